This is an optimization exercise on Yosys and OpenROAD, whose aim is small area, not a production implementation. At most, simulation tests tie the RTL to the original design; equivalence was not proved. Runs are listed by start time; runs that overlapped did not see each other's results, and the first one shown may already differ from the original design. Some runs may be left out. An edit can pass the tests and still lose a function that they never use. No functional check of the RTL was part of runs 4 and 5. The clock cells of runs 4 to 8, 10 and 12 to 15 come from the design's own scripts or RTL, not from TritonCTS. The clock input has no modelled driver; a real chip could not lean on it and would need a root buffer or a full tree.

===== run.sh =====
#!/bin/bash
# synth_recipe.tcl (not shown) runs the flow's synth.tcl, then flattens the netlist and writes it again
# the make line also repeats each setting of config.mk as NAME=value (left out here)
make -C /OpenROAD-flow-scripts/flow DESIGN_CONFIG=/design/flow/config.mk WORK_HOME=/design/flow/orfs CLKGATE_MAP_FILE= SYNTH_SCRIPT=/design/flow/synth_recipe.tcl finish

===== config.mk =====
export PLATFORM = sky130hd
export DESIGN_NAME = top
export DESIGN_NICKNAME = top
export VERILOG_FILES = /design/flow/design.v
export SDC_FILE = /design/flow/constraint.sdc
export NUM_CORES = 4
export LEC_CHECK = 0
export CAP_MARGIN = 20
export CORE_MARGIN = 2
export CORE_UTILIZATION = 40
export SLEW_MARGIN = 20

===== constraint.sdc =====
create_clock -name core_clock -period 20.0 [get_ports {clk}]
set_input_delay 4.0000 -clock core_clock [delete_from_list [all_inputs] [get_ports {clk}]]
set_output_delay 4.0000 -clock core_clock [all_outputs]
set_load 0.01 [all_outputs]

===== design.v =====
module top(
		o_seg_enb,
		o_seg_dp,
		o_seg,
		o_alarm,
		i_sw0,
		i_sw1,
		i_sw2,
		i_sw3,
		clk,
		rst_n);
output	[5:0]	o_seg_enb	;
output		o_seg_dp	;
output	[6:0]	o_seg		;
output		o_alarm		;
input		i_sw0		;
input		i_sw1		;
input		i_sw2		;
input		i_sw3		;
input		clk		;
input		rst_n		;
reg	[4:0]	c0;	 
reg	[2:0]	b0;	 
reg	[4:0]	b1;	 
reg	[1:0]	b2;	 
wire	c0_w = (c0 == 5'd24);
wire	b0_w = (b0 == 3'd7);
wire	b1_w = (b1 == 5'd24);
always @(posedge clk or negedge rst_n) begin
	if (!rst_n) begin
		c0 <= 5'd0; b0 <= 3'd0; b1 <= 5'd0; b2 <= 2'd0;
	end else begin
		c0 <= c0_w ? 5'd0 : c0 + 5'd1;
		if (c0_w) begin
			b0 <= b0 + 3'd1;
			if (b0_w) begin
				b1 <= b1_w ? 5'd0 : b1 + 5'd1;
				if (b1_w) b2 <= b2 + 2'd1;
			end
		end
	end
end
wire	c0_0	= (c0 == 5'd0);
wire	clk_bit	= b2[0];	 
wire	clk_1hz	= b2[1];	 
wire	disp_p	= c0_0 & b0[0];			 
wire	sw_p	= c0_0 & (b0 == 3'd4);		 
wire	b_4	= (b0 == 3'd4);
wire	p101	= (c0 == 5'd1) & b_4;
wire	p102	= (c0 == 5'd2) & b_4;
wire	p103	= (c0 == 5'd3) & b_4;
wire	bz	= (b0 == 3'd0) & (b1 == 5'd0);
wire	mel_p	= c0_0 & bz & b2[0];		 
wire	t10000	= c0_0 & bz & (b2 == 2'd2);
wire	t10001	= (c0 == 5'd1) & bz & (b2 == 2'd2);
reg	[3:0]	d1, d2;
reg	[2:0]	d3;	 
always @(posedge clk or negedge rst_n) begin
	if (!rst_n) begin
		d1 <= 4'h0; d2 <= 4'h0; d3 <= 3'h0;
	end else if (sw_p) begin
		d1 <= ~{i_sw3, i_sw2, i_sw1, i_sw0};
		d2 <= d1;
		d3 <= {d2[3], d2[1:0]};
	end
end
wire	n2 = d1[2] & ~d2[2];		 
wire	e0 = d2[0] & ~d3[0];		 
wire	e1 = d2[1] & ~d3[1];
wire	e3 = d2[3] & ~d3[2];
reg	[1:0]	mode;
reg		pos;
reg		alarm_en;
always @(posedge clk or negedge rst_n) begin
	if (!rst_n) begin
		mode <= 2'd0; pos <= 1'b0; alarm_en <= 1'b0;
	end else if (p101) begin
		if (e0) mode <= mode[1] ? 2'd0 : mode + 2'd1;
		if (e1) pos <= ~pos;
		if (e3) alarm_en <= ~alarm_en;
	end
end
wire	[1:0]	mode_o = e0 ? (mode == 2'd0 ? 2'd2 : mode - 2'd1) : mode;
wire		pos_o  = pos ^ e1;
reg	[3:0]	so, mo, aso, amo;
reg	[2:0]	st, mt, ast, amt;
reg		maxhit;
wire	mca   = ~mode[0];		 
wire	mca_o = ~mode_o[0];
wire	ms    = (mode == 2'd1);
wire	ms_o  = (mode_o == 2'd1);
wire	ma    = (mode == 2'd2);
wire	ma_o  = (mode_o == 2'd2);
wire	tk_s   = mca   ? clk_1hz : (ms   & ~pos   & n2);
wire	tk_s_o = mca_o ? clk_1hz : (ms_o & ~pos_o & n2);
wire	tk_m   = mca   ? maxhit  : (ms   &  pos   & n2);
wire	tk_m_o = mca_o ? maxhit  : (ms_o &  pos_o & n2);
wire	tk_as   = ma   & ~pos   & n2;
wire	tk_as_o = ma_o & ~pos_o & n2;
wire	tk_am   = ma   &  pos   & n2;
wire	tk_am_o = ma_o &  pos_o & n2;
wire	ed_s102 = tk_s & ~tk_s_o;
wire	ed_s  = (t10000 & mca) | (p101 & ms & ~pos & n2) | (p102 & ed_s102);
wire	ed_m  = (t10001 & mca & maxhit) | (p101 & ms & pos & n2) |
		(p102 & tk_m & ~tk_m_o) | (p103 & mca & maxhit & ed_s102);
wire	ed_as = (p101 & tk_as) | (p102 & tk_as & ~tk_as_o);
wire	ed_am = (p101 & tk_am) | (p102 & tk_am & ~tk_am_o);
wire	so_w = (so == 4'd9);
wire	s_w  = so_w & (st == 3'd5);
always @(posedge clk or negedge rst_n) begin
	if (!rst_n) begin
		so <= 4'd0; st <= 3'd0; maxhit <= 1'b0;
	end else if (ed_s) begin
		so <= so_w ? 4'd0 : so + 4'd1;
		if (so_w) st <= (st == 3'd5) ? 3'd0 : st + 3'd1;
		maxhit <= s_w;
	end
end
always @(posedge clk or negedge rst_n) begin
	if (!rst_n) begin
		mo <= 4'd0; mt <= 3'd0;
	end else if (ed_m) begin
		mo <= (mo == 4'd9) ? 4'd0 : mo + 4'd1;
		if (mo == 4'd9) mt <= (mt == 3'd5) ? 3'd0 : mt + 3'd1;
	end
end
always @(posedge clk or negedge rst_n) begin
	if (!rst_n) begin
		aso <= 4'd0; ast <= 3'd0;
	end else if (ed_as) begin
		aso <= (aso == 4'd9) ? 4'd0 : aso + 4'd1;
		if (aso == 4'd9) ast <= (ast == 3'd5) ? 3'd0 : ast + 3'd1;
	end
end
always @(posedge clk or negedge rst_n) begin
	if (!rst_n) begin
		amo <= 4'd0; amt <= 3'd0;
	end else if (ed_am) begin
		amo <= (amo == 4'd9) ? 4'd0 : amo + 4'd1;
		if (amo == 4'd9) amt <= (amt == 3'd5) ? 3'd0 : amt + 3'd1;
	end
end
reg		al;
always @(posedge clk or negedge rst_n) begin
	if (!rst_n) al <= 1'b0;
	else al <= ({st, so, mt, mo} == {ast, aso, amt, amo}) ? alarm_en : (al & alarm_en);
end
reg	[2:0]	dg;
always @(posedge clk or negedge rst_n) begin
	if (!rst_n) dg <= 3'd0;
	else if (disp_p) dg <= {~dg[0], dg[2:1]};
end
wire	g0 = ~dg[2] & ~dg[0];
wire	g1 =  dg[2] & ~dg[1];
wire	g2 =  dg[1] & ~dg[0];
wire	g3 =  dg[2] &  dg[0];
wire	g4 = ~dg[2] &  dg[1];
wire	g5 = ~dg[1] &  dg[0];
wire	[3:0]	num = ({4{g0}} & (ma ? aso : so)) |
		      ({4{g1}} & {1'b0, ma ? ast : st}) |
		      ({4{g2}} & (ma ? amo : mo)) |
		      ({4{g3}} & {1'b0, ma ? amt : mt});
reg	[6:0]	seg7;
always @(*) begin
	case (num)
		4'd0:	seg7 = 7'b111_1110;
		4'd1:	seg7 = 7'b011_0000;
		4'd2:	seg7 = 7'b110_1101;
		4'd3:	seg7 = 7'b111_1001;
		4'd4:	seg7 = 7'b011_0011;
		4'd5:	seg7 = 7'b101_1011;
		4'd6:	seg7 = 7'b101_1111;
		4'd7:	seg7 = 7'b111_0000;
		4'd8:	seg7 = 7'b111_1111;
		4'd9:	seg7 = 7'b111_0011;
		default:seg7 = 7'b000_0000;
	endcase
end
assign	o_seg = (g4 | g5) ? 7'd0 : seg7;
assign	o_seg_enb = ~{g5, g4, g3, g2, g1, g0};
assign	o_seg_dp = (g0 & mode[0]) | (g1 & mode[1]);
reg	[4:0]	note;
always @(posedge clk or negedge rst_n) begin
	if (!rst_n) note <= 5'd0;
	else if (mel_p) note <= (note >= 5'd24) ? 5'd0 : note + 5'd1;
end
reg	[3:0]	th;
always @(*) begin
	case (note)
		5'd00: th = 4'd14;	 
		5'd01: th = 4'd12;	 
		5'd02: th = 4'd7;	 
		5'd03: th = 4'd8;	 
		5'd04: th = 4'd12;
		5'd05: th = 4'd13;	 
		5'd06: th = 4'd14;
		5'd07: th = 4'd14;
		5'd08: th = 4'd14;
		5'd09: th = 4'd13;
		5'd10: th = 4'd12;
		5'd11: th = 4'd10;	 
		5'd12: th = 4'd12;
		5'd13: th = 4'd14;
		5'd14: th = 4'd12;
		5'd15: th = 4'd7;
		5'd16: th = 4'd8;
		5'd17: th = 4'd12;
		5'd18: th = 4'd13;
		5'd19: th = 4'd14;
		5'd20: th = 4'd12;
		5'd21: th = 4'd12;
		5'd22: th = 4'd10;
		5'd23: th = 4'd9;	 
		default: th = 4'd8;
	endcase
end
reg	[3:0]	tc;
reg		tone;
wire	tc_hit = al & (tc >= th);
always @(posedge clk or negedge rst_n) begin
	if (!rst_n) begin
		tc <= 4'd0; tone <= 1'b0;
	end else if (tc_hit) begin
		tc <= 4'd0; tone <= ~tone;
	end else if (tc != 4'd15) begin
		tc <= tc + 4'd1;
	end
end
assign	o_alarm = tone & al & clk_bit;
endmodule

==> results of run 1 <==
worst max-delay path, stage by stage (launching register included):
cell and delay [ps]:
dfrtp_1 470, inv_1 210, ha_1 720, mux2i_1 310, o22ai_1 110, nor2_1 380
inv_1 160, ha_1 340, nor2_1 110, a21oi_1 50, nor2_1 100, clkdlybuf4s50_1 540
path summary, 6_finish.rpt:
path | from | endpoint | cells past startpoint
worst max-delay path | mode[0] | o_seg[3] | 11
worst max register to register | mode[0] | st[1] | 9
worst min-delay path | tone | tone | 1
worst min register to register | tone | tone | 1
min in group asynchronous | rst_n | d1[1] | 1
max in group asynchronous | rst_n | mt[1] | 1
state kept, by name, summed over array words and instances, names as in the netlist, 2 cells and up:
signal / count
aso: 4
ast: 3
mt: 3
b0: 3
amo: 4
d1: 4
dg: 3
d2: 4
b1: 5
c0: 5
d3: 3
mode: 2
amt: 3
note: 5
tc: 4
so: 4
st: 3
mo: 4
b2: 2
metal layers:
metal | part of all wire [%] | global-route usage [%] | vias to the layer above
met1 | 51 | 21.8 | 1621
met5 | 0 | 0 | -
li1 | - | - | 1692
met4 | 1.3 | 5.10 | 0
met2 | 46 | 24.5 | 21
met3 | 1.5 | 2.52 | 9
through the flow:
step,hold WS [ps],std cells
3_3_place_gp,452,626
4_1_cts,468,642
3_5_place_dp,459,626
5_1_grt,479,642
6_report,466,642
2_1_floorplan,435,478
Yosys cell counts, drive strengths merged, types with 2 or more instances:
| library cell | count | area share (%) |
|---|---|---|
| a211o | 2 | 0.38 |
| a211oi | 4 | 0.76 |
| a21o | 6 | 0.98 |
| a21oi | 11 | 1.2 |
| a221o | 2 | 0.44 |
| a22o | 2 | 0.38 |
| a22oi | 3 | 0.49 |
| a31oi | 6 | 0.82 |
| and2 | 5 | 0.71 |
| and3 | 7 | 0.96 |
| and4b | 3 | 0.66 |
| buf | 5 | 0.71 |
| clkbuf | 10 | 0.82 |
| dfrtp | 73 | 40 |
| ha | 33 | 9.0 |
| inv | 27 | 2.2 |
| mux2 | 22 | 5.4 |
| mux2i | 16 | 3.5 |
| nand2 | 50 | 4.1 |
| nand2b | 5 | 0.68 |
| nand3 | 9 | 0.98 |
| nand4 | 5 | 0.68 |
| nand4b | 3 | 0.57 |
| nor2 | 41 | 3.4 |
| nor2b | 16 | 2.5 |
| nor3 | 6 | 0.66 |
| nor3b | 5 | 0.82 |
| nor4 | 2 | 0.27 |
| nor4b | 4 | 0.90 |
| o211ai | 2 | 0.33 |
| o21ai | 29 | 3.2 |
| o22ai | 8 | 1.1 |
| o41ai | 2 | 0.38 |
| or2 | 2 | 0.27 |
| xnor2 | 26 | 5.0 |
| xor2 | 14 | 2.7 |
layout make-up:
class	instances	area, sq um
clock buffer	10	229
fill	1078	6140
clock inverter	6	66.3
timing repair buffer	20	198
tap	143	179
sequential	73	1830
inverter	27	101
multi-input combinational	363	2580
logic make-up after synthesis:
family	after synthesis	synth area share (%)
xor gates and xnor gates	40	7.64
and+or+nand+nor	169	19.2
AOI/OAI and AO/OA	83	11.6
buffers and inverters	42	3.74
adders and majority gates	33	9.01
DFF	73	39.9
muxes	38	8.90
==> summary.md, run 1 <==
| Metric | Value |
|---|---|
| Status | `finished clean` |
| Min Tclk post-route | `~8000 ps` |
| Clock transition at path regs | `roughly 60 ps` |
| #FFs+latches synth | `73` |
| Crit Path Category | `flip-flop to primary output` |
| Clk sink count | `73` |
| Iter 0 DRT Violations | `161` |
| Hold Vio Cnt, Final | `0` |
| Commonest non-fill, non-tap cell in the layout | `dfrtp_1` |
| Initial core utilization | `between 40 and 50%` |
| Site Rows | `39` |
| RSZ-0062 raised after global routing | `no` |
| Share of cells above drive strength 1 | `around 9.6%` |
| CTS root buf | `clkbuf_16` |
| Remaining global-route overflow | `0` |
| Worst setup margin | `~12000 ps` |
| Fmax achieved | `around 0.13 GHz` |
| Gate Count Post-Synth | `~480` |
| Critical Path RT | `~16000 ps` |
| ANT cells | `0` |
| Post-CTS Setup Inserts | `0` |
| Ys async rst share | `between 90% and 100%` |
| Relative slew slack | `39.1%` |
| CTS buffer count | `9` |
| R2R setup slack | `approximately 17000 ps` |
| Core ar. | `11300 sq um` |
| Die area | `about 12000 sq um` |
| Clock Latency Late Sink | `approximately 330 ps` |
| CTS tree | `yes` |
| Area Overhead vs Synth | `13.1%` |
| Setup TNS | `0 ps` |
| Syn Area/Cell | `9.59 sq um` |
| First-pass GRT wire length | `15800 um` |
| Fin nets | `~530` |
| Vias/cell | `5.21` |
| Final core area utilization | `45.8%` |
| Most frequent cells in the layout | `73 x dfrtp_1, 50 x nand2_1, 41 x nor2_1` |
| Remaining antenna violation count | `0` |
| Startpoint types | `flip-flop` |
| Arr. time, crit path | `~3800 ps` |
| Worst Setup End Kind | `primary output` |
| PortBufs | `20` |
| Via count | `roughly 3300` |
| Routability Congestion | `between 0.8 and 0.9` |
| Vias in the first global route | `between 3000 and 4000` |
| Overall routed net length | `~9000 um` |
| Setup WS pre-CTS | `roughly 13000 ps` |
| Sequential element share of the synthesized area | `around two fifths` |
| Post-CTS Resized | `0` |
| Max FO, Critical Path | `16` |
| Synthesized Nets | `just over 500` |
| Fin area | `5180 sq um` |
| Num ports | `21` |
| CTS HTree Levels | `3` |
| Hold buffers post-CTS | `0` |
| Slew Viols, Final | `0` |
| Die Wd | `roughly 110 um` |
| Initial antenna violation count | `0` |
| Clock skew | `roughly 8.5 ps` |
| CTS Buffer Depth | `2` |
| Die H | `about 110 um` |
| Top_reg_cell synth | `dfrtp_1` |
| Drt drc | `0` |
| Yosys warning total | `1` |
| Final setup vio count | `0` |
| Hold/Removal Path Class | `flip-flop to flip-flop` |
| # Max-Cap Violations | `0` |
| Routed length per instance | `around 14 um` |
| GRT Total Usage | `between 10% and 20%` |
| Post-DP HPWL | `about 6600 um` |
| Worst Max-Slew Pin Slew | `between 900 and 1000 ps` |
| Post-route clock period utilization | `between 30% and 40%` |
| Number of synthesized flops with an enable pin | `0` |
| Placement Cell Area | `between 4000 and 5000 sq um` |
| Drt first pass iters | `4` |
| Yosys cell types | `55` |
| Largest net degree at the start of global routing | `between 70 and 80` |
| Post-Syn Area | `between 4000 and 5000 sq um` |
Power of run 1 is not shown: the default activity estimate is doubtful for this run.
==> inputs of run 2 (changes only) <==
--- a/config.mk
+++ b/config.mk
@@ -8,4 +8,7 @@
 export CAP_MARGIN = 20
 export CORE_MARGIN = 2
-export CORE_UTILIZATION = 40
+export CORE_UTILIZATION = 60
+export CTS_BUF_LIST = sky130_fd_sc_hd__clkbuf_8
+export CTS_CLUSTER_DIAMETER = 200
+export CTS_CLUSTER_SIZE = 80
 export SLEW_MARGIN = 20
==> run 2 against run 1 <==
  * Maximum frequency rose by 1.0%
  * Via count down 0.27%
  * Highest routed layer unchanged
  * Hold slack improved by 3.0 ps
  * Synthesized cell count did not move
  * Global-route usage increased by 7.0 points
==> summary.md, run 2 <==
| Metric | Value |
|---|---|
| Largest net degree at the start of global routing | `74 (unchanged)` |
| Mux cell area share after synthesis | `8.90% (unchanged)` |
| Post-Syn Area | `4580 sq um (unchanged)` |
| CTS HTree Levels | `3 (unchanged)` |
| Hold/Removal Path Class | `flip-flop to flip-flop` |
| Drt first pass iters | `4 (unchanged)` |
| Vias/cell | `5.58 (+7.1%)` |
| Remaining antenna violation count | `0 (unchanged)` |
| Final core area utilization | `68.7% (+23 points)` |
| Met2 Resource Use GR | `37.2% (+13 points)` |
| Sequential element share of the synthesized area | `39.9% (unchanged)` |
| Worst Max-Slew Pin Slew | `906 ps (-8.29 ps)` |
| Grt met3 use | `5.81% (+3.3 points)` |
| Final setup vio count | `0 (unchanged)` |
| Drt drc | `0 (unchanged)` |
| CTS root buf | `clkbuf_8` |
| Post-CTS Resized | `0 (unchanged)` |
| Site Rows | `31 (-21%)` |
| Count leader, synth | `dfrtp_1` |
| Iter 0 DRT Violations | `129 (-20%)` |
| Adder-Cell Fraction of Synth Area | `9.01% (unchanged)` |
| Area Overhead vs Synth | `9.91%` |
| #FFs+latches synth | `73 (unchanged)` |
| Top_reg_cell synth | `dfrtp_1` |
| Clock Latency Late Sink | `350 ps (+20 ps)` |
| Post-synthesis compound-gate area fraction | `11.6% (unchanged)` |
| Routability Congestion | `0.815 (+0.28%)` |
| Overall routed net length | `8710 um (-2.8%)` |
| CTS Buffer Depth | `2 (unchanged)` |
| Die Wd | `91.4 um (-18%)` |
| Via count | `3334 (-0.27%)` |
| Top cells by area, synth | `dfrtp_1 40%, ha_1 9.0%, mux2_2 5.4%` |
| Die H | `91.4 um (-18%)` |
| Min Tclk post-route | `7750 ps (-81.1 ps)` |
| Commonest non-fill, non-tap cell in the layout | `dfrtp_1` |
| Die area | `8350 sq um (-32%)` |
| Gate Count Post-Synth | `478 (unchanged)` |
| ANT cells | `0 (unchanged)` |
| Worst Setup End Kind | `primary output` |
| Yosys cell types | `55 (unchanged)` |
| Largest family of logic cells by synthesized area | `simple AND/OR/NAND/NOR gates` |
| Post-CTS Setup Inserts | `0 (unchanged)` |
| Clock transition at path regs | `80 ps (+20 ps)` |
| Max FO, Critical Path | `16 (unchanged)` |
| First-pass GRT wire length | `15200 um (-4.0%)` |
| Number of synthesized flops with an enable pin | `0 (unchanged)` |
| RSZ-0062 raised after global routing | `no` |
| GRT Total Usage | `22.5% (+7.0 points)` |
| Hold buffers post-CTS | `0 (unchanged)` |
| CTS buffer count | `9 (unchanged)` |
| End of the worst register-to-register path | `st[1]` |
| Area leader, netlist | `dfrtp_1` |
| R2R setup slack | `17080 ps (+30 ps)` |
| Initial antenna violation count | `0 (unchanged)` |
| Slew Viols, Final | `0 (unchanged)` |
| Status | `finished clean` |
| PortBufs | `20 (unchanged)` |
| Top Registers | `b1 x5, c0 x5, note x5` |
| Hold depth | `1 (unchanged)` |
| # Max-Cap Violations | `0 (unchanged)` |
| Routed length per instance | `14.6 um (+4.4%)` |
| Most frequent cells in the layout | `73 x dfrtp_1, 50 x nand2_1, 41 x nor2_1` |
| Num ports | `21 (unchanged)` |
| Hold Startpoint | `tone` |
| Worst R2R Path Depth | `9 (unchanged)` |
| Gr busiest metal | `met2` |
| Yosys warning total | `1 (unchanged)` |
| CTS tree | `yes` |
| Share of cells above drive strength 1 | `9.82% (+0.20 points)` |
| Fin nets | `533 (unchanged)` |
| Hold EP | `tone` |
| Critical Path RT | `16000 ps (about the same)` |
| Fmax achieved | `0.129 GHz (+1.0%)` |
| Relative slew slack | `39.6% (+0.55 points)` |
| Crit Path Category | `flip-flop to primary output` |
| Core ar. | `7330 sq um (-35%)` |
| Fin Hold WS | `469 ps (+3.01 ps)` |
| Clock skew | `10.2 ps (+1.72 ps)` |
| XOR/XNOR Fraction of Synth Area | `7.64% (unchanged)` |
| R2r startpoint | `mode[0]` |
| Synthesized Nets | `517 (unchanged)` |
| Yosys top cell area share | `39.9% (unchanged)` |
| Remaining global-route overflow | `0 (unchanged)` |
| Vias in the first global route | `3273 (+0.71%)` |
| Syn Area/Cell | `9.59 sq um (unchanged)` |
| Synth top cells by count | `73 x dfrtp_1, 50 x nand2_1, 41 x nor2_1` |
| Clk sink count | `73 (unchanged)` |
| Global Route met1 Usage | `28.7% (+6.8 points)` |
| Synth Area in Simple Gates | `19.2% (unchanged)` |
| Arr. time, crit path | `3750 ps (-80 ps)` |
| Setup TNS | `0 ps (unchanged)` |
| Hold Vio Cnt, Final | `0 (unchanged)` |
| Post-DP HPWL | `6430 um (-3.1%)` |
| Ys async rst share | `100% (unchanged)` |
| Post-route clock period utilization | `38.8% (-0.41 points)` |
| Startpoint types | `flip-flop` |
| Initial core utilization | `62.5% (+22 points)` |
[run 2: changes by cell type in the layout (fill, tap and decap cells not counted)]
cell	previous run	this run
clkbuf_1	1	0
clkbuf_16	9	0
clkbuf_8	0	10
clkinv_4	2	1
clkinvlp_4	0	1
[run 2: cells by family (layout without fill, tap and decap cells)]
family / Yosys count / count (layout)
and+or+nand+nor: 169 / 169
DFF: 73 / 73
buffers and inverters: 42 / 63
xor gates and xnor gates: 40 / 40
AOI/OAI and AO/OA: 83 / 83
adders and majority gates: 33 / 33
muxes: 38 / 38
[run 2: how the worst max path moves through the flow]
stage	startpoint	end	slack [ps]	cells past startpoint
2_1_floorplan	mode[0]	o_seg[3]	13490	12
3_3_place_gp	mode[0]	o_seg[3]	12760	11
3_5_place_dp	mode[0]	o_seg[3]	12640	11
4_1_cts	mode[0]	o_seg[3]	12240	11
5_1_grt	mode[0]	o_seg[3]	11890	11
6_report	mode[0]	o_seg[3]	12250	11
[run 2: worst max-delay path, cell delays in order (launching register included)]
cell and delay, ps:
dfrtp_1 480, inv_1 200, ha_1 690, mux2i_1 270, o22ai_1 100, nor2_1 370
inv_1 160, ha_1 340, nor2_1 110, a21oi_1 50, nor2_1 100, clkdlybuf4s50_1 530
[run 2: metal layers]
metal,share of wire (%),routed length (um)
met1,47,4070
met2,49,4300
met3,2.5,218
met4,1.3,115
met5,0,0
[run 2: cell type report]
| class | instances | area, sq um |
|---|---|---|
| Multi-Input combinational cell | 363 | 2580 |
| Fill cell | 591 | 2290 |
| Sequential cell | 73 | 1830 |
| Timing Repair Buffer | 20 | 198 |
| Clock buffer | 10 | 138 |
| Tap cell | 99 | 124 |
| Inverter | 27 | 101 |
| Clock inverter | 6 | 65.1 |
[run 2: stage by stage]
stage               setup slack, ps  instances  instance area (sq um)
finish                        12250        598                   5040
global route                  11890        598                   5040
CTS                           12240        598                   5040
detailed placement            12640        582                   4830
global placement              12760        582                   4830
floorplan                     13490        478                   4580
Power of run 2 is not shown: the default activity estimate is doubtful for this run.
==> inputs of run 3 (changes only) <==
==> flow/run.sh (new file) <==
#!/bin/bash
# Own layout flow: the standard synthesis, then its combinational logic re-mapped
# for area (registers untouched), then the standard layout steps from floorplan on.
set -euo pipefail
W=$PWD
F=$W/flow
R=$W/orfs/results/$FLOW_PLATFORM/top/base
PLAT=$FLOW_HOME/platforms/$FLOW_PLATFORM

bash standard.sh synth > $W/log_1_standard_synth.log 2>&1
cp $R/1_2_yosys.v $W/1_2_yosys.standard.v

printf 'set_driving_cell sky130_fd_sc_hd__buf_1\nset_load 5\n' > $W/abc.constr
export RS_LIB=$PLAT/lib/sky130_fd_sc_hd__tt_025C_1v80.lib
export RS_IN=$W/1_2_yosys.standard.v
export RS_OUT=$W/1_2_yosys.resyn.v
export RS_TOP=$FLOW_TOP
export RS_ABC=$F/area.abc
export RS_CONSTR=$W/abc.constr
export RS_PERIOD_PS=$(python3 -c "print(int(round($FLOW_PERIOD_NS*1000)))")
export RS_DONT_USE="$(sed -n '/DONT_USE_CELLS/,/^$/p' $PLAT/config.mk | grep -o 'sky130_fd_sc_hd__[a-z0-9_]*' | tr '\n' ' ')"
yosys -c $F/resyn.tcl > $W/log_2_resyn.log 2>&1
cp $RS_OUT $R/1_2_yosys.v

bash standard.sh do-1_synth > $W/log_3_synth_odb.log 2>&1
bash standard.sh \
  "BUFFER_PORTS_ARGS=-buffer_cell sky130_fd_sc_hd__buf_1" \
  "CTS_ARGS=-sink_clustering_enable -repair_clock_nets -dont_use_dummy_load -buf_list sky130_fd_sc_hd__clkbuf_8 -root_buf sky130_fd_sc_hd__clkbuf_8 -sink_clustering_size 40 -sink_clustering_max_diameter 150" \
  finish > $W/log_4_standard_finish.log 2>&1
==> flow/area.abc (new file) <==
strash
&get -n
&deepsyn -T 60
&put
dch -f
amap
topo
==> flow/resyn.tcl (new file) <==
# Re-map the combinational logic of the standard synthesis netlist for area.
# The flip-flops stay as they are (same instances, names and cell types).
set lib $::env(RS_LIB)
yosys read_liberty -ignore_miss_func $lib
yosys read_verilog $::env(RS_IN)
yosys hierarchy -top $::env(RS_TOP)
yosys blackbox sky130_fd_sc_hd__df*
yosys flatten
yosys delete t:\$scopeinfo
yosys opt -purge
set du {}
foreach c $::env(RS_DONT_USE) { lappend du -dont_use $c }
yosys abc -script $::env(RS_ABC) -liberty $lib {*}$du -constr $::env(RS_CONSTR) -D $::env(RS_PERIOD_PS)
yosys opt_clean -purge
yosys hilomap -singleton -hicell sky130_fd_sc_hd__conb_1 HI -locell sky130_fd_sc_hd__conb_1 LO
yosys splitnets
yosys opt_clean -purge
yosys stat -liberty $lib
yosys write_verilog -noattr -noexpr -nohex -nodec $::env(RS_OUT)
==> standard.sh (new file) <==
#!/bin/bash
# synth_recipe.tcl (not shown) runs the flow's synth.tcl, then flattens the netlist and writes it again
# the make line also repeats each setting of config.mk as NAME=value (left out here)
make -C /OpenROAD-flow-scripts/flow DESIGN_CONFIG=/design/flow/config.mk WORK_HOME=/design/flow/orfs CLKGATE_MAP_FILE= SYNTH_SCRIPT=/design/flow/synth_recipe.tcl "${@:-finish}"
--- a/config.mk
+++ b/config.mk
@@ -9,6 +9,3 @@
 export CORE_MARGIN = 2
 export CORE_UTILIZATION = 60
-export CTS_BUF_LIST = sky130_fd_sc_hd__clkbuf_8
-export CTS_CLUSTER_DIAMETER = 200
-export CTS_CLUSTER_SIZE = 80
 export SLEW_MARGIN = 20
removed: run.sh
==> run 3 against run 2 <==
  * Synthesized cell count shrank 9.2%
  * Routed wire length shrank 12%
  * Global-route usage grew 3.1 points
  * Highest routed layer unchanged
  * Critical path type unchanged
  * Synthesized area shrank 21%
  * Utilization shrank 1.9 points
==> summary.md, run 3 <==
| Metric | Value |
|---|---|
| Die area | `6690 sq um (-20%)` |
| Core ar. | `5890 sq um (-20%)` |
| Worst Max-Slew Pin Slew | `933 ps (+27.7 ps)` |
| CTS HTree Levels | `3 (unchanged)` |
| Crit Path Category | `flip-flop to primary output` |
| Syn Area/Cell | `8.37 sq um (-13%)` |
| Routability Congestion | `1.01 (+25%)` |
| Overall routed net length | `7660 um (-12%)` |
| FILL cells | `500 (-15%)` |
| Initial antenna violation count | `0 (unchanged)` |
| CTS tree | `yes` |
| CTS Buffer Depth | `2 (unchanged)` |
| Drt first pass iters | `6 (+2)` |
| Max FO, Critical Path | `7 (-9)` |
| Arr. time, crit path | `3130 ps (-620 ps)` |
| RSZ-0062 raised after global routing | `no` |
| Clock Latency Late Sink | `340 ps (about the same)` |
| Setup TNS | `0 ps (unchanged)` |
| Gate Count Post-Synth | `434 (-9.2%)` |
| Worst Setup End Kind | `primary output` |
| Die H | `81.8 um (-10%)` |
| Slew Viols, Final | `0 (unchanged)` |
| Sequential cell area | `1830 sq um (unchanged)` |
| Yosys warning total | `1 (unchanged)` |
| GRT Total Usage | `25.5% (+3.1 points)` |
| Post-CTS Resized | `0 (unchanged)` |
| R2r startpoint | `c0[4]` |
| Fin nets | `471 (-12%)` |
| Drt drc | `0 (unchanged)` |
| Hold buffers post-CTS | `0 (unchanged)` |
| Clock skew | `15.7 ps (+5.50 ps)` |
| Final setup vio count | `0 (unchanged)` |
| Routed length per instance | `14.2 um (-2.3%)` |
| Fmax achieved | `0.140 GHz (+8.7%)` |
| First-pass GRT wire length | `13000 um (-14%)` |
| Site Rows | `28 (-9.7%)` |
| Hold/Removal Path Class | `flip-flop to flip-flop` |
| Clock transition at path regs | `70 ps (about the same)` |
| Top Registers | `b1 x5, c0 x5, note x5` |
| Hold Vio Cnt, Final | `0 (unchanged)` |
| CTS buffer count | `9 (unchanged)` |
| ANT cells | `0 (unchanged)` |
| PortBufs | `20 (unchanged)` |
| Area Overhead vs Synth | `8.16%` |
| CTS root buf | `clkbuf_8` |
| Post-route clock period utilization | `35.7% (-3.1 points)` |
| # Max-Cap Violations | `0 (unchanged)` |
| Status | `finished clean` |
| Post-Syn Area | `3630 sq um (-21%)` |
| Remaining antenna violation count | `0 (unchanged)` |
| Vias/cell | `5.91 (+6.1%)` |
| Clk sink count | `73 (unchanged)` |
| Largest net degree at the start of global routing | `74 (unchanged)` |
| Min Tclk post-route | `7130 ps (-621 ps)` |
| Share of cells above drive strength 1 | `2.16% (-7.7 points)` |
| Startpoint types | `flip-flop` |
| Vias in the first global route | `2960 (-9.6%)` |
| Post-CTS Setup Inserts | `0 (unchanged)` |
| Relative slew slack | `37.5% (-2.1 points)` |
| Post-DP HPWL | `5670 um (-12%)` |
| Most frequent cells in the layout | `84 x nor2_1, 73 x dfrtp_1, 70 x clkinv_1` |
| Commonest non-fill, non-tap cell in the layout | `nor2_1` |
| Iter 0 DRT Violations | `236 (+83%)` |
| Via count | `3181 (-4.6%)` |
| Critical Path RT | `16000 ps (about the same)` |
| Num ports | `21 (unchanged)` |
| Initial core utilization | `61.7% (-0.78 points)` |
| Synthesized Nets | `440 (-15%)` |
| Remaining global-route overflow | `0 (unchanged)` |
| Hold Startpoint | `tone` |
| Die Wd | `81.8 um (-10%)` |
| Area of the multi-input gates | `1540 sq um (-40%)` |
| CP startpoint | `mode[1]` |
[run 3: cell count changes in the layout (fill, tap and decap cells not counted), moves of 13 or more]
cell             change
a21oi_1             +13
buf_1               +19
clkdlybuf4s50_1     -19
clkinv_1            +70
ha_1                -33
inv_1               -27
mux2_2              -22
mux2i_1             -16
nor2_1              +43
o21a_1              +15
xnor2_1             -26
xor2_1              -14
[run 3: area by class of cell]
type	instances	share of cell area (%)
well taps	75	2.39
inverters	70	6.69
clock buffers	9	3.15
multi-input cells	291	39.3
flip-flops and latches	73	46.5
repair buffers	20	2.01
[run 3: per-stage QoR]
stage	utilization, %	setup slack, ps	cell area (sq um)	hold slack (ps)	cells
finish	66.8	12870	3930	466	538
global route	66.8	12480	3930	491	538
CTS	66.8	13010	3930	462	538
detailed placement	64.7	13390	3810	451	529
global placement	64.7	13600	3810	446	529
floorplan	-	13730	3630	431	434
[run 3: worst paths after layout]
check	endpoint	slack [ps]	depth (start not counted)
setup / recovery	o_seg[1]	12870	13
hold reg to reg	tone	470	1
min in group asynchronous	mt[2]	3770	1
setup reg to reg	st[1]	16730	12
max in group asynchronous	ast[0]	15630	1
hold / removal	tone	470	1
[run 3: critical path, stage by stage, from the launching register on]
cell	delay, ps
dfrtp_1	410
clkinv_1	120
nor2_1	440
clkinv_1	320
nor3_1	250
o21ai_0	120
o41ai_1	150
clkinv_1	220
o21ai_0	160
nor2_1	70
nor3_1	220
nor2_1	80
nor2_1	80
buf_1	150
[run 3: layer usage]
metal / vias to the layer above / track usage [%] / part of all wire (%)
li1: 1572 / - / -
met1: 1458 / 33.8 / 46
met2: 122 / 39.9 / 45
met3: 29 / 5.60 / 4.9
met4: 0 / 12.2 / 3.5
met5: - / 0 / 0
Power of run 3 is not shown: the default activity estimate is doubtful for this run.
==> inputs of run 4 (changes only) <==
--- a/design.v
+++ b/design.v
@@ -216,14 +216,13 @@
 end
 reg	[3:0]	tc;
+always @(posedge clk) begin
+	if (!al) tc <= 4'd15;
+	else if (tc >= th) tc <= 4'd0;
+	else tc <= tc + 4'd1;
+end
 reg		tone;
-wire	tc_hit = al & (tc >= th);
-always @(posedge clk or negedge rst_n) begin
-	if (!rst_n) begin
-		tc <= 4'd0; tone <= 1'b0;
-	end else if (tc_hit) begin
-		tc <= 4'd0; tone <= ~tone;
-	end else if (tc != 4'd15) begin
-		tc <= tc + 4'd1;
-	end
+always @(posedge clk or negedge rst_n) begin
+	if (!rst_n) tone <= 1'b0;
+	else if (al && tc >= th) tone <= ~tone;
 end
 assign	o_alarm = tone & al & clk_bit;
--- a/flow/run.sh
+++ b/flow/run.sh
@@ -24,5 +24,8 @@
 
 bash standard.sh do-1_synth > $W/log_3_synth_odb.log 2>&1
+export OWN_FLOW_DIR=$F
+export OWN_CLK_LEAVES=5
 bash standard.sh \
+  "POST_CTS_TCL=$F/post_cts.tcl" \
   "BUFFER_PORTS_ARGS=-buffer_cell sky130_fd_sc_hd__buf_1" \
   "CTS_ARGS=-sink_clustering_enable -repair_clock_nets -dont_use_dummy_load -buf_list sky130_fd_sc_hd__clkbuf_8 -root_buf sky130_fd_sc_hd__clkbuf_8 -sink_clustering_size 40 -sink_clustering_max_diameter 150" \
==> flow/clk_tree.tcl (new file) <==
# Replace the clock tree that CTS built with a two-level tree: one root buffer
# on the clock port driving a few leaf buffers, each placed at the centre of a
# group of nearby registers (k-means on register positions).
proc rebuild_clock_tree { nleaf root_master leaf_master } {
  set db [ord::get_db]
  set block [ord::get_db_block]
  set clk [$block findNet clk]
  # find the root buffer (the clock buffer on the port net)
  set root ""
  foreach it [$clk getITerms] {
    set inst [$it getInst]
    if { [string match "*clkbuf*" [[$inst getMaster] getName]] } { set root $inst }
  }
  if { $root eq "" } { error "no root clock buffer" }
  set rootnet [[$root findITerm X] getNet]
  # walk the tree below the root: buffers and sinks
  set todo [list $rootnet]
  set bufs {}
  set sinks {}
  while { [llength $todo] } {
    set n [lindex $todo 0]; set todo [lrange $todo 1 end]
    foreach it [$n getITerms] {
      if { [$it isOutputSignal] } { continue }
      set inst [$it getInst]
      if { $inst eq $root } { continue }
      set m [[$inst getMaster] getName]
      if { [string match "*clkbuf*" $m] && [[$inst findITerm A] getNet] eq $n } {
        lappend bufs $inst
        lappend todo [[$inst findITerm X] getNet]
      } else {
        lappend sinks $it
      }
    }
  }
  # sink positions
  set pts {}
  foreach it $sinks {
    set b [[$it getInst] getBBox]
    lappend pts [list [expr {([$b xMin] + [$b xMax]) / 2}] [expr {([$b yMin] + [$b yMax]) / 2}]]
  }
  set n [llength $pts]
  # k-means, seeded with points spread along x
  set sorted [lsort -integer -index 0 [lmap p $pts {set p}]]
  set cent {}
  for {set k 0} {$k < $nleaf} {incr k} {
    lappend cent [lindex $sorted [expr {int(($k + 0.5) * $n / $nleaf)}]]
  }
  for {set iter 0} {$iter < 50} {incr iter} {
    set asg {}
    foreach p $pts {
      set best 0; set bd 1e30
      for {set k 0} {$k < $nleaf} {incr k} {
        set c [lindex $cent $k]
        set d [expr {abs([lindex $p 0] - [lindex $c 0]) + abs([lindex $p 1] - [lindex $c 1])}]
        if { $d < $bd } { set bd $d; set best $k }
      }
      lappend asg $best
    }
    set new {}
    for {set k 0} {$k < $nleaf} {incr k} {
      set sx 0; set sy 0; set c 0
      foreach p $pts a $asg { if { $a == $k } { incr sx [lindex $p 0]; incr sy [lindex $p 1]; incr c } }
      if { $c } { lappend new [list [expr {$sx / $c}] [expr {$sy / $c}]] } else { lappend new [lindex $cent $k] }
    }
    if { $new eq $cent } { break }
    set cent $new
  }
  # remove the old buffers below the root
  foreach b $bufs {
    set o [[$b findITerm X] getNet]
    foreach it [$o getITerms] { if { ![$it isOutputSignal] } { $it disconnect } }
    odb::dbInst_destroy $b
    odb::dbNet_destroy $o
  }
  foreach it $sinks { $it disconnect }
  $root swapMaster [$db findMaster $root_master]
  set lm [$db findMaster $leaf_master]
  for {set k 0} {$k < $nleaf} {incr k} {
    set inst [odb::dbInst_create $block $lm "clkbuf_leaf_${k}_clk"]
    set net [odb::dbNet_create $block "clknet_leaf_${k}_clk"]
    $net setSigType CLOCK
    [$inst findITerm A] connect $rootnet
    [$inst findITerm X] connect $net
    set c [lindex $cent $k]
    $inst setLocation [lindex $c 0] [lindex $c 1]
    $inst setPlacementStatus PLACED
    foreach it $sinks a $asg { if { $a == $k } { $it connect $net } }
  }
  # root buffer at the centre of the leaves
  set sx 0; set sy 0
  foreach c $cent { incr sx [lindex $c 0]; incr sy [lindex $c 1] }
  $root setLocation [expr {$sx / $nleaf}] [expr {$sy / $nleaf}]
  puts "rebuild_clock_tree: $n sinks, removed [llength $bufs] buffers, $nleaf leaves of $leaf_master, root $root_master"
}
==> flow/post_cts.tcl (new file) <==
# ORFS POST_CTS hook: swap the H-tree for a two-level tree, then legalize.
source $::env(OWN_FLOW_DIR)/clk_tree.tcl
rebuild_clock_tree $::env(OWN_CLK_LEAVES) sky130_fd_sc_hd__clkbuf_4 sky130_fd_sc_hd__clkbuf_8
detailed_placement
check_placement -verbose
--- a/config.mk
+++ b/config.mk
@@ -8,4 +8,4 @@
 export CAP_MARGIN = 20
 export CORE_MARGIN = 2
-export CORE_UTILIZATION = 60
+export CORE_UTILIZATION = 70
 export SLEW_MARGIN = 20
==> run 4 against run 3 <==
  * Cell count grew 0.19%
  * Still clean
  * Register-to-register slack lost 80 ps
  * First-iteration DRC count grew 0.42%
  * Highest routed layer unchanged
  * Critical endpoint is now o_seg[3]
  * Synthesized cell count grew 1.6%
  * Critical path type unchanged
  * Global-route usage grew 4.9 points
  * Die area shrank 14%
  * Sequential cell count is the same
  * Hold slack gained 20 ps
==> summary.md, run 4 <==
| Metric | Value |
|---|---|
| Worst Setup End Kind | `primary output` |
| Vias in the first global route | `3073 (+3.8%)` |
| First-pass GRT wire length | `14000 um (+7.7%)` |
| Core ar. | `5040 sq um (-14%)` |
| RSZ-0062 raised after global routing | `no` |
| Hold Vio Cnt, Final | `0 (unchanged)` |
| Crit Path Category | `flip-flop to primary output` |
| ANT cells | `0 (unchanged)` |
| Die area | `5780 sq um (-14%)` |
| FILL cells | `371 (-26%)` |
| Yosys warning total | `1 (unchanged)` |
| R2r startpoint | `mode[1]` |
| Met2 Resource Use GR | `47.5% (+7.6 points)` |
| R2R setup slack | `16650 ps (-80 ps)` |
| CP top delay family | `compound AO/OA/AOI/OAI gates` |
| Fin nets | `477 (+1.3%)` |
| Iter 0 DRT Violations | `237 (+0.42%)` |
| Largest net degree at the start of global routing | `70 (-5.4%)` |
| Syn Area/Cell | `8.24 sq um (-1.6%)` |
| Most frequent cells in the layout | `87 x nor2_1, 81 x clkinv_1, 69 x dfrtp_1` |
| Global Route met1 Usage | `42.7% (+9.0 points)` |
| Most frequent CP cell | `clkinv_1` |
| Startpoint types | `flip-flop` |
| Drt drc | `0 (unchanged)` |
| Clk sink count | `73 (unchanged)` |
| Num ports | `21 (unchanged)` |
| Site Rows | `26 (-7.1%)` |
| Initial core utilization | `72.0% (+10 points)` |
| Post-DP HPWL | `6140 um (+8.3%)` |
| GRT Total Usage | `30.4% (+4.9 points)` |
| Max FO, Critical Path | `8 (+1)` |
| Max incr delay on CP | `430 ps (about the same)` |
| PortBufs | `20 (unchanged)` |
| Worst Max-Slew Pin Slew | `841 ps (-91.9 ps)` |
| Grt met3 use | `7.23% (+1.6 points)` |
| Relative slew slack | `43.9% (+6.4 points)` |
| Drt first pass iters | `5 (-1)` |
| Placed insts | `533 (+0.76%)` |
| Levels on crit path | `12 (-1)` |
| Final core area utilization | `77.1% (+10 points)` |
| Fin Hold WS | `486 ps (+20.2 ps)` |
| Remaining antenna violation count | `0 (unchanged)` |
| Clock skew | `44.1 ps (+28.4 ps)` |
| Via count | `3198 (+0.53%)` |
| Post-Syn Area | `3630 sq um (about the same)` |
| Post-route insts no fill | `539 (+0.19%)` |
| End of the worst register-to-register path | `mt[2]` |
| # Max-Cap Violations | `0 (unchanged)` |
| Gr busiest metal | `met2` |
| Top Registers | `b1 x5, c0 x5, note x5` |
| Vias/cell | `5.93 (+0.35%)` |
| Die H | `76.0 um (-7.1%)` |
| Die Wd | `76.0 um (-7.1%)` |
| Final setup vio count | `0 (unchanged)` |
| Worst R2R Path Depth | `13 (+1)` |
| Gate Count Post-Synth | `441 (+1.6%)` |
| Routed length per instance | `14.8 um (+4.3%)` |
| Clock transition at path regs | `100 ps (+30 ps)` |
| CP startpoint | `mode[1]` |
| Hold/Removal Path Class | `flip-flop to flip-flop` |
| Buf/Inv on CP | `4 (unchanged)` |
| Setup TNS | `0 ps (unchanged)` |
| Area Overhead vs Synth | `7.03%` |
| Cell chain of the critical path | `clkinv_1 > nor2_1 > clkinv_1 > a22oi_1 > o22ai_1 > nor2_1 > clkinv_1 > o21ai_0 > o21ai_0 > and2_0 > a21o_1 > buf_1` |
| Arr. time, crit path | `3220 ps (+90 ps)` |
| Fmax achieved | `0.139 GHz (-1.2%)` |
| Commonest non-fill, non-tap cell in the layout | `nor2_1` |
| CP Capture Point | `o_seg[3]` |
| Status | `finished clean` |
| Overall routed net length | `8000 um (+4.5%)` |
| Initial antenna violation count | `0 (unchanged)` |
| Routability Congestion | `0.953 (-6.1%)` |
| Clock Latency Late Sink | `430 ps (+90 ps)` |
| Synthesized Nets | `447 (+1.6%)` |
| Slowest CP cell | `nor2_1` |
| Post-route clock period utilization | `36.1% (+0.42 points)` |
| Slew Viols, Final | `0 (unchanged)` |
| Share of cells above drive strength 1 | `1.92% (-0.24 points)` |
| Min Tclk post-route | `7220 ps (+84.9 ps)` |
| Remaining global-route overflow | `0 (unchanged)` |
| Critical Path RT | `16000 ps (about the same)` |
-- run 4: how the worst min path moves through the flow --
stage / startpoint / end / slack (ps) / cells past startpoint
2_1_floorplan: tone / tone / 430 / 1
3_3_place_gp: tone / tone / 440 / 1
3_5_place_dp: tone / tone / 470 / 1
5_1_grt: c0[0] / c0[0] / 510 / 1
6_report: c0[0] / c0[0] / 490 / 1
-- run 4: routing by layer --
layer,up-vias,routed length (um),share of wire (%)
li1,1604,-,-
met1,1470,3670,46
met2,102,3660,46
met3,22,483,6.0
met4,0,188,2.3
met5,-,0,0
-- run 4: stage by stage --
stage | setup WS, ps | instance area, sq um
after global routing | 12460 | 3890
after floorplan | 13660 | 3630
final | 12780 | 3890
after global placement | 13530 | 3810
after detailed placement | 13300 | 3810
-- run 4: layout make-up, clock buffers not listed --
class	instances	area [sq um]	share of cell area, %
repair buffers	22	91.3	2.35
plain buffers	5	68.8	1.77
inverters	81	304	7.82
flip-flops and latches	73	1810	46.5
well taps	70	87.6	2.25
multi-input cells	287	1520	39.1
-- run 4: worst reg2reg max path, cell delays in order (launching register included) --
cell      delay (ps)
dfrtp_1          340
clkinv_1         130
nor2_1           430
clkinv_1         320
a32oi_1          300
a21oi_1          110
or4_1            420
o311ai_0         170
nand2_1          240
o21ai_0          260
nor2_1           100
nand2_1          140
a21oi_1           70
o22a_1           190
Power of run 4 is not shown: the default activity estimate is doubtful for this run.
==> inputs of run 5 (changes only) <==
--- a/flow/run.sh
+++ b/flow/run.sh
@@ -25,5 +25,5 @@
 bash standard.sh do-1_synth > $W/log_3_synth_odb.log 2>&1
 export OWN_FLOW_DIR=$F
-export OWN_CLK_LEAVES=5
+export OWN_CLK_SLEW_TARGET=0.105
 bash standard.sh \
   "POST_CTS_TCL=$F/post_cts.tcl" \
--- a/flow/clk_tree.tcl
+++ b/flow/clk_tree.tcl
@@ -93,2 +93,24 @@
   puts "rebuild_clock_tree: $n sinks, removed [llength $bufs] buffers, $nleaf leaves of $leaf_master, root $root_master"
 }
+
+proc worst_clock_pin_slew { } {
+  set worst 0
+  foreach p [get_pins -hierarchical */CLK] {
+    set s [get_property $p slew_max]
+    if { $s > $worst } { set worst $s }
+  }
+  return $worst
+}
+
+# Fewest leaves whose estimated worst register clock-pin slew is below target (ns).
+proc build_small_clock_tree { target root_master leaf_master } {
+  for {set n 3} {$n <= 16} {incr n} {
+    rebuild_clock_tree $n $root_master $leaf_master
+    detailed_placement
+    estimate_parasitics -placement
+    set w [worst_clock_pin_slew]
+    puts "build_small_clock_tree: $n leaves, worst clock pin slew $w"
+    if { $w < $target } { return $n }
+  }
+  return $n
+}
==> flow/post_cts.tcl (replaced) <==
# ORFS POST_CTS hook: swap the H-tree for a two-level tree (root buffer on the
# clock port, a few leaf buffers near groups of registers), using the fewest
# leaves whose estimated register clock-pin slew stays well under the limit.
source $::env(OWN_FLOW_DIR)/clk_tree.tcl
build_small_clock_tree $::env(OWN_CLK_SLEW_TARGET) sky130_fd_sc_hd__clkbuf_4 sky130_fd_sc_hd__clkbuf_8
check_placement -verbose
==> run 5 against run 4 <==
  * Cell area increased by 0.71%
  * Global-route usage rose by 0.16 points
  * Register-to-register slack got worse by 100 ps
  * Sequential cell count did not move
  * Critical path depth did not move
==> summary.md, run 5 <==
| Metric | Value |
|---|---|
| Initial antenna violation count | `0 (unchanged)` |
| Clk sink count | `73 (unchanged)` |
| Post-DP HPWL | `6140 um (unchanged)` |
| Drt first pass iters | `8 (+3)` |
| Most frequent CP cell | `clkinv_1` |
| Die H | `76.0 um (unchanged)` |
| Site Rows | `26 (unchanged)` |
| Num ports | `21 (unchanged)` |
| Buf/Inv on CP | `4 (unchanged)` |
| Critical Path RT | `16000 ps (about the same)` |
| Max FO, Critical Path | `8 (unchanged)` |
| Fin area | `3920 sq um (+0.71%)` |
| Iter 0 DRT Violations | `268 (+13%)` |
| Die area | `5780 sq um (unchanged)` |
| Fin nets | `479 (+0.42%)` |
| Remaining antenna violation count | `0 (unchanged)` |
| RSZ-0062 raised after global routing | `no` |
| Relative slew slack | `43.9% (about the same)` |
| Min Tclk post-route | `7280 ps (+59.2 ps)` |
| First-pass GRT wire length | `14000 um (about the same)` |
| Max incr delay on CP | `450 ps (+20 ps)` |
| Clock transition at path regs | `80 ps (-20 ps)` |
| Worst Max-Slew Pin Slew | `842 ps (+0.419 ps)` |
| Worst Setup End Kind | `primary output` |
| Area Overhead vs Synth | `7.78%` |
| Remaining global-route overflow | `0 (unchanged)` |
| Startpoint types | `flip-flop` |
| Routability Congestion | `0.953 (unchanged)` |
| Arr. time, crit path | `3280 ps (+60 ps)` |
| Share of cells above drive strength 1 | `2.34% (+0.42 points)` |
| Overall routed net length | `8070 um (+0.81%)` |
| Drt drc | `0 (unchanged)` |
| Final core area utilization | `77.6% (+0.55 points)` |
| Die Wd | `76.0 um (unchanged)` |
| Yosys warning total | `1 (unchanged)` |
| Cell chain of the critical path | `clkinv_1 > nor2_1 > clkinv_1 > a22oi_1 > o22ai_1 > nor2_1 > clkinv_1 > o21ai_0 > o21ai_0 > and2_0 > a21o_1 > buf_1` |
| Largest net degree at the start of global routing | `70 (unchanged)` |
| ANT cells | `0 (unchanged)` |
| CP top delay family | `compound AO/OA/AOI/OAI gates` |
| Post-route clock period utilization | `36.4% (+0.30 points)` |
| Slew Viols, Final | `0 (unchanged)` |
| Initial core utilization | `72.0% (unchanged)` |
| # Max-Cap Violations | `0 (unchanged)` |
| Via count | `3211 (+0.41%)` |
| Final setup vio count | `0 (unchanged)` |
| PortBufs | `20 (unchanged)` |
| Hold/Removal Path Class | `flip-flop to flip-flop` |
| Clock Latency Late Sink | `440 ps (about the same)` |
| Setup TNS | `0 ps (unchanged)` |
| Vias in the first global route | `3068 (-0.16%)` |
| Synthesized Nets | `447 (unchanged)` |
| Gate Count Post-Synth | `441 (unchanged)` |
| Routed length per instance | `14.9 um (+0.44%)` |
| Crit Path Category | `flip-flop to primary output` |
| Vias/cell | `5.94 (about the same)` |
| Hold Vio Cnt, Final | `0 (unchanged)` |
| Clock skew | `25.6 ps (-18.5 ps)` |
| Fmax achieved | `0.137 GHz (-0.81%)` |
| Placement Cell Area | `3810 sq um (unchanged)` |
| Top Registers | `b1 x5, c0 x5, note x5` |
| Status | `finished clean` |
| Post-Syn Area | `3630 sq um (unchanged)` |
| Slowest CP cell | `nor2_1` |
| Commonest non-fill, non-tap cell in the layout | `nor2_1` |
| Core ar. | `5040 sq um (unchanged)` |
| GRT Total Usage | `30.6% (+0.16 points)` |
| Syn Area/Cell | `8.24 sq um (unchanged)` |
| Most frequent cells in the layout | `87 x nor2_1, 81 x clkinv_1, 69 x dfrtp_1` |
[run 5: worst paths after layout]
check | from | to | slack [ps] | cells past startpoint
worst max-delay path | mode[1] | o_seg[3] | 12720 | 12
worst min-delay path | c0[0] | c0[0] | 480 | 1
worst max register to register | mode[1] | mo[3] | 16550 | 13
worst min register to register | c0[0] | c0[0] | 480 | 1
max in group asynchronous | rst_n | c0[3] | 15690 | 2
min in group asynchronous | rst_n | b1[0] | 3740 | 2
[run 5: routing by layer]
| layer | global-route usage [%] | routed length (um) | up-vias |
|---|---|---|---|
| met1 | 42.5 | 3740 | 1477 |
| li1 | - | - | 1611 |
| met4 | 12.7 | 213 | 0 |
| met5 | 0 | 0 | - |
| met2 | 47.4 | 3670 | 102 |
| met3 | 6.52 | 446 | 21 |
[run 5: layout make-up, clock buffers not listed]
cell class,instances,area [sq um]
timing repair buffer,22,91.3
inverter,81,304
tap,70,87.6
multi-input combinational,287,1520
sequential,73,1810
buffer,7,96.3
fill,364,1130
[run 5: metrics by stage]
| stage | std cells | setup slack, ps | hold WS (ps) |
|---|---|---|---|
| 2_1_floorplan | 441 | 13660 | 432 |
| 3_3_place_gp | 533 | 13530 | 442 |
| 3_5_place_dp | 533 | 13300 | 471 |
| 5_1_grt | 541 | 12490 | 500 |
| 6_report | 541 | 12720 | 484 |
Power of run 5 is not shown: the default activity estimate is doubtful for this run.
==> inputs of run 6 (changes only) <==
--- a/design.v
+++ b/design.v
@@ -20,9 +20,30 @@
 input		clk		;
 input		rst_n		;
-reg	[4:0]	c0;	 
+reg	[4:0]	c0;
 reg	[2:0]	b0;	 
 reg	[4:0]	b1;	 
 reg	[1:0]	b2;	 
-wire	c0_w = (c0 == 5'd24);
+reg		c0_f;
+always @(*) begin
+	case ({c0[3], c0[1], c0[0], c0[4]})
+	4'd0: c0_f = 1'b1;
+	4'd1: c0_f = 1'b0;
+	4'd2: c0_f = 1'b1;
+	4'd3: c0_f = 1'b0;
+	4'd4: c0_f = 1'b0;
+	4'd5: c0_f = 1'b1;
+	4'd6: c0_f = 1'b1;
+	4'd7: c0_f = 1'b0;
+	4'd8: c0_f = 1'b0;
+	4'd9: c0_f = 1'b1;
+	4'd10: c0_f = 1'b0;
+	4'd11: c0_f = 1'b1;
+	4'd12: c0_f = 1'b0;
+	4'd13: c0_f = 1'b0;
+	4'd14: c0_f = 1'b0;
+	4'd15: c0_f = 1'b0;
+	endcase
+end
+wire	c0_w = (c0 == 5'd16);	 
 wire	b0_w = (b0 == 3'd7);
 wire	b1_w = (b1 == 5'd24);
@@ -31,5 +52,5 @@
 		c0 <= 5'd0; b0 <= 3'd0; b1 <= 5'd0; b2 <= 2'd0;
 	end else begin
-		c0 <= c0_w ? 5'd0 : c0 + 5'd1;
+		c0 <= {c0[3:0], c0_f};
 		if (c0_w) begin
 			b0 <= b0 + 3'd1;
@@ -41,5 +62,8 @@
 	end
 end
-wire	c0_0	= (c0 == 5'd0);
+wire	c0_0	= (c0 == 5'd0);	 
+wire	c0_1	= (c0 == 5'd1);	 
+wire	c0_2	= (c0 == 5'd3);	 
+wire	c0_3	= (c0 == 5'd7);	 
 wire	clk_bit	= b2[0];	 
 wire	clk_1hz	= b2[1];	 
@@ -47,11 +71,11 @@
 wire	sw_p	= c0_0 & (b0 == 3'd4);		 
 wire	b_4	= (b0 == 3'd4);
-wire	p101	= (c0 == 5'd1) & b_4;
-wire	p102	= (c0 == 5'd2) & b_4;
-wire	p103	= (c0 == 5'd3) & b_4;
+wire	p101	= c0_1 & b_4;
+wire	p102	= c0_2 & b_4;
+wire	p103	= c0_3 & b_4;
 wire	bz	= (b0 == 3'd0) & (b1 == 5'd0);
 wire	mel_p	= c0_0 & bz & b2[0];		 
 wire	t10000	= c0_0 & bz & (b2 == 2'd2);
-wire	t10001	= (c0 == 5'd1) & bz & (b2 == 2'd2);
+wire	t10001	= c0_1 & bz & (b2 == 2'd2);
 reg	[3:0]	d1, d2;
 reg	[2:0]	d3;	 
@@ -181,35 +205,57 @@
 assign	o_seg_dp = (g0 & mode[0]) | (g1 & mode[1]);
 reg	[4:0]	note;
+reg		note_f;
+always @(*) begin
+	case ({note[3], note[1], note[0], note[4]})
+	4'd0: note_f = 1'b1;
+	4'd1: note_f = 1'b0;
+	4'd2: note_f = 1'b1;
+	4'd3: note_f = 1'b0;
+	4'd4: note_f = 1'b0;
+	4'd5: note_f = 1'b1;
+	4'd6: note_f = 1'b1;
+	4'd7: note_f = 1'b0;
+	4'd8: note_f = 1'b0;
+	4'd9: note_f = 1'b1;
+	4'd10: note_f = 1'b0;
+	4'd11: note_f = 1'b1;
+	4'd12: note_f = 1'b0;
+	4'd13: note_f = 1'b0;
+	4'd14: note_f = 1'b0;
+	4'd15: note_f = 1'b0;
+	endcase
+end
 always @(posedge clk or negedge rst_n) begin
 	if (!rst_n) note <= 5'd0;
-	else if (mel_p) note <= (note >= 5'd24) ? 5'd0 : note + 5'd1;
+	else if (mel_p) note <= {note[3:0], note_f};
 end
 reg	[3:0]	th;
 always @(*) begin
 	case (note)
-		5'd00: th = 4'd14;	 
-		5'd01: th = 4'd12;	 
-		5'd02: th = 4'd7;	 
-		5'd03: th = 4'd8;	 
-		5'd04: th = 4'd12;
-		5'd05: th = 4'd13;	 
-		5'd06: th = 4'd14;
-		5'd07: th = 4'd14;
-		5'd08: th = 4'd14;
-		5'd09: th = 4'd13;
-		5'd10: th = 4'd12;
-		5'd11: th = 4'd10;	 
-		5'd12: th = 4'd12;
-		5'd13: th = 4'd14;
-		5'd14: th = 4'd12;
-		5'd15: th = 4'd7;
-		5'd16: th = 4'd8;
-		5'd17: th = 4'd12;
-		5'd18: th = 4'd13;
-		5'd19: th = 4'd14;
-		5'd20: th = 4'd12;
-		5'd21: th = 4'd12;
-		5'd22: th = 4'd10;
-		5'd23: th = 4'd9;	 
+		5'd0: th = 4'd14;	 
+		5'd1: th = 4'd12;	 
+		5'd3: th = 4'd7;	 
+		5'd7: th = 4'd8;	 
+		5'd15: th = 4'd12;	 
+		5'd30: th = 4'd13;	 
+		5'd28: th = 4'd14;	 
+		5'd25: th = 4'd14;	 
+		5'd19: th = 4'd14;	 
+		5'd6: th = 4'd13;	 
+		5'd12: th = 4'd12;	 
+		5'd24: th = 4'd10;	 
+		5'd17: th = 4'd12;	 
+		5'd2: th = 4'd14;	 
+		5'd4: th = 4'd12;	 
+		5'd9: th = 4'd7;	 
+		5'd18: th = 4'd8;	 
+		5'd5: th = 4'd12;	 
+		5'd11: th = 4'd13;	 
+		5'd22: th = 4'd14;	 
+		5'd13: th = 4'd12;	 
+		5'd26: th = 4'd12;	 
+		5'd20: th = 4'd10;	 
+		5'd8: th = 4'd9;	 
+		5'd16: th = 4'd8;	 
 		default: th = 4'd8;
 	endcase
--- a/flow/clk_tree.tcl
+++ b/flow/clk_tree.tcl
@@ -1,2 +1,19 @@
+proc split_points { pts idx parts } {
+  if { $parts <= 1 || [llength $idx] <= 1 } { return [list $idx] }
+  set xs {}; set ys {}
+  foreach i $idx { lappend xs [lindex $pts $i 0]; lappend ys [lindex $pts $i 1] }
+  set xs [lsort -integer $xs]; set ys [lsort -integer $ys]
+  set axis [expr {([lindex $xs end] - [lindex $xs 0]) >= ([lindex $ys end] - [lindex $ys 0]) ? 0 : 1}]
+  set keyed {}
+  foreach i $idx { lappend keyed [list [lindex $pts $i $axis] $i] }
+  set keyed [lsort -integer -index 0 $keyed]
+  set pa [expr {$parts / 2}]
+  set na [expr {int(round(double([llength $idx]) * $pa / $parts))}]
+  set a {}; set b {}
+  set j 0
+  foreach kv $keyed { if { $j < $na } { lappend a [lindex $kv 1] } else { lappend b [lindex $kv 1] }; incr j }
+  return [concat [split_points $pts $a $pa] [split_points $pts $b [expr {$parts - $pa}]]]
+}
+
 # Replace the clock tree that CTS built with a two-level tree: one root buffer
 # on the clock port driving a few leaf buffers, each placed at the centre of a
@@ -40,29 +57,16 @@
   }
   set n [llength $pts]
-  # k-means, seeded with points spread along x
-  set sorted [lsort -integer -index 0 [lmap p $pts {set p}]]
+  # balanced groups by recursive bisection along the wider side
+  set idx {}
+  for {set i 0} {$i < $n} {incr i} { lappend idx $i }
+  set groups [split_points $pts $idx $nleaf]
+  set asg [lrepeat $n 0]
   set cent {}
-  for {set k 0} {$k < $nleaf} {incr k} {
-    lappend cent [lindex $sorted [expr {int(($k + 0.5) * $n / $nleaf)}]]
-  }
-  for {set iter 0} {$iter < 50} {incr iter} {
-    set asg {}
-    foreach p $pts {
-      set best 0; set bd 1e30
-      for {set k 0} {$k < $nleaf} {incr k} {
-        set c [lindex $cent $k]
-        set d [expr {abs([lindex $p 0] - [lindex $c 0]) + abs([lindex $p 1] - [lindex $c 1])}]
-        if { $d < $bd } { set bd $d; set best $k }
-      }
-      lappend asg $best
-    }
-    set new {}
-    for {set k 0} {$k < $nleaf} {incr k} {
-      set sx 0; set sy 0; set c 0
-      foreach p $pts a $asg { if { $a == $k } { incr sx [lindex $p 0]; incr sy [lindex $p 1]; incr c } }
-      if { $c } { lappend new [list [expr {$sx / $c}] [expr {$sy / $c}]] } else { lappend new [lindex $cent $k] }
-    }
-    if { $new eq $cent } { break }
-    set cent $new
+  set k 0
+  foreach g $groups {
+    set sx 0; set sy 0
+    foreach i $g { lset asg $i $k; incr sx [lindex $pts $i 0]; incr sy [lindex $pts $i 1] }
+    lappend cent [list [expr {$sx / [llength $g]}] [expr {$sy / [llength $g]}]]
+    incr k
   }
   # remove the old buffers below the root
@@ -103,14 +107,22 @@
 }
 
-# Fewest leaves whose estimated worst register clock-pin slew is below target (ns).
-proc build_small_clock_tree { target root_master leaf_master } {
-  for {set n 3} {$n <= 16} {incr n} {
-    rebuild_clock_tree $n $root_master $leaf_master
+proc build_small_clock_tree { target root_master leaf_masters } {
+  set db [ord::get_db]
+  set cands {}
+  foreach m $leaf_masters {
+    set mst [$db findMaster $m]
+    set a [expr {[$mst getWidth] * [$mst getHeight]}]
+    for {set n 2} {$n <= 12} {incr n} { lappend cands [list [expr {$a * $n}] $n $m] }
+  }
+  set cands [lsort -integer -index 0 $cands]
+  foreach c $cands {
+    lassign $c a n m
+    rebuild_clock_tree $n $root_master $m
     detailed_placement
     estimate_parasitics -placement
     set w [worst_clock_pin_slew]
-    puts "build_small_clock_tree: $n leaves, worst clock pin slew $w"
-    if { $w < $target } { return $n }
+    puts "build_small_clock_tree: $n leaves of $m, worst clock pin slew $w"
+    if { $w < $target } { return $c }
   }
-  return $n
+  error "build_small_clock_tree: no candidate met the slew target"
 }
==> flow/post_cts.tcl (replaced) <==
source $::env(OWN_FLOW_DIR)/clk_tree.tcl
build_small_clock_tree $::env(OWN_CLK_SLEW_TARGET) sky130_fd_sc_hd__clkbuf_4 \
  {sky130_fd_sc_hd__clkbuf_4 sky130_fd_sc_hd__clkbuf_8 sky130_fd_sc_hd__clkbuf_16}
check_placement -verbose
==> run 6 against run 5 <==
  * Sequential cell count is the same
  * Still clean on timing, DRC and antenna
  * Largest cell class unchanged
  * Clock skew down 6.4 ps
  * Routed wire length is 2.4% lower
  * Critical path depth up 3
  * Synthesized cell count down 2.9%
  * Hold slack worse by 95 ps
==> summary.md, run 6 <==
| Metric | Value |
|---|---|
| Remaining antenna violation count | `0 (unchanged)` |
| Iter 0 DRT Violations | `314 (+17%)` |
| Yosys warning total | `1 (unchanged)` |
| ANT cells | `0 (unchanged)` |
| Clock Latency Late Sink | `400 ps (-40 ps)` |
| Clk sink count | `73 (unchanged)` |
| Final setup vio count | `0 (unchanged)` |
| Syn Area/Cell | `8.35 sq um (+1.4%)` |
| Die H | `75.5 um (-0.74%)` |
| # Max-Cap Violations | `0 (unchanged)` |
| Largest net degree at the start of global routing | `70 (unchanged)` |
| Relative slew slack | `36.8% (-7.1 points)` |
| Area Overhead vs Synth | `6.93%` |
| Die area | `5700 sq um (-1.5%)` |
| PortBufs | `20 (unchanged)` |
| Drt first pass iters | `5 (-3)` |
| Via count | `3200 (-0.34%)` |
| Clock skew | `19.2 ps (-6.39 ps)` |
| FILL cells | `404 (+11%)` |
| Synthesized Nets | `434 (-2.9%)` |
| Num ports | `21 (unchanged)` |
| Fmax achieved | `0.131 GHz (-4.4%)` |
| Vias/cell | `6.10 (+2.7%)` |
| Post-DP HPWL | `5640 um (-8.1%)` |
| Setup TNS | `0 ps (unchanged)` |
| Post-Syn Area | `3580 sq um (-1.6%)` |
| First-pass GRT wire length | `12600 um (-9.8%)` |
| Crit Path Category | `flip-flop to primary output` |
| Initial antenna violation count | `0 (unchanged)` |
| Clock transition at path regs | `100 ps (+20 ps)` |
| Share of cells above drive strength 1 | `1.76% (-0.58 points)` |
| Post-route insts no fill | `525 (-3.0%)` |
| Post-route clock period utilization | `38.1% (+1.7 points)` |
| Commonest non-fill, non-tap cell in the layout | `nor2_1` |
| Site Rows | `26 (unchanged)` |
| Sequential cell area | `1810 sq um (unchanged)` |
| GRT Total Usage | `29.5% (-1.1 points)` |
| Initial core utilization | `71.4% (-0.66 points)` |
| Critical Path RT | `16000 ps (about the same)` |
| Core ar. | `5010 sq um (-0.65%)` |
| Startpoint types | `flip-flop` |
| Placed insts | `519 (-2.6%)` |
| Fin nets | `463 (-3.3%)` |
| Slew Viols, Final | `0 (unchanged)` |
| Most frequent cells in the layout | `81 x nor2_1, 75 x clkinv_1, 69 x dfrtp_1` |
| Worst Setup End Kind | `primary output` |
| Routability Congestion | `0.902 (-5.3%)` |
| Area of the multi-input gates | `1490 sq um (-2.2%)` |
| Gate Count Post-Synth | `428 (-2.9%)` |
| Status | `finished clean` |
| Hold Vio Cnt, Final | `0 (unchanged)` |
| Routed length per instance | `15.0 um (+0.56%)` |
| Top Registers | `b1 x5, c0 x5, note x5` |
| Drt drc | `0 (unchanged)` |
| Hold/Removal Path Class | `flip-flop to flip-flop` |
| Overall routed net length | `7870 um (-2.4%)` |
| Die Wd | `75.5 um (-0.74%)` |
| Max FO, Critical Path | `11 (+3)` |
| Vias in the first global route | `2779 (-9.4%)` |
| Min Tclk post-route | `7610 ps (+337 ps)` |
| Remaining global-route overflow | `0 (unchanged)` |
| RSZ-0062 raised after global routing | `no` |
| Worst Max-Slew Pin Slew | `944 ps (+102 ps)` |
| Arr. time, crit path | `3610 ps (+330 ps)` |
run 6: area by class of cell, clock buffers not listed:
cell class / instances / area share (%)
inverters: 75 / 7.36
repair buffers: 21 / 2.19
plain buffers: 5 / 1.80
flip-flops and latches: 73 / 47.3
well taps: 70 / 2.29
multi-input cells: 280 / 38.9
run 6: worst paths after layout:
| check | startpoint | to | slack [ps] | cells after the start |
|---|---|---|---|---|
| worst min-delay path | c0[2] | c0[3] | 390 | 0 |
| worst min register to register | c0[2] | c0[3] | 390 | 0 |
| max in group asynchronous | rst_n | ast[0] | 15650 | 2 |
| min in group asynchronous | rst_n | mode[0] | 3790 | 2 |
| worst max-delay path | mode[1] | o_seg[6] | 12390 | 15 |
| worst max register to register | mode[1] | maxhit | 16570 | 16 |
run 6: metal layers:
| metal | share of wire [%] | vias up | global-route usage (%) | routed length, um |
|---|---|---|---|---|
| li1 | - | 1552 | - | - |
| met1 | 46 | 1497 | 42.6 | 3610 |
| met2 | 45 | 132 | 44.1 | 3550 |
| met3 | 7.0 | 19 | 6.75 | 554 |
| met4 | 2.0 | 0 | 10.9 | 157 |
| met5 | 0 | - | 0 | 0 |
run 6: through the flow:
| stage | area [sq um] | utilization [%] | setup WS, ps | hold WS, ps |
|---|---|---|---|---|
| finish | 3820 | 76.3 | 12390 | 389 |
| global placement | 3750 | 74.8 | 13150 | 368 |
| global route | 3820 | 76.3 | 12030 | 411 |
| detailed placement | 3750 | 74.8 | 12960 | 371 |
| floorplan | 3580 | - | 13200 | 361 |
run 6: worst max-delay path, stage by stage, from the launching register on:
cell and delay [ps]:
dfrtp_1 360, clkinv_1 110, nor2_1 540, clkinv_1 260, o22ai_1 210, a32o_1 190, or2_0 240, nor2b_1 110
nor2_1 180, nor2_1 70, nor2_1 140, o22ai_1 120, o21ai_0 290, nor2_1 90, o21bai_1 140, buf_1 160
Power of run 6 is not shown: the default activity estimate is doubtful for this run.
==> inputs of run 7 (changes only) <==
--- a/design.v
+++ b/design.v
@@ -262,13 +262,35 @@
 end
 reg	[3:0]	tc;
+reg	[3:0]	tci;
+always @(*) begin
+	case (tc)
+		4'd1: tci = 4'd0;
+		4'd2: tci = 4'd1;
+		4'd3: tci = 4'd4;
+		4'd4: tci = 4'd2;
+		4'd5: tci = 4'd8;
+		4'd6: tci = 4'd5;
+		4'd7: tci = 4'd10;
+		4'd8: tci = 4'd14;
+		4'd9: tci = 4'd3;
+		4'd10: tci = 4'd7;
+		4'd11: tci = 4'd9;
+		4'd12: tci = 4'd13;
+		4'd13: tci = 4'd6;
+		4'd14: tci = 4'd12;
+		4'd15: tci = 4'd11;
+		default: tci = 4'd14;
+	endcase
+end
+wire	hit = (tci >= th);
 always @(posedge clk) begin
-	if (!al) tc <= 4'd15;
-	else if (tc >= th) tc <= 4'd0;
-	else tc <= tc + 4'd1;
+	if (!al) tc <= 4'd8;
+	else if (hit) tc <= 4'd1;
+	else tc <= {tc[2:0], tc[3] ^ tc[2]};
 end
 reg		tone;
 always @(posedge clk or negedge rst_n) begin
 	if (!rst_n) tone <= 1'b0;
-	else if (al && tc >= th) tone <= ~tone;
+	else if (al && hit) tone <= ~tone;
 end
 assign	o_alarm = tone & al & clk_bit;
==> run 7 against run 6 <==
  * Routed wire length grew 7.6%
  * Clock skew is 5.8 ps higher
  * Global-route usage increased by 2.8 points
  * Sequential share of layout area shrank 0.46 points
  * Cell area up 0.98%
  * Via count is 4.9% higher
  * Critical endpoint is now o_seg[3]
  * Still clean
  * Synthesized area is 1.1% higher
  * Critical path depth fell by 2
  * Highest routed layer unchanged
  * Cell count grew 3.6%
  * First-iteration DRC count up 17%
==> summary.md, run 7 <==
| Metric | Value |
|---|---|
| CP top delay family | `compound AO/OA/AOI/OAI gates` |
| Worst Setup End Kind | `primary output` |
| Die area | `5750 sq um (+1.0%)` |
| Post-Syn Area | `3610 sq um (+1.1%)` |
| Routability Congestion | `0.986 (+9.3%)` |
| Post-route clock period utilization | `37.8% (-0.22 points)` |
| PortBufs | `20 (unchanged)` |
| Synthesized Nets | `449 (+3.5%)` |
| Vias in the first global route | `3023 (+8.8%)` |
| Crit Path Category | `flip-flop to primary output` |
| RSZ-0062 raised after global routing | `no` |
| # Max-Cap Violations | `0 (unchanged)` |
| Max FO, Critical Path | `8 (-3)` |
| Fin area | `3860 sq um (+0.98%)` |
| Most frequent cells in the layout | `85 x nor2_1, 73 x clkinv_1, 69 x dfrtp_1` |
| CP Capture Point | `o_seg[3]` |
| Levels on crit path | `13 (-2)` |
| Area Overhead vs Synth | `6.82%` |
| ANT cells | `0 (unchanged)` |
| Vias/cell | `6.17 (+1.2%)` |
| Worst Max-Slew Pin Slew | `839 ps (-105 ps)` |
| Iter 0 DRT Violations | `367 (+17%)` |
| Routed length per instance | `15.6 um (+3.8%)` |
| GRT Total Usage | `32.3% (+2.8 points)` |
| Top Registers | `b1 x5, c0 x5, note x5` |
| Num ports | `21 (unchanged)` |
| Drt first pass iters | `6 (+1)` |
| Clk sink count | `73 (unchanged)` |
| Share of cells above drive strength 1 | `2.53% (+0.77 points)` |
| Initial core utilization | `71.7% (+0.31 points)` |
| R2r startpoint | `mode[1]` |
| Buf/Inv on CP | `4 (+1)` |
| Yosys warning total | `1 (unchanged)` |
| Die Wd | `75.9 um (+0.51%)` |
| Placement Cell Area | `3790 sq um (+1.0%)` |
| Arr. time, crit path | `3570 ps (-40 ps)` |
| Min Tclk post-route | `7570 ps (-43.9 ps)` |
| Largest net degree at the start of global routing | `70 (unchanged)` |
| End of the worst register-to-register path | `st[1]` |
| Final setup vio count | `0 (unchanged)` |
| Remaining antenna violation count | `0 (unchanged)` |
| Status | `finished clean` |
| CP startpoint | `mode[1]` |
| Cell chain of the critical path | `clkinv_1 > nor2_1 > clkinv_1 > a31oi_1 > a31oi_1 > nor3_1 > clkinv_1 > o22ai_1 > nor2_1 > a311oi_1 > nor2b_1 > o21bai_1 > buf_1` |
| R2R setup slack | `16930 ps (+360 ps)` |
| Post-DP HPWL | `6060 um (+7.5%)` |
| Max incr delay on CP | `410 ps (-130 ps)` |
| Startpoint types | `flip-flop` |
| Drt drc | `0 (unchanged)` |
| Setup TNS | `0 ps (unchanged)` |
| Overall routed net length | `8470 um (+7.6%)` |
| Core ar. | `5040 sq um (+0.65%)` |
| Initial antenna violation count | `0 (unchanged)` |
| Gate Count Post-Synth | `443 (+3.5%)` |
| Site Rows | `26 (unchanged)` |
| Worst R2R Path Depth | `12 (-4)` |
| Remaining global-route overflow | `0 (unchanged)` |
| Critical Path RT | `16000 ps (about the same)` |
| Syn Area/Cell | `8.16 sq um (-2.3%)` |
| Hold/Removal Path Class | `flip-flop to flip-flop` |
| Via count | `3357 (+4.9%)` |
| First-pass GRT wire length | `13500 um (+6.9%)` |
| Clock transition at path regs | `90 ps (about the same)` |
| Die H | `75.9 um (+0.51%)` |
| Relative slew slack | `44.1% (+7.2 points)` |
| Clock Latency Late Sink | `450 ps (+50 ps)` |
| Fin nets | `482 (+4.1%)` |
| Slowest CP cell | `dfrtp_1` |
| Most frequent CP cell | `clkinv_1` |
| Fmax achieved | `0.132 GHz (+0.58%)` |
| Commonest non-fill, non-tap cell in the layout | `nor2_1` |
| Clock skew | `25.0 ps (+5.82 ps)` |
| Slew Viols, Final | `0 (unchanged)` |
| Hold Vio Cnt, Final | `0 (unchanged)` |
run 7: stage by stage:
step | utilization, % | cells | hold slack (ps) | setup WS (ps)
after floorplan | - | 443 | 396 | 13080
after global placement | 75.1 | 534 | 422 | 13210
after detailed placement | 75.1 | 534 | 419 | 13030
after global routing | 76.6 | 544 | 468 | 11970
final | 76.6 | 544 | 444 | 12430
run 7: layer usage:
layer	vias up	GRT usage [%]	part of all wire [%]
met5	-	0	0
met4	0	11.3	2.3
met3	31	9.13	7.3
met2	152	50.8	48
met1	1569	43.3	42
li1	1605	-	-
run 7: worst min-delay path by stage:
stage | start | end | slack [ps] | cells after the start
detailed placement | c0[0] | c0[1] | 420 | 0
global placement | c0[3] | c0[4] | 420 | 0
floorplan | c0[2] | c0[3] | 400 | 0
global route | c0[3] | c0[4] | 470 | 0
finish | c0[0] | c0[1] | 440 | 0
run 7: worst register-to-register path, cell delays in order (launching register included):
cell	delay, ps
dfrtp_1	410
clkinv_1	130
nor2_1	280
clkinv_1	290
a211o_1	350
or3_1	330
nand2_1	60
o21ai_0	220
o21ai_0	320
nor2_1	90
nand2_1	160
nor2_1	80
a211oi_1	250
run 7: layout make-up, clock buffers not listed:
cell class	count	area, sq um
flip-flops and latches	73	1810
multi-input cells	297	1530
fillers	362	1180
inverters	73	274
well taps	70	87.6
repair buffers	21	83.8
plain buffers	9	67.6
Power of run 7 is not shown: the default activity estimate is doubtful for this run.
==> inputs of run 8 (changes only) <==
--- a/flow/run.sh
+++ b/flow/run.sh
@@ -14,12 +14,21 @@
 export RS_LIB=$PLAT/lib/sky130_fd_sc_hd__tt_025C_1v80.lib
 export RS_IN=$W/1_2_yosys.standard.v
-export RS_OUT=$W/1_2_yosys.resyn.v
 export RS_TOP=$FLOW_TOP
-export RS_ABC=$F/area.abc
 export RS_CONSTR=$W/abc.constr
 export RS_PERIOD_PS=$(python3 -c "print(int(round($FLOW_PERIOD_NS*1000)))")
 export RS_DONT_USE="$(sed -n '/DONT_USE_CELLS/,/^$/p' $PLAT/config.mk | grep -o 'sky130_fd_sc_hd__[a-z0-9_]*' | tr '\n' ' ')"
-yosys -c $F/resyn.tcl > $W/log_2_resyn.log 2>&1
-cp $RS_OUT $R/1_2_yosys.v
+# one re-mapping per random seed of ABC's &deepsyn, in parallel; keep the smallest
+for S in 1 2 3 4; do
+  sed "s/@SEED@/$S/" $F/area.abc > $W/area_$S.abc
+  ( RS_ABC=$W/area_$S.abc RS_OUT=$W/1_2_yosys.resyn_$S.v \
+      yosys -c $F/resyn.tcl > $W/log_2_resyn_$S.log 2>&1 ) &
+done
+wait
+best=$(for S in 1 2 3 4; do
+  a=$(grep "Chip area for module" $W/log_2_resyn_$S.log | tail -1 | awk '{print $NF}')
+  [ -n "$a" ] && echo "$a $S"
+done | sort -g | head -1 | awk '{print $2}')
+echo "resyn seed $best" > $W/log_2_resyn_choice.log
+cp $W/1_2_yosys.resyn_$best.v $R/1_2_yosys.v
 
 bash standard.sh do-1_synth > $W/log_3_synth_odb.log 2>&1
==> flow/area.abc (replaced) <==
strash
&get -n
&deepsyn -T 90 -S @SEED@
&put
dch -f
amap
topo
==> run 8 against run 7 <==
  * Still clean
  * First-iteration DRC count rose by 10%
  * Sequential cell count stayed put
  * Routed wire length decreased by 3.7%
  * Synthesized cell count decreased by 4.7%
  * Global-route usage shrank 0.54 points
  * Cell area down 1.1%
  * Sequential share of layout area rose by 0.51 points
  * Cell count shrank 3.9%
  * Highest routed layer unchanged
==> summary.md, run 8 <==
| Metric | Value |
|---|---|
| Min Tclk post-route | `7430 ps (-142 ps)` |
| CP startpoint | `mode[1]` |
| Worst Setup End Kind | `primary output` |
| Die area | `5690 sq um (-1.1%)` |
| Overall routed net length | `8150 um (-3.7%)` |
| Post-route clock period utilization | `37.1% (-0.71 points)` |
| Worst setup margin | `12570 ps (+142 ps)` |
| Status | `finished clean` |
| Clock transition at path regs | `100 ps (about the same)` |
| Vias in the first global route | `2908 (-3.8%)` |
| PortBufs | `20 (unchanged)` |
| Critical Path RT | `16000 ps (about the same)` |
| Site Rows | `26 (unchanged)` |
| Clock Latency Late Sink | `430 ps (-20 ps)` |
| Commonest non-fill, non-tap cell in the layout | `nor2_1` |
| Num ports | `21 (unchanged)` |
| Drt first pass iters | `6 (unchanged)` |
| Slew Viols, Final | `0 (unchanged)` |
| Arr. time, crit path | `3430 ps (-140 ps)` |
| Synthesized Nets | `428 (-4.7%)` |
| GRT Total Usage | `31.7% (-0.54 points)` |
| Crit Path Category | `flip-flop to primary output` |
| Fmax achieved | `0.135 GHz (+1.9%)` |
| Syn Area/Cell | `8.47 sq um (+3.8%)` |
| Hold/Removal Path Class | `flip-flop to flip-flop` |
| Hold Vio Cnt, Final | `0 (unchanged)` |
| Top Registers | `b1 x5, c0 x5, note x5` |
| Routed length per instance | `15.6 um (+0.16%)` |
| Iter 0 DRT Violations | `404 (+10%)` |
| Worst Max-Slew Pin Slew | `992 ps (+153 ps)` |
| Core ar. | `5010 sq um (-0.65%)` |
| Most frequent cells in the layout | `82 x nor2_1, 69 x dfrtp_1, 68 x clkinv_1` |
| Die H | `75.5 um (-0.54%)` |
| Final setup vio count | `0 (unchanged)` |
| Yosys warning total | `1 (unchanged)` |
| Area Overhead vs Synth | `6.90% (about the same)` |
| Initial core utilization | `71.3% (-0.36 points)` |
| FILL cells | `385 (+6.4%)` |
| Startpoint types | `flip-flop` |
| Gate Count Post-Synth | `422 (-4.7%)` |
| First-pass GRT wire length | `13300 um (-1.2%)` |
| Initial antenna violation count | `0 (unchanged)` |
| Max FO, Critical Path | `8 (unchanged)` |
| Share of cells above drive strength 1 | `2.65% (+0.12 points)` |
| Largest net degree at the start of global routing | `70 (unchanged)` |
| Remaining global-route overflow | `0 (unchanged)` |
| Placed insts | `513 (-3.9%)` |
| Fin nets | `461 (-4.4%)` |
| Post-DP HPWL | `5830 um (-3.9%)` |
| Hold Startpoint | `c0[0]` |
| Via count | `3220 (-4.1%)` |
| Post-Syn Area | `3570 sq um (-1.1%)` |
| Routability Congestion | `0.909 (-7.9%)` |
| Remaining antenna violation count | `0 (unchanged)` |
| # Max-Cap Violations | `0 (unchanged)` |
| Die Wd | `75.5 um (-0.54%)` |
| ANT cells | `0 (unchanged)` |
| Clk sink count | `73 (unchanged)` |
| Post-route insts no fill | `523 (-3.9%)` |
| Setup TNS | `0 ps (unchanged)` |
| Setup WS pre-CTS | `13160 ps (+128 ps)` |
| Relative slew slack | `33.6% (-10 points)` |
| Drt drc | `0 (unchanged)` |
| Clock skew | `17.2 ps (-7.79 ps)` |
| Vias/cell | `6.16 (-0.23%)` |
| R2r startpoint | `d2[0]` |
| RSZ-0062 raised after global routing | `no` |
## run 8: routing by layer
layer | vias to the layer above | global-route usage (%) | share of wire (%) | wire length, um
met5 | - | 0 | 0 | 0
met1 | 1492 | 42.7 | 43 | 3520
met2 | 144 | 50.0 | 47 | 3860
met3 | 18 | 9.13 | 7.4 | 603
li1 | 1566 | - | - | -
met4 | 0 | 11.1 | 2.0 | 166
## run 8: per-stage QoR
stage | instance area, sq um | utilization (%) | hold WS, ps
3_5_place_dp | 3740 | 74.8 | 383
6_report | 3820 | 76.2 | 410
5_1_grt | 3820 | 76.2 | 438
3_3_place_gp | 3740 | 74.8 | 374
2_1_floorplan | 3570 | - | 368
## run 8: worst paths after layout
| check | to | slack, ps | cells after the start |
|---|---|---|---|
| max in group asynchronous | mo[2] | 15680 | 2 |
| max | o_seg[4] | 12570 | 13 |
| max reg2reg | maxhit | 16230 | 14 |
| min reg2reg | c0[1] | 410 | 0 |
| min in group asynchronous | so[2] | 3740 | 2 |
| min | c0[1] | 410 | 0 |
## run 8: final cells by class, clock buffers not listed
type                       count  area [sq um]  share of cell area (%)
inverter                      68           255                    6.68
tap                           70          87.6                    2.29
buffer                         9          67.6                    1.77
multi-input combinational    281          1510                    39.6
sequential                    73          1810                    47.3
timing repair buffer          21          83.8                    2.19
## run 8: worst max-delay path, stage by stage (launching register included)
cell      delay [ps]
dfrtp_1          410
clkinv_1         120
nor2_1           340
clkinv_1         340
a31oi_1          230
a31oi_1          180
nand2b_1         200
nand2_1           80
nand3_1          170
a211oi_1         370
nor2_1            80
a21oi_1          170
o21bai_1         130
buf_1            160
Power of run 8 is not shown: the default activity estimate is doubtful for this run.
==> inputs of run 9 (changes only) <==
--- a/design.v
+++ b/design.v
@@ -78,11 +78,13 @@
 wire	t10000	= c0_0 & bz & (b2 == 2'd2);
 wire	t10001	= c0_1 & bz & (b2 == 2'd2);
-reg	[3:0]	d1, d2;
+reg	[3:0]	d1;
+always @(posedge clk or negedge rst_n) begin
+	if (!rst_n) d1 <= 4'h0;
+	else if (sw_p) d1 <= ~{i_sw3, i_sw2, i_sw1, i_sw0};
+end
+reg	[3:0]	d2;
 reg	[2:0]	d3;	 
-always @(posedge clk or negedge rst_n) begin
-	if (!rst_n) begin
-		d1 <= 4'h0; d2 <= 4'h0; d3 <= 3'h0;
-	end else if (sw_p) begin
-		d1 <= ~{i_sw3, i_sw2, i_sw1, i_sw0};
+always @(posedge clk) begin
+	if (sw_p) begin
 		d2 <= d1;
 		d3 <= {d2[3], d2[1:0]};
--- a/flow/resyn.tcl
+++ b/flow/resyn.tcl
@@ -5,5 +5,5 @@
 yosys read_verilog $::env(RS_IN)
 yosys hierarchy -top $::env(RS_TOP)
-yosys blackbox sky130_fd_sc_hd__df*
+yosys blackbox sky130_fd_sc_hd__*df*
 yosys flatten
 yosys delete t:\$scopeinfo
--- a/config.mk
+++ b/config.mk
@@ -8,4 +8,4 @@
 export CAP_MARGIN = 20
 export CORE_MARGIN = 2
-export CORE_UTILIZATION = 70
+export CORE_UTILIZATION = 85
 export SLEW_MARGIN = 20
==> run 9 against run 8 <==
  * The run now fails in global placement without I/O (3_1_place_gp_skip_io)
  * Synthesized cell count unchanged
  * Synthesized area fell by 0.60%
==> summary.md, run 9 <==
| Metric | Value |
|---|---|
| Status | `stopped before the end` |
| Stop stage | `global placement without I/O (3_1_place_gp_skip_io)` |
| Tool error | `[ERROR GPL-0301] Utilization 100.900 % exceeds 100%.` |
| Initial core utilization | `88.8% (+17 points)` |
| Syn Area/Cell | `8.42 sq um (-0.60%)` |
| Die Wd | `68.6 um (-9.0%)` |
| Die H | `68.6 um (-9.0%)` |
| Site Rows | `23 (-12%)` |
| Yosys warning total | `1 (unchanged)` |
| Gate Count Post-Synth | `422 (unchanged)` |
| Synthesized Nets | `428 (unchanged)` |
| Post-Syn Area | `3550 sq um (-0.60%)` |
==> inputs of run 10 (changes only) <==
--- a/config.mk
+++ b/config.mk
@@ -8,4 +8,4 @@
 export CAP_MARGIN = 20
 export CORE_MARGIN = 2
-export CORE_UTILIZATION = 85
+export CORE_UTILIZATION = 70
 export SLEW_MARGIN = 20
==> run 10 against run 9 <==
  * Now clean on timing, DRC and antenna
  * Synthesized cell count is 2.4% lower
  * Synthesized area hardly changed
==> summary.md, run 10 <==
| Metric | Value |
|---|---|
| Status | `finished clean` |
| Min Tclk post-route | `slightly below 8000 ps` |
| Hold depth | `0` |
| Site Rows | `25 (+8.7%)` |
| Relative slew slack | `49.6%` |
| Initial core utilization | `73.8% (-15 points)` |
| Clk sink count | `73` |
| Routed length per instance | `between 15 and 20 um` |
| GRT Total Usage | `around a third` |
| Arr. time, crit path | `roughly 3700 ps` |
| Setup TNS | `0 ps` |
| Gate Count Post-Synth | `412 (-2.4%)` |
| Clock transition at path regs | `approximately 110 ps` |
| Clock Latency Late Sink | `between 400 and 500 ps` |
| Hold/Removal Path Class | `flip-flop to flip-flop` |
| Area Overhead vs Synth | `7.04%` |
| # Max-Cap Violations | `0` |
| Syn Area/Cell | `8.63 sq um (+2.5%)` |
| Synthesized Nets | `418 (-2.3%)` |
| Num ports | `21` |
| Vias/cell | `around 6.2` |
| Top Registers | `b1 x5, c0 x5, note x5` |
| ANT cells | `0` |
| Commonest non-fill, non-tap cell in the layout | `nor2_1` |
| First-pass GRT wire length | `around 13000 um` |
| Worst R2R Path Depth | `10` |
| Post-route clock period utilization | `slightly below 40%` |
| Final core area utilization | `79.0%` |
| Die Wd | `75.3 um (+9.6%)` |
| Post-Syn Area | `3550 sq um (about the same)` |
| Post-DP HPWL | `around 6000 um` |
| Fin area | `3800 sq um` |
| Worst Max-Slew Pin Slew | `about 760 ps` |
| Vias in the first global route | `~3000` |
| Placement Cell Area | `3720 sq um` |
| Routability Congestion | `slightly below 1` |
| Hold Vio Cnt, Final | `0` |
| Startpoint types | `flip-flop` |
| Worst Setup End Kind | `primary output` |
| Largest net degree at the start of global routing | `63` |
| Final setup vio count | `0` |
| Iter 0 DRT Violations | `about 390` |
| PortBufs | `20` |
| Core ar. | `around 4800 sq um` |
| Yosys warning total | `1 (unchanged)` |
| RSZ-0062 raised after global routing | `no` |
| Die H | `75.3 um (+9.6%)` |
| Overall routed net length | `a little over 8000 um` |
| Slew Viols, Final | `0` |
| Max FO, Critical Path | `8` |
| Initial antenna violation count | `0` |
| Remaining global-route overflow | `0` |
| Drt first pass iters | `6` |
| Share of cells above drive strength 1 | `under 10%` |
| Fin nets | `452` |
| Crit Path Category | `flip-flop to primary output` |
| Most frequent cells in the layout | `78 x nor2_1, 67 x clkinv_1, 62 x dfrtp_1` |
| Fmax achieved | `between 0.1 and 0.15 GHz` |
| Drt drc | `0` |
| Critical Path RT | `around 16000 ps` |
| Clock skew | `around 22 ps` |
| Remaining antenna violation count | `0` |
| Via count | `3164` |
| Die area | `between 5000 and 6000 sq um` |
run 10: worst max-delay path: stages (launching register included):
cell,delay (ps)
dfrtp_1,390
clkinv_1,110
nor2_1,400
clkinv_1,350
o41ai_1,530
clkinv_1,230
nor3_1,270
nor2_1,130
nor2_1,170
nor2_1,80
a21oi_1,200
a21o_1,190
or2_0,110
buf_1,150
run 10: worst paths after layout:
| path | start | to | slack [ps] |
|---|---|---|---|
| setup / recovery | mode[1] | o_seg[6] | 12270 |
| max in group asynchronous | rst_n | st[2] | 15770 |
| setup reg to reg | mode[1] | mt[1] | 16310 |
| hold reg to reg | c0[0] | c0[1] | 420 |
| min in group asynchronous | rst_n | note[0] | 3720 |
| hold / removal | c0[0] | c0[1] | 420 |
run 10: layout make-up, clock buffers not listed:
class	instances	area (sq um)
Tap cell	67	83.8
Timing Repair Buffer	22	91.3
Fill cell	339	1010
Sequential cell	73	1840
Multi-Input combinational cell	272	1460
Inverter	67	251
Buffer	9	67.6
run 10: through the flow:
stage	hold WS (ps)	setup slack (ps)	instances
after floorplan	376	13250	412
final	417	12270	511
after global routing	442	11860	511
after detailed placement	396	12790	500
after global placement	397	13100	500
run 10: per-layer routing:
metal	vias up	global-route usage [%]	wire, um
met3	23	8.43	635
li1	1510	-	-
met2	145	52.5	3850
met1	1486	43.2	3570
met5	-	0	0
met4	0	10.3	177
Power of run 10 is not shown: the default activity estimate is doubtful for this run.
==> inputs of run 11 (changes only) <==
--- a/config.mk
+++ b/config.mk
@@ -7,5 +7,7 @@
 export LEC_CHECK = 0
 export CAP_MARGIN = 20
+export CELL_PAD_IN_SITES_DETAIL_PLACEMENT = 0
+export CELL_PAD_IN_SITES_GLOBAL_PLACEMENT = 0
 export CORE_MARGIN = 2
-export CORE_UTILIZATION = 70
+export CORE_UTILIZATION = 85
 export SLEW_MARGIN = 20
==> run 11 against run 10 <==
  * The run now fails in global placement without I/O (3_1_place_gp_skip_io)
  * Synthesized cell count rose by 2.2%
  * Synthesized area is essentially flat
==> summary.md, run 11 <==
| Metric | Value |
|---|---|
| Stop stage | `global placement without I/O (3_1_place_gp_skip_io)` |
| Yosys warning total | `1 (unchanged)` |
| Initial core utilization | `88.9% (+15 points)` |
| Post-Syn Area | `3560 sq um (about the same)` |
| Die H | `68.7 um (-8.7%)` |
| Syn Area/Cell | `8.45 sq um (-2.1%)` |
| Status | `stopped before the end` |
| Synthesized Nets | `427 (+2.2%)` |
| Site Rows | `23 (-8.0%)` |
| Tool error | `[ERROR GPL-0301] Utilization 100.602 % exceeds 100%.` |
| Die Wd | `68.7 um (-8.7%)` |
| Gate Count Post-Synth | `421 (+2.2%)` |
==> inputs of run 12 (changes only) <==
--- a/flow/run.sh
+++ b/flow/run.sh
@@ -18,17 +18,30 @@
 export RS_PERIOD_PS=$(python3 -c "print(int(round($FLOW_PERIOD_NS*1000)))")
 export RS_DONT_USE="$(sed -n '/DONT_USE_CELLS/,/^$/p' $PLAT/config.mk | grep -o 'sky130_fd_sc_hd__[a-z0-9_]*' | tr '\n' ' ')"
-# one re-mapping per random seed of ABC's &deepsyn, in parallel; keep the smallest
-for S in 1 2 3 4; do
-  sed "s/@SEED@/$S/" $F/area.abc > $W/area_$S.abc
-  ( RS_ABC=$W/area_$S.abc RS_OUT=$W/1_2_yosys.resyn_$S.v \
-      yosys -c $F/resyn.tcl > $W/log_2_resyn_$S.log 2>&1 ) &
+# Re-map in rounds: each round runs ABC's &deepsyn with 4 random seeds in
+# parallel from the best netlist so far, and keeps a result only if smaller.
+area_of() { grep "Chip area for module" $1 | tail -1 | awk '{print $NF}'; }
+cur=$RS_IN
+cur_area=1e9
+: > $W/log_2_resyn_choice.log
+for round in 0 1 2; do
+  for k in 1 2 3 4; do
+    S=$((round * 4 + k))
+    sed "s/@SEED@/$S/" $F/area.abc > $W/area_$S.abc
+    ( RS_IN=$cur RS_ABC=$W/area_$S.abc RS_OUT=$W/1_2_yosys.resyn_$S.v \
+        yosys -c $F/resyn.tcl > $W/log_2_resyn_$S.log 2>&1 ) &
+  done
+  wait
+  for k in 1 2 3 4; do
+    S=$((round * 4 + k))
+    a=$(area_of $W/log_2_resyn_$S.log || true)
+    [ -n "$a" ] || continue
+    if python3 -c "import sys; sys.exit(0 if $a < $cur_area else 1)"; then
+      cur_area=$a; best=$S
+    fi
+  done
+  cur=$W/1_2_yosys.resyn_$best.v
+  echo "round $round: best seed $best, area $cur_area" >> $W/log_2_resyn_choice.log
 done
-wait
-best=$(for S in 1 2 3 4; do
-  a=$(grep "Chip area for module" $W/log_2_resyn_$S.log | tail -1 | awk '{print $NF}')
-  [ -n "$a" ] && echo "$a $S"
-done | sort -g | head -1 | awk '{print $2}')
-echo "resyn seed $best" > $W/log_2_resyn_choice.log
-cp $W/1_2_yosys.resyn_$best.v $R/1_2_yosys.v
+cp $cur $R/1_2_yosys.v
 
 bash standard.sh do-1_synth > $W/log_3_synth_odb.log 2>&1
--- a/config.mk
+++ b/config.mk
@@ -7,7 +7,5 @@
 export LEC_CHECK = 0
 export CAP_MARGIN = 20
-export CELL_PAD_IN_SITES_DETAIL_PLACEMENT = 0
-export CELL_PAD_IN_SITES_GLOBAL_PLACEMENT = 0
 export CORE_MARGIN = 2
-export CORE_UTILIZATION = 85
+export CORE_UTILIZATION = 70
 export SLEW_MARGIN = 20
==> run 12 against run 11 <==
  * Synthesized cell count shrank 4.8%
  * Now clean on timing, DRC and antenna
  * Synthesized area shrank 1.5%
==> summary.md, run 12 <==
| Metric | Value |
|---|---|
| Clock transition at path regs | `around 100 ps` |
| Vias in the first global route | `2876` |
| Largest net degree at the start of global routing | `44` |
| Share of cells above drive strength 1 | `about 2.6%` |
| Synthesized Nets | `407 (-4.7%)` |
| Post-Syn Area | `3500 sq um (-1.5%)` |
| Crit Path Category | `flip-flop to primary output` |
| ANT cells | `0` |
| Setup TNS | `0 ps` |
| Slew Viols, Final | `0` |
| Iter 0 DRT Violations | `around 350` |
| Max incr delay on CP | `approximately 420 ps` |
| Die area | `roughly 5600 sq um` |
| Post-route clock period utilization | `around two fifths` |
| Startpoint types | `flip-flop` |
| Remaining antenna violation count | `0` |
| Die H | `74.7 um (+8.8%)` |
| Gate Count Post-Synth | `401 (-4.8%)` |
| Min Tclk post-route | `7620 ps` |
| Fin area | `3740 sq um` |
| Site Rows | `25 (+8.7%)` |
| Via count | `~3100` |
| Worst Max-Slew Pin Slew | `999 ps` |
| Placement Cell Area | `approximately 3700 sq um` |
| Status | `finished clean` |
| Clk sink count | `73` |
| Slowest CP cell | `nor2_1` |
| Cell chain of the critical path | `clkinv_1 > nor2_1 > clkinv_1 > a221oi_1 > a2111oi_0 > nand2_1 > nor2_1 > nor2_1 > nor2_1 > nor2_1 > o22ai_1 > o22ai_1 > nor2_1 > or2_0 > buf_1` |
| Area Overhead vs Synth | `6.71%` |
| Top Registers | `b1 x5, c0 x5, note x5` |
| RSZ-0062 raised after global routing | `no` |
| Buf/Inv on CP | `3` |
| Initial core utilization | `73.2% (-16 points)` |
| Critical Path RT | `~16000 ps` |
| Hold/Removal Path Class | `flip-flop to flip-flop` |
| Hold Vio Cnt, Final | `0` |
| Post-DP HPWL | `between 5000 and 6000 um` |
| Relative slew slack | `about a third` |
| Most frequent cells in the layout | `76 x nor2_1, 63 x clkinv_1, 62 x dfrtp_1` |
| Syn Area/Cell | `8.74 sq um (+3.4%)` |
| Most frequent CP cell | `nor2_1` |
| Commonest non-fill, non-tap cell in the layout | `nor2_1` |
| Num ports | `21` |
| Drt first pass iters | `5` |
| GRT Total Usage | `approximately a third` |
| Routability Congestion | `roughly 0.94` |
| Fmax achieved | `0.131 GHz` |
| Max FO, Critical Path | `11` |
| Core ar. | `~4800 sq um` |
| # Max-Cap Violations | `0` |
| PortBufs | `20` |
| Initial antenna violation count | `0` |
| Arr. time, crit path | `between 3000 and 4000 ps` |
| Clock skew | `~12 ps` |
| Clock Latency Late Sink | `390 ps` |
| Fin nets | `439` |
| Drt drc | `0` |
| Yosys warning total | `1 (unchanged)` |
| Overall routed net length | `slightly above 8000 um` |
| Final setup vio count | `0` |
| Vias/cell | `roughly 6.3` |
| CP top delay family | `simple AND/OR/NAND/NOR gates` |
| Remaining global-route overflow | `0` |
| Die Wd | `74.7 um (+8.8%)` |
| First-pass GRT wire length | `roughly 13000 um` |
| Routed length per instance | `between 15 and 20 um` |
| Final core area utilization | `78.1%` |
| Worst Setup End Kind | `primary output` |
==> run 12: cell type report, clock buffers not listed <==
class / instances / area (sq um)
Fill cell: 323 / 1050
Timing Repair Buffer: 21 / 83.8
Multi-Input combinational cell: 265 / 1430
Buffer: 8 / 60.1
Tap cell: 67 / 83.8
Inverter: 63 / 236
Sequential cell: 73 / 1840
==> run 12: metrics by stage <==
stage	hold WS (ps)	setup WS, ps	cells
final	413	12380	498
after global routing	420	11980	498
after detailed placement	397	12920	489
after global placement	389	13080	489
after floorplan	368	13190	401
==> run 12: final timing paths <==
path	cells after the start	slack (ps)	endpoint	startpoint
setup / recovery	15	12380	o_seg[5]	mode[1]
hold / removal	0	410	c0[1]	c0[0]
setup reg to reg	10	16460	mt[2]	c0[1]
hold reg to reg	0	410	c0[1]	c0[0]
max in group asynchronous	2	15510	pos	rst_n
min in group asynchronous	1	3570	tone	rst_n
==> run 12: routing by layer <==
layer | vias up | share of wire (%) | routed length (um) | GRT usage (%)
met5 | - | 0 | 0 | 0
met4 | 0 | 2.3 | 184 | 10.5
met1 | 1476 | 43 | 3460 | 42.2
met3 | 22 | 6.7 | 538 | 7.90
li1 | 1487 | - | - | -
met2 | 141 | 48 | 3890 | 52.0
Power of run 12 is not shown: the default activity estimate is doubtful for this run.
==> inputs of run 13 (changes only) <==
--- a/flow/run.sh
+++ b/flow/run.sh
@@ -20,9 +20,12 @@
 # Re-map in rounds: each round runs ABC's &deepsyn with 4 random seeds in
 # parallel from the best netlist so far, and keeps a result only if smaller.
+# Stop after 8 rounds, or after 2 rounds in a row without a smaller result.
 area_of() { grep "Chip area for module" $1 | tail -1 | awk '{print $NF}'; }
 cur=$RS_IN
 cur_area=1e9
+stale=0
 : > $W/log_2_resyn_choice.log
-for round in 0 1 2; do
+for round in 0 1 2 3 4 5 6 7; do
+  improved=0
   for k in 1 2 3 4; do
     S=$((round * 4 + k))
@@ -37,9 +40,11 @@
     [ -n "$a" ] || continue
     if python3 -c "import sys; sys.exit(0 if $a < $cur_area else 1)"; then
-      cur_area=$a; best=$S
+      cur_area=$a; best=$S; improved=1
     fi
   done
   cur=$W/1_2_yosys.resyn_$best.v
   echo "round $round: best seed $best, area $cur_area" >> $W/log_2_resyn_choice.log
+  if [ $improved = 1 ]; then stale=0; else stale=$((stale + 1)); fi
+  [ $stale -ge 2 ] && break
 done
 cp $cur $R/1_2_yosys.v
==> run 13 against run 12 <==
  * Synthesized area rose by 0.32%
  * Routed wire length rose by 1.0%
  * Global-route usage rose by 0.21 points
  * Cell count rose by 1.8%
  * Clock skew rose by 3.1 ps
  * Critical path depth fell by 1
  * First-iteration DRC count rose by 6.5%
  * Via count rose by 0.93%
  * Still clean on timing, DRC and antenna
==> summary.md, run 13 <==
| Metric | Value |
|---|---|
| Status | `finished clean` |
| Drt drc | `0 (unchanged)` |
| Commonest non-fill, non-tap cell in the layout | `nor2_1` |
| Die Wd | `74.9 um (+0.15%)` |
| Drt first pass iters | `6 (+1)` |
| Critical Path RT | `16000 ps (about the same)` |
| GRT Total Usage | `32.0% (+0.21 points)` |
| Core ar. | `4790 sq um (unchanged)` |
| Top Registers | `b1 x5, c0 x5, note x5` |
| PortBufs | `20 (unchanged)` |
| Fin nets | `448 (+2.1%)` |
| CP top delay family | `compound AO/OA/AOI/OAI gates` |
| Clock Latency Late Sink | `430 ps (+40 ps)` |
| Area Overhead vs Synth | `6.69% (about the same)` |
| Clock transition at path regs | `110 ps (about the same)` |
| Hold Vio Cnt, Final | `0 (unchanged)` |
| Vias/cell | `6.22 (-0.86%)` |
| FILL cells | `334 (+3.4%)` |
| Crit Path Category | `flip-flop to primary output` |
| Post-Syn Area | `3510 sq um (+0.32%)` |
| Hold depth | `0 (unchanged)` |
| Max FO, Critical Path | `7 (-4)` |
| Synthesized Nets | `416 (+2.2%)` |
| Post-DP HPWL | `5730 um (-1.4%)` |
| Yosys warning total | `1 (unchanged)` |
| Remaining global-route overflow | `0 (unchanged)` |
| Fmax achieved | `0.137 GHz (+4.5%)` |
| Routability Congestion | `0.929 (-0.77%)` |
| RSZ-0062 raised after global routing | `no` |
| Die area | `5600 sq um (+0.31%)` |
| Largest net degree at the start of global routing | `63 (+43%)` |
| Buf/Inv on CP | `4 (+1)` |
| Area of the multi-input gates | `1410 sq um (-1.3%)` |
| Setup TNS | `0 ps (unchanged)` |
| Slowest CP cell | `o41ai_1` |
| R2R setup slack | `16790 ps (+330 ps)` |
| Share of cells above drive strength 1 | `2.50% (-0.052 points)` |
| Syn Area/Cell | `8.57 sq um (-1.9%)` |
| Cell chain of the critical path | `clkinv_1 > nand2_1 > o21ai_0 > o41ai_1 > clkinv_1 > o21ai_0 > nor2_1 > a21oi_1 > nor2_1 > nand2_1 > clkinv_1 > nor2_1 > a21oi_1 > buf_1` |
| Die H | `74.9 um (+0.15%)` |
| Arr. time, crit path | `3290 ps (-330 ps)` |
| Via count | `3155 (+0.93%)` |
| Startpoint types | `flip-flop` |
| CP startpoint | `dg[2]` |
| # Max-Cap Violations | `0 (unchanged)` |
| Slew Viols, Final | `0 (unchanged)` |
| Min Tclk post-route | `7290 ps (-329 ps)` |
| Clock skew | `15.6 ps (+3.07 ps)` |
| Worst Setup End Kind | `primary output` |
| Sequential cell area | `1840 sq um (unchanged)` |
| Vias in the first global route | `2904 (+0.97%)` |
| Relative slew slack | `36.0% (+2.9 points)` |
| Routed length per instance | `16.1 um (-0.75%)` |
| Initial antenna violation count | `0 (unchanged)` |
| Final setup vio count | `0 (unchanged)` |
| Hold/Removal Path Class | `flip-flop to flip-flop` |
| R2r startpoint | `c0[4]` |
| Iter 0 DRT Violations | `376 (+6.5%)` |
| Levels on crit path | `14 (-1)` |
| Num ports | `21 (unchanged)` |
| First-pass GRT wire length | `13200 um (+0.79%)` |
| Overall routed net length | `8160 um (+1.0%)` |
| Post-route insts no fill | `507 (+1.8%)` |
| Clk sink count | `73 (unchanged)` |
| Initial core utilization | `73.4% (+0.24 points)` |
| Gate Count Post-Synth | `410 (+2.2%)` |
| End of the worst register-to-register path | `mt[1]` |
| Max incr delay on CP | `610 ps (+190 ps)` |
| Remaining antenna violation count | `0 (unchanged)` |
| Most frequent cells in the layout | `78 x nor2_1, 71 x clkinv_1, 62 x dfrtp_1` |
| Hold Startpoint | `c0[0]` |
| Hold EP | `c0[1]` |
| Worst R2R Path Depth | `13 (+3)` |
| Placed insts | `498 (+1.8%)` |
| Site Rows | `25 (unchanged)` |
| Worst Max-Slew Pin Slew | `956 ps (-42.8 ps)` |
| Post-route clock period utilization | `36.5% (-1.6 points)` |
| ANT cells | `0 (unchanged)` |
[run 13: routing by layer]
| metal | track usage, % | share of wire [%] | routed length [um] | vias up |
|---|---|---|---|---|
| met2 | 49.8 | 47 | 3850 | 128 |
| met1 | 42.6 | 44 | 3560 | 1495 |
| met4 | 10.7 | 2.2 | 178 | 0 |
| met3 | 11.0 | 7.1 | 579 | 26 |
| li1 | - | - | - | 1506 |
| met5 | 0 | 0 | 0 | - |
[run 13: per-stage QoR]
step / cell area [sq um] / worst slack [ps] / hold WS, ps / util, %
5_1_grt: 3750 / 12400 / 424 / 78.4
3_3_place_gp: 3680 / 13470 / 368 / 76.9
3_5_place_dp: 3680 / 13230 / 385 / 76.9
2_1_floorplan: 3510 / 13540 / 361 / -
6_report: 3750 / 12710 / 416 / 78.4
[run 13: layout make-up, clock buffers not listed]
cell class | count | area share [%]
well taps | 67 | 2.24
inverters | 71 | 7.11
repair buffers | 21 | 2.24
flip-flops and latches | 73 | 49.1
multi-input cells | 266 | 37.5
plain buffers | 8 | 1.60
[run 13: worst max-delay path by stage]
stage,to,slack [ps]
final,o_seg[3],12710
after global routing,o_seg[3],12400
after detailed placement,o_seg[3],13230
after global placement,o_seg[3],13470
after floorplan,o_seg[3],13540
[run 13: worst register-to-register path: cells and delay by family (launching register included)]
kind	cells	cell delay, ps
simple gates	9	2060
flops	1	440
compound gates	4	620
Power of run 13 is not shown: the default activity estimate is doubtful for this run.
==> inputs of run 14 (changes only) <==
--- a/design.v
+++ b/design.v
@@ -109,6 +109,5 @@
 wire	[1:0]	mode_o = e0 ? (mode == 2'd0 ? 2'd2 : mode - 2'd1) : mode;
 wire		pos_o  = pos ^ e1;
-reg	[3:0]	so, mo, aso, amo;
-reg	[2:0]	st, mt, ast, amt;
+reg	[5:0]	sec, min, asec, amin;
 reg		maxhit;
 wire	mca   = ~mode[0];		 
@@ -132,43 +131,29 @@
 wire	ed_as = (p101 & tk_as) | (p102 & tk_as & ~tk_as_o);
 wire	ed_am = (p101 & tk_am) | (p102 & tk_am & ~tk_am_o);
-wire	so_w = (so == 4'd9);
-wire	s_w  = so_w & (st == 3'd5);
+wire	sec_w = (sec == 6'd59);
 always @(posedge clk or negedge rst_n) begin
 	if (!rst_n) begin
-		so <= 4'd0; st <= 3'd0; maxhit <= 1'b0;
+		sec <= 6'd0; maxhit <= 1'b0;
 	end else if (ed_s) begin
-		so <= so_w ? 4'd0 : so + 4'd1;
-		if (so_w) st <= (st == 3'd5) ? 3'd0 : st + 3'd1;
-		maxhit <= s_w;
-	end
-end
-always @(posedge clk or negedge rst_n) begin
-	if (!rst_n) begin
-		mo <= 4'd0; mt <= 3'd0;
-	end else if (ed_m) begin
-		mo <= (mo == 4'd9) ? 4'd0 : mo + 4'd1;
-		if (mo == 4'd9) mt <= (mt == 3'd5) ? 3'd0 : mt + 3'd1;
-	end
-end
-always @(posedge clk or negedge rst_n) begin
-	if (!rst_n) begin
-		aso <= 4'd0; ast <= 3'd0;
-	end else if (ed_as) begin
-		aso <= (aso == 4'd9) ? 4'd0 : aso + 4'd1;
-		if (aso == 4'd9) ast <= (ast == 3'd5) ? 3'd0 : ast + 3'd1;
-	end
-end
-always @(posedge clk or negedge rst_n) begin
-	if (!rst_n) begin
-		amo <= 4'd0; amt <= 3'd0;
-	end else if (ed_am) begin
-		amo <= (amo == 4'd9) ? 4'd0 : amo + 4'd1;
-		if (amo == 4'd9) amt <= (amt == 3'd5) ? 3'd0 : amt + 3'd1;
-	end
+		sec <= sec_w ? 6'd0 : sec + 6'd1;
+		maxhit <= sec_w;
+	end
+end
+always @(posedge clk or negedge rst_n) begin
+	if (!rst_n) min <= 6'd0;
+	else if (ed_m) min <= (min == 6'd59) ? 6'd0 : min + 6'd1;
+end
+always @(posedge clk or negedge rst_n) begin
+	if (!rst_n) asec <= 6'd0;
+	else if (ed_as) asec <= (asec == 6'd59) ? 6'd0 : asec + 6'd1;
+end
+always @(posedge clk or negedge rst_n) begin
+	if (!rst_n) amin <= 6'd0;
+	else if (ed_am) amin <= (amin == 6'd59) ? 6'd0 : amin + 6'd1;
 end
 reg		al;
 always @(posedge clk or negedge rst_n) begin
 	if (!rst_n) al <= 1'b0;
-	else al <= ({st, so, mt, mo} == {ast, aso, amt, amo}) ? alarm_en : (al & alarm_en);
+	else al <= ({sec, min} == {asec, amin}) ? alarm_en : (al & alarm_en);
 end
 reg	[2:0]	dg;
@@ -183,8 +168,8 @@
 wire	g4 = ~dg[2] &  dg[1];
 wire	g5 = ~dg[1] &  dg[0];
-wire	[3:0]	num = ({4{g0}} & (ma ? aso : so)) |
-		      ({4{g1}} & {1'b0, ma ? ast : st}) |
-		      ({4{g2}} & (ma ? amo : mo)) |
-		      ({4{g3}} & {1'b0, ma ? amt : mt});
+wire	[5:0]	v = g0 | g1 ? (ma ? asec : sec) : (ma ? amin : min);
+wire	[3:0]	vt = v / 10;
+wire	[3:0]	vo = v % 10;
+wire	[3:0]	num = (g1 | g3) ? vt : vo;
 reg	[6:0]	seg7;
 always @(*) begin
--- a/flow/run.sh
+++ b/flow/run.sh
@@ -20,12 +20,9 @@
 # Re-map in rounds: each round runs ABC's &deepsyn with 4 random seeds in
 # parallel from the best netlist so far, and keeps a result only if smaller.
-# Stop after 8 rounds, or after 2 rounds in a row without a smaller result.
 area_of() { grep "Chip area for module" $1 | tail -1 | awk '{print $NF}'; }
 cur=$RS_IN
 cur_area=1e9
-stale=0
 : > $W/log_2_resyn_choice.log
-for round in 0 1 2 3 4 5 6 7; do
-  improved=0
+for round in 0 1 2; do
   for k in 1 2 3 4; do
     S=$((round * 4 + k))
@@ -40,11 +37,9 @@
     [ -n "$a" ] || continue
     if python3 -c "import sys; sys.exit(0 if $a < $cur_area else 1)"; then
-      cur_area=$a; best=$S; improved=1
+      cur_area=$a; best=$S
     fi
   done
   cur=$W/1_2_yosys.resyn_$best.v
   echo "round $round: best seed $best, area $cur_area" >> $W/log_2_resyn_choice.log
-  if [ $improved = 1 ]; then stale=0; else stale=$((stale + 1)); fi
-  [ $stale -ge 2 ] && break
 done
 cp $cur $R/1_2_yosys.v
==> run 14 against run 13 <==
  * Still clean on timing, DRC and antenna
  * First-iteration DRC count decreased by 37%
  * Cell count increased by 1.2%
  * Cell area shrank 1.2%
  * Routed wire length is 3.5% lower
  * Synthesized cell count grew 1.5%
  * Maximum frequency down 11%
  * Synthesized area is 1.3% lower
  * Via count is 0.63% lower
  * Critical endpoint is now o_seg[6]
==> summary.md, run 14 <==
| Metric | Value |
|---|---|
| Status | `finished clean` |
| Share of cells above drive strength 1 | `2.47% (-0.034 points)` |
| Max incr delay on CP | `410 ps (-200 ps)` |
| Worst Max-Slew Pin Slew | `942 ps (-14.1 ps)` |
| Synthesized Nets | `422 (+1.4%)` |
| ANT cells | `0 (unchanged)` |
| Yosys warning total | `1 (unchanged)` |
| Area of the multi-input gates | `1470 sq um (+4.2%)` |
| GRT Total Usage | `32.2% (+0.17 points)` |
| Startpoint types | `flip-flop` |
| Clock Latency Late Sink | `420 ps (about the same)` |
| Final setup vio count | `0 (unchanged)` |
| CP top delay family | `simple AND/OR/NAND/NOR gates` |
| Vias/cell | `6.11 (-1.8%)` |
| Iter 0 DRT Violations | `237 (-37%)` |
| Sequential cell area | `1740 sq um (-5.4%)` |
| Fin nets | `454 (+1.3%)` |
| Hold/Removal Path Class | `flip-flop to flip-flop` |
| Site Rows | `25 (unchanged)` |
| Cell chain of the critical path | `clkinv_1 > nor2_1 > clkinv_1 > nand2_1 > o22ai_1 > a31oi_1 > o21ai_0 > nand2_1 > clkinv_1 > nor2_1 > clkinv_1 > o221ai_1 > a21oi_1 > a21oi_1 > clkinv_1 > or2_0 > nand3_1 > nand2_1 > o22ai_1 > buf_1` |
| Drt drc | `0 (unchanged)` |
| Routability Congestion | `0.910 (-2.1%)` |
| RSZ-0062 raised after global routing | `no` |
| Vias in the first global route | `2983 (+2.7%)` |
| Most frequent CP cell | `clkinv_1` |
| Post-Syn Area | `3470 sq um (-1.3%)` |
| Routed length per instance | `15.3 um (-4.7%)` |
| Final core area utilization | `77.9% (-0.43 points)` |
| Via count | `3135 (-0.63%)` |
| Max FO, Critical Path | `8 (+1)` |
| First-pass GRT wire length | `13300 um (+0.73%)` |
| Relative slew slack | `37.0% (+0.94 points)` |
| Core ar. | `4750 sq um (-0.65%)` |
| Critical Path RT | `16000 ps (about the same)` |
| Clock skew | `21.3 ps (+5.78 ps)` |
| Largest net degree at the start of global routing | `59 (-6.3%)` |
| Clk sink count | `69 (-5.5%)` |
| Worst Setup End Kind | `primary output` |
| Clock transition at path regs | `100 ps (about the same)` |
| Crit Path Category | `flip-flop to primary output` |
| Buf/Inv on CP | `6 (+2)` |
| Hold Vio Cnt, Final | `0 (unchanged)` |
| Drt first pass iters | `5 (-1)` |
| # Max-Cap Violations | `0 (unchanged)` |
| Initial antenna violation count | `0 (unchanged)` |
| Area Overhead vs Synth | `6.78% (about the same)` |
| Slowest CP cell | `nor2_1` |
| FILL cells | `344 (+3.0%)` |
| Fin Hold WS | `406 ps (-10.2 ps)` |
| Syn Area/Cell | `8.34 sq um (-2.7%)` |
| Fmax achieved | `0.122 GHz (-11%)` |
| Overall routed net length | `7870 um (-3.5%)` |
| Slew Viols, Final | `0 (unchanged)` |
| Gate Count Post-Synth | `416 (+1.5%)` |
| Initial core utilization | `73.0% (-0.46 points)` |
| PortBufs | `20 (unchanged)` |
| Post-DP HPWL | `5740 um (+0.16%)` |
| Die H | `74.4 um (-0.61%)` |
| Most frequent cells in the layout | `71 x nor2_1, 70 x clkinv_1, 58 x dfrtp_1` |
| Post-route clock period utilization | `41.1% (+4.7 points)` |
| Die area | `5540 sq um (-1.2%)` |
| Setup TNS | `0 ps (unchanged)` |
| Arr. time, crit path | `4230 ps (+940 ps)` |
| Die Wd | `74.4 um (-0.61%)` |
| Num ports | `21 (unchanged)` |
| Remaining antenna violation count | `0 (unchanged)` |
| Commonest non-fill, non-tap cell in the layout | `nor2_1` |
| Min Tclk post-route | `8230 ps (+932 ps)` |
| Remaining global-route overflow | `0 (unchanged)` |
## run 14: worst paths after layout
check / endpoint / from / cells past startpoint / slack (ps)
setup / recovery: o_seg[6] / mode[1] / 20 / 11770
hold / removal: c0[1] / c0[0] / 0 / 410
setup reg to reg: min[4] / mode[0] / 14 / 16630
hold reg to reg: c0[1] / c0[0] / 0 / 410
max in group asynchronous: sec[2] / rst_n / 2 / 15800
min in group asynchronous: al / rst_n / 2 / 3720
## run 14: worst register-to-register path: stages, from the launching register on
cell and delay (ps):
dfrtp_1 470, clkinv_1 190, or3_1 450, or2_0 240
a21oi_1 160, o221ai_1 160, a21oi_1 190, nor2_1 80
nor4_1 190, o21ai_0 180, nor2_1 210, nand2_1 150
nor2_1 240, nand2_1 100, a211oi_1 260
## run 14: metal layers
metal  global-route usage (%)  part of all wire [%]  vias to the layer above
met2                     49.0                    47                      144
li1                         -                     -                     1529
met5                        0                     0                        -
met4                     11.5                   1.6                        0
met3                     10.2                   7.6                       14
met1                     44.0                    43                     1448
## run 14: metrics by stage
step / worst slack (ps) / area, sq um / instances
after global routing: 11280 / 3700 / 513
after detailed placement: 12330 / 3640 / 504
final: 11770 / 3700 / 513
after global placement: 12630 / 3640 / 504
after floorplan: 12950 / 3470 / 416
## run 14: area by class of cell, clock buffers not listed
cell class / count / share of cell area [%]
Sequential cell: 69 / 47.0
Multi-Input combinational cell: 277 / 39.5
Inverter: 70 / 7.09
Timing Repair Buffer: 21 / 2.26
Tap cell: 67 / 2.26
Buffer: 8 / 1.62
Power of run 14 is not shown: the default activity estimate is doubtful for this run.
==> inputs of run 15 (changes only) <==
--- a/flow/run.sh
+++ b/flow/run.sh
@@ -18,13 +18,16 @@
 export RS_PERIOD_PS=$(python3 -c "print(int(round($FLOW_PERIOD_NS*1000)))")
 export RS_DONT_USE="$(sed -n '/DONT_USE_CELLS/,/^$/p' $PLAT/config.mk | grep -o 'sky130_fd_sc_hd__[a-z0-9_]*' | tr '\n' ' ')"
-# Re-map in rounds: each round runs ABC's &deepsyn with 4 random seeds in
+# Re-map in rounds: each round runs ABC's &deepsyn with 8 random seeds in
 # parallel from the best netlist so far, and keeps a result only if smaller.
+# Stop after 6 rounds, or after 2 rounds in a row without a smaller result.
 area_of() { grep "Chip area for module" $1 | tail -1 | awk '{print $NF}'; }
 cur=$RS_IN
 cur_area=1e9
 : > $W/log_2_resyn_choice.log
-for round in 0 1 2; do
-  for k in 1 2 3 4; do
-    S=$((round * 4 + k))
+stale=0
+for round in 0 1 2 3 4 5; do
+  improved=0
+  for k in 1 2 3 4 5 6 7 8; do
+    S=$((round * 8 + k))
     sed "s/@SEED@/$S/" $F/area.abc > $W/area_$S.abc
     ( RS_IN=$cur RS_ABC=$W/area_$S.abc RS_OUT=$W/1_2_yosys.resyn_$S.v \
@@ -32,14 +35,16 @@
   done
   wait
-  for k in 1 2 3 4; do
-    S=$((round * 4 + k))
+  for k in 1 2 3 4 5 6 7 8; do
+    S=$((round * 8 + k))
     a=$(area_of $W/log_2_resyn_$S.log || true)
     [ -n "$a" ] || continue
     if python3 -c "import sys; sys.exit(0 if $a < $cur_area else 1)"; then
-      cur_area=$a; best=$S
+      cur_area=$a; best=$S; improved=1
     fi
   done
   cur=$W/1_2_yosys.resyn_$best.v
   echo "round $round: best seed $best, area $cur_area" >> $W/log_2_resyn_choice.log
+  if [ $improved = 1 ]; then stale=0; else stale=$((stale + 1)); fi
+  [ $stale -ge 2 ] && break
 done
 cp $cur $R/1_2_yosys.v
==> run 15 against run 14 <==
  * Still clean on timing, DRC and antenna
  * Maximum frequency rose by 0.69%
  * Setup slack improved by 56 ps
  * Utilization rose by 0.079 points
==> summary.md, run 15 <==
| Metric | Value |
|---|---|
| Status | `finished clean` |
| First-pass GRT wire length | `13100 um (-2.0%)` |
| Most frequent CP cell | `nor2_1` |
| Crit Path Category | `flip-flop to primary output` |
| Iter 0 DRT Violations | `283 (+19%)` |
| Met2 wire length | `3430 um (-7.9%)` |
| Hold EP | `c0[2]` |
| Area Overhead vs Synth | `7.00%` |
| Slew Viols, Final | `0 (unchanged)` |
| Final setup vio count | `0 (unchanged)` |
| Hold Startpoint | `c0[1]` |
| Overall routed net length | `7700 um (-2.1%)` |
| Core ar. | `4750 sq um (unchanged)` |
| Worst Setup End Kind | `primary output` |
| R2R setup slack | `16700 ps (+70 ps)` |
| Clock Latency Late Sink | `420 ps (about the same)` |
| Vias in the first global route | `2933 (-1.7%)` |
| Hold Vio Cnt, Final | `0 (unchanged)` |
| Die area | `5530 sq um (about the same)` |
| Critical Path RT | `16000 ps (about the same)` |
| FILL cells | `351 (+2.0%)` |
| ANT cells | `0 (unchanged)` |
| Cell chain of the critical path | `clkinv_1 > nor2_1 > clkinv_1 > nand2_1 > o22ai_1 > nor2_1 > nand2_1 > and2_0 > o22ai_1 > nor2_1 > a21o_1 > nor2_1 > o311ai_0 > a31oi_1 > a31oi_1 > o21bai_1 > buf_1` |
| R2r startpoint | `d3[0]` |
| Post-DP HPWL | `5470 um (-4.7%)` |
| Die Wd | `74.4 um (about the same)` |
| PortBufs | `20 (unchanged)` |
| Routability Congestion | `0.978 (+7.6%)` |
| Site Rows | `25 (unchanged)` |
| GRT Total Usage | `31.9% (-0.33 points)` |
| Final core area utilization | `78.0% (+0.079 points)` |
| Setup TNS | `0 ps (unchanged)` |
| Worst Max-Slew Pin Slew | `983 ps (+41.0 ps)` |
| Yosys warning total | `1 (unchanged)` |
| Wire length on met3 | `518 um (-14%)` |
| Gate Count Post-Synth | `420 (+0.96%)` |
| Slowest CP cell | `dfrtp_1` |
| Largest net degree at the start of global routing | `59 (unchanged)` |
| Die H | `74.4 um (about the same)` |
| Min Tclk post-route | `8170 ps (-56.0 ps)` |
| Top layer in use | `met4` |
| Hold depth | `0 (unchanged)` |
| Drt first pass iters | `5 (unchanged)` |
| Hold/Removal Path Class | `flip-flop to flip-flop` |
| Share of cells above drive strength 1 | `2.66% (+0.19 points)` |
| Initial core utilization | `72.9% (-0.079 points)` |
| Syn Area/Cell | `8.25 sq um (-1.1%)` |
| Vias/cell | `6.13 (+0.30%)` |
| End of the worst register-to-register path | `min[4]` |
| Via count | `3175 (+1.3%)` |
| Clk sink count | `69 (unchanged)` |
| Arr. time, crit path | `4170 ps (-60 ps)` |
| Synthesized Nets | `426 (+0.95%)` |
| Max FO, Critical Path | `6 (-2)` |
| Max incr delay on CP | `370 ps (-40 ps)` |
| Startpoint types | `flip-flop` |
| Post-Syn Area | `3470 sq um (-0.11%)` |
| RSZ-0062 raised after global routing | `no` |
| Fmax achieved | `0.122 GHz (+0.69%)` |
| Num ports | `21 (unchanged)` |
| Relative slew slack | `34.2% (-2.7 points)` |
| Routed length per instance | `14.9 um (-3.1%)` |
| Clock transition at path regs | `90 ps (about the same)` |
| Remaining global-route overflow | `0 (unchanged)` |
| Most frequent cells in the layout | `75 x clkinv_1, 75 x nor2_1, 58 x dfrtp_1` |
| Fin nets | `459 (+1.1%)` |
| Clock skew | `21.7 ps (+0.322 ps)` |
| Post-route clock period utilization | `40.8% (-0.28 points)` |
| Wl on met1 | `3610 um (+5.6%)` |
| Worst R2R Path Depth | `17 (+3)` |
| # Max-Cap Violations | `0 (unchanged)` |
| Initial antenna violation count | `0 (unchanged)` |
| Remaining antenna violation count | `0 (unchanged)` |
| Drt drc | `0 (unchanged)` |
run 15: cell count changes in the layout (fill, tap and decap cells not counted), moves of 4 or more:
cell,change
nor3_1,-6
o22ai_1,+6
clkinv_1,+5
nand2_1,+5
or2_0,-5
a21oi_1,-4
and3_1,-4
nor2_1,+4
run 15: per-layer routing:
| metal | global-route usage (%) | up-vias |
|---|---|---|
| li1 | - | 1552 |
| met3 | 9.35 | 19 |
| met2 | 49.4 | 147 |
| met1 | 44.3 | 1457 |
| met5 | 0 | - |
| met4 | 9.52 | 0 |
run 15: worst max-delay path, delay by kind of cell (launching register included):
| kind | cells | cell delay [ps] |
|---|---|---|
| and+or+nand+nor | 7 | 1410 |
| buffers and inverters | 3 | 500 |
| AOI/OAI and AO/OA | 7 | 1460 |
| DFF | 1 | 370 |
run 15: per-stage QoR:
step / area, sq um / std cells / hold slack [ps] / setup slack [ps]
after floorplan: 3470 / 420 / 381 / 12920
after global placement: 3630 / 508 / 395 / 12740
after detailed placement: 3630 / 508 / 407 / 12480
after global routing: 3710 / 518 / 438 / 11410
final: 3710 / 518 / 421 / 11830
run 15: worst max path at each step:
stage | from | cells after the start | to
3_5_place_dp | mode[1] | 17 | o_seg[6]
2_1_floorplan | mode[1] | 16 | o_seg[1]
6_report | mode[1] | 17 | o_seg[6]
3_3_place_gp | mode[1] | 17 | o_seg[6]
5_1_grt | mode[1] | 17 | o_seg[6]
run 15: area by class of cell, clock buffers not listed:
type                    instances  area [sq um]  area share [%]
flip-flops and latches         69          1740            47.0
well taps                      67          83.8            2.26
multi-input cells             276          1440            38.9
inverters                      75           282            7.59
plain buffers                   9          67.6            1.82
repair buffers                 21          83.8            2.26
Power of run 15 is not shown: the default activity estimate is doubtful for this run.

afterwards: timing with drivers on the ports:
Ports are ideal in the flow. The routed layouts listed here were re-timed in OpenROAD. Step 1: set_driving_cell puts a clkbuf_16 on clk and a buf_2 on each other input, an assumption about the parent block. Step 2 also shifts input and output timing later by t, the mid clock arrival at the registers, as if the neighbouring blocks saw the same clock. Three values: no drivers, after step 1, after step 2; two values: the first two.
run | shift t [ns] | slack for setup (ns) | hold slack, ns | worst setup path at the end | worst data-port slew with drivers (ns)
run 1 | 0.366 | 12.167 / 12.130 / 12.497 | 0.466 / 0.466 / 0.466 | register to output | 0.03
run 2 | 0.377 | 12.248 / 12.217 / 12.593 | 0.469 / 0.469 / 0.469 | register to output | 0.03
run 3 | 0.364 | 12.868 / 12.839 / 13.203 | 0.466 / 0.466 / 0.466 | register to output | 0.03
run 4 | 0.434 | 12.784 / 12.754 / 13.189 | 0.486 / 0.486 / 0.486 | register to output | 0.03
run 5 | 0.455 | 12.724 / 12.696 / 13.151 | 0.484 / 0.484 / 0.484 | register to output | 0.03
run 6 | 0.416 | 12.387 / 12.359 / 12.775 | 0.389 / 0.389 / 0.389 | register to output | 0.03
run 7 | 0.462 | 12.431 / 12.403 / 12.864 | 0.444 / 0.444 / 0.444 | register to output | 0.03
run 8 | 0.450 | 12.573 / 12.547 / 12.996 | 0.410 / 0.410 / 0.410 | register to output | 0.03
run 10 | 0.448 | 12.273 / 12.244 / 12.692 | 0.417 / 0.417 / 0.417 | register to output | 0.03
run 12 | 0.409 | 12.378 / 12.353 / 12.762 | 0.413 / 0.413 / 0.413 | register to output | 0.03
run 13 | 0.446 | 12.706 / 12.678 / 13.124 | 0.416 / 0.416 / 0.416 | register to output | 0.03
run 14 | 0.437 | 11.774 / 11.747 / 12.184 | 0.406 / 0.406 / 0.406 | register to output | 0.03
run 15 | 0.441 | 11.830 / 11.803 / 12.244 | 0.421 / 0.421 / 0.421 | register to output | 0.03
After both steps every run listed still meets setup and hold.
